Source: an optimization exercise on an open RTL-to-GDS flow (aim: small area). Production flows keep margins and buffers that such runs may drop. Function was checked by simulation only, so behaviour that the tests miss may differ from the original. The runs stand in the order in which they began. Some may have run side by side, so a run need not build on the results above it, and the first need not be the original design. Some runs may be left out. An edit can pass the tests and still lose a function that they never use. No activity file was given, so power comes from the tool's default toggle rates.

File: flow/design.v
`timescale 1ns / 1ps
module UART(
    input               clk,
    input               rst,
    input               EIGHT,
    input               PEN,
    input               OHEL,
    input               RX,
    input               Write,
    input   [1:0]       Read,
    input   [3:0]       Baud,
    input   [15:0]      OUT_PORT,
    output              TX,
    output              UART_INT,
    output  reg [7:0]   UART_DS
    );
    reg [18:0] tk, th;
    always @(*)
        case(Baud)
            4'd0: tk = 19'h0c157;   
            4'd1: tk = 19'h489f2;   
            4'd2: tk = 19'h4f593;   
            4'd3: tk = 19'h24543;   
            4'd4: tk = 19'h1a612;   
            4'd5: tk = 19'h705ee;   
            4'd6: tk = 19'h7b2b5;   
            4'd7: tk = 19'h7c52f;   
            4'd8: tk = 19'h04e5f;   
            4'd9: tk = 19'h62e76;   
            4'd10: tk = 19'h4db27;   
            4'd11: tk = 19'h25fb2;   
            4'd12: tk = 19'h00000;   
            4'd13: tk = 19'h00000;   
            4'd14: tk = 19'h00000;   
            4'd15: tk = 19'h00000;   
        endcase
    always @(*)
        case(Baud)
            4'd0: th = 19'h6e8e8;   
            4'd1: th = 19'h27ac9;   
            4'd2: th = 19'h24543;   
            4'd3: th = 19'h4d309;   
            4'd4: th = 19'h705ee;   
            4'd5: th = 19'h7b2b5;   
            4'd6: th = 19'h624cc;   
            4'd7: th = 19'h04e5f;   
            4'd8: th = 19'h62e76;   
            4'd9: th = 19'h4db27;   
            4'd10: th = 19'h52fd9;   
            4'd11: th = 19'h30bc0;   
            4'd12: th = 19'h00000;   
            4'd13: th = 19'h00000;   
            4'd14: th = 19'h00000;   
            4'd15: th = 19'h00000;   
        endcase
    function [18:0] step;
        input [18:0] q;
        step = {q[17:0], ~(q[18] ^ q[5])};
    endfunction
    reg         TXRDY, tdoit, tld;
    reg  [18:0] tq;              
    reg  [3:0]  tc;              
    reg  [10:0] ts;              
    wire        tbtu  = (tq == tk);
    wire        tdone = (tc == 4'd11);
    reg bit_10, bit_9;
    always @(*)
        case({EIGHT,PEN,OHEL})
            3'b000, 3'b001: {bit_10,bit_9} = 2'b11;
            3'b010 : {bit_10,bit_9} = {1'b1,^OUT_PORT[6:0]};
            3'b011 : {bit_10,bit_9} = {1'b1,~^OUT_PORT[6:0]};
            3'b100, 3'b101: {bit_10,bit_9} = {1'b1,OUT_PORT[7]};
            3'b110 : {bit_10,bit_9} = {^OUT_PORT[7:0],OUT_PORT[7]};
            default: {bit_10,bit_9} = {~^OUT_PORT[7:0],OUT_PORT[7]};
        endcase
    always @(posedge clk, posedge rst)
        if(rst) begin
            TXRDY <= 1'b1;
            tdoit <= 1'b0;
            tld   <= 1'b0;
        end else begin
            TXRDY <= tdone | (TXRDY & ~Write);
            tdoit <= Write | (tdoit & ~tdone);
            tld   <= Write;
        end
    always @(posedge clk) begin
        tq <= (tdoit & ~tbtu) ? step(tq) : 19'd0;
        tc <= ~tdoit ? 4'd0 : tbtu ? tc + 4'd1 : tc;
    end
    always @(posedge clk, posedge rst)
        if(rst)
            ts <= 11'h7ff;
        else begin
            if(Write)           ts[10:2] <= {bit_10, bit_9, OUT_PORT[6:0]};
            else if(tld)        ts[10:2] <= ts[10:2];
            else if(tbtu)       ts[10:2] <= {1'b1, ts[10:3]};
            if(tld)             ts[1:0] <= 2'b01;
            else if(tbtu)       ts[1:0] <= ts[2:1];
        end
    assign TX = ts[0];
    reg         ract, rstart;
    reg  [18:0] rq;
    reg  [3:0]  rc;
    reg  [9:0]  rsr;
    reg         RXRDY, PERR, FERR, OVF;
    wire        rbtu  = (rq == (rstart ? th : tk));
    reg  [3:0]  fx;
    always @(*)
        case({EIGHT,PEN})
            2'b00:   fx = 4'd9;
            2'b11:   fx = 4'd11;
            default: fx = 4'd10;
        endcase
    wire        rdone = (rc == fx);
    always @(posedge clk, posedge rst)
        if(rst) begin
            ract   <= 1'b0;
            rstart <= 1'b0;
        end else begin
            ract   <= (ract & ~rstart) ? ~rdone : ~RX;
            rstart <= ~RX & (~ract | (rstart & ~rbtu));
        end
    always @(posedge clk) begin
        rq <= (ract & ~rbtu) ? step(rq) : 19'd0;
        rc <= ~ract ? 4'd0 : rbtu ? rc + 4'd1 : rc;
    end
    always @(posedge clk, posedge rst)
        if(rst)                  rsr <= 10'd0;
        else if(rbtu & ~rstart)  rsr <= {RX, rsr[9:1]};
    reg  [9:0] qo;
    always @(*)
        if(EIGHT ^ PEN)          qo = {1'b1, rsr[9:1]};
        else if(~EIGHT & ~PEN)   qo = {2'b11, rsr[9:2]};
        else                     qo = rsr;
    wire pgen   = EIGHT ? qo[7] : 1'b0;
    wire prcv   = EIGHT ? qo[8] : qo[7];
    wire stopb  = ({EIGHT,PEN} == 2'b00) ? qo[7] :
                  ({EIGHT,PEN} == 2'b11) ? qo[9] : qo[8];
    wire perr_s = PEN & (^{qo[6:0], pgen, OHEL, prcv});
    always @(posedge clk, posedge rst)
        if(rst) begin
            RXRDY <= 1'b0;
            PERR  <= 1'b0;
            FERR  <= 1'b0;
            OVF   <= 1'b0;
        end else begin
            RXRDY <= rdone | (RXRDY & ~Read[0]);
            PERR  <= (rdone & perr_s) | (PERR & ~Read[0]);
            FERR  <= (rdone & stopb)  | (FERR & ~Read[0]);
            OVF   <= (rdone & RXRDY)  | (OVF  & ~Read[0]);
        end
    reg ev1, intr;
    always @(posedge clk, posedge rst)
        if(rst) begin
            ev1  <= 1'b1;
            intr <= 1'b0;
        end else begin
            ev1  <= (tdone & ~TXRDY) | (rdone & ~RXRDY);
            intr <= ev1;
        end
    assign UART_INT = intr;
    always @(*)
        if(Read[1])         UART_DS = {3'b000, OVF, FERR, PERR, TXRDY, RXRDY};
        else if(Read[0])    UART_DS = qo[7:0];
        else                UART_DS = 8'd0;
endmodule
File: flow/config.mk
export PLATFORM = sky130hd
export DESIGN_NAME = UART
export DESIGN_NICKNAME = UART
export VERILOG_FILES = /design/flow/design.v
export SDC_FILE = /design/flow/constraint.sdc
export NUM_CORES = 4
export LEC_CHECK = 0
export CAP_MARGIN = 20
export CORE_MARGIN = 2
export CORE_UTILIZATION = 40
export SLEW_MARGIN = 20
File: flow/constraint.sdc
create_clock -name core_clock -period 10.0 [get_ports {clk}]
set_input_delay 2.0000 -clock core_clock [delete_from_list [all_inputs] [get_ports {clk}]]
set_output_delay 2.0000 -clock core_clock [all_outputs]
set_load 0.01 [all_outputs]
File: flow/run.sh
#!/bin/bash
# synth_recipe.tcl (not shown) runs the flow's synth.tcl, then flattens the netlist and writes it again
# the make line also repeats each setting of config.mk as NAME=value (left out here)
make -C /OpenROAD-flow-scripts/flow DESIGN_CONFIG=/design/flow/config.mk WORK_HOME=/design/flow/orfs CLKGATE_MAP_FILE= SYNTH_SCRIPT=/design/flow/synth_recipe.tcl finish
==> reports/results.tsv, run 1 <==
metric	value	unit
wire_per_inst	16.1	um
via_count	4003	
ant_nets	0	
rrSetupSlack	6.35	ns
drtPass1Iterations	7	
rr_endpoint	rsr[0]	
worst-path-buf-inv	3	
cts_root_buffer	clkbuf_16	
synth_nets	590	
rows	40	
syn_area	4940	sq um
hold_violations	0	
synth_commonest_cells	dfxtp_1 (46), and3_1 (38), o21ai_0 (35)	
drt_wl_total	11.4	mm
min_path_cells	0	
viasPerCell	5.65	
cts_made_buffers	9	
grt_pass1_wl	19.3	mm
insertion_delay	0.33	ns
cts_resized	0	
holdWs	0.407	ns
stdcell_area	5520	sq um
cts_hold_buf	0	
grt_util_all_layers	18.3	%
clock.fmax	0.148	GHz
first_global_vias	3891	
htreeDepth	3	
r2r_start	rstart	
yosysWarnings	1	
slowest_delay	0.74	ns
power.density	156	nW/um^2
leakage	2.25	nW
crit_top_cell	clkdlybuf4s50_1	
fin_nets	600	
synth.most_common_cell	dfxtp_1	
cpLargestDelayFamily	buffers and inverters	
clkTransAtPathRegs	0.06	ns
run_status	timing/DRC/antenna clean	
clock_sinks	78	
hold_end	intr	
start_util	41.1	%
cts_buffer_depth	2	
die_width	115	um
synth_area_leader_cell	dfxtp_1	
die_h	115	um
synth_edf_count	0	
place_congestion	0.857	
slew_violations	0	
crit_required	8.00	ns
min_period	6.75	ns
yosysSeqAreaShare	35.2	%
critPathCaptureType	primary output	
grt-ovfl-total	0	
setup_violations	0	
dp_hpwl	7.75	mm
die_area	13200	sq um
worstSetupStartpointType	input port	
drive_gt1_share	11.8	%
ir_drop	0.0855	mV
yosys.area.top_type_share	18.7	%
r2r_cells	9	
finalCritPeriodShare	67.5	%
critical_path_class	in -> out	
antenna_found_initial	0	
synthFlopType	dfxtp_1	
area_growth	11.8	%
rsz0062_at_grt	no	
synthArstFlopShare	41.0	%
pin_count	39	
drc_errors	0	
synth_cell_type_count	65	
hold_path_class	reg -> reg	
worstPathCellList	clkdlybuf4s50_1 > inv_1 > ha_1 > a21oi_1 > o21ai_0 > clkdlybuf4s50_1	
grt_max_degree	50	
first_iter_violations	292	
postPlaceCellArea	5250	sq um
hp-start	ev1	
path_max_fanout	23	
io_buffers	30	
cts_tree	built	
synth_area_leaders	dfxtp_1 (19%), dfrtp_1 (9.6%), dfstp_2 (6.9%)	
antenna_cells	0	
worst_slew_margin_rel	40.5	%
setup-tns-final	0	ns
cp_slowest_cell	ha_1	
cp.arrival	4.75	ns
core	12000	sq um
synthCells	546	
synth_seq_cells	78	
syn_area_per_cell	9.04	sq um
post-cts-setup-buffers	0	
finClkSkew	0.00484	ns
cap_violations	0	
worst_pin_slew	0.892	ns
-- final cells by class --
type	count	area, sq um
Clock buffer	10	229
Clock inverter	6	38.8
Fill cell	1201	6490
Inverter	25	93.8
Multi-Input combinational cell	408	2910
Sequential cell	78	1740
Tap cell	147	184
Timing Repair Buffer	34	330
-- how the worst max path moves through the flow --
stage                      from    endpoint  slack (ns)  cells past startpoint
after global routing      EIGHT  UART_DS[1]        3.06                      6
after CTS                 EIGHT  UART_DS[4]        3.23                      7
final                     EIGHT  UART_DS[0]        3.25                      6
after global placement    EIGHT  UART_DS[4]        3.24                      7
after floorplan             PEN  UART_DS[1]        4.65                      7
after detailed placement  EIGHT  UART_DS[4]        3.24                      7
-- cells by family (layout without fill, tap and decap cells) --
family          count (synthesis)  count (layout)  synth area share (%)
mux                            43              43                  9.12
xor+xnor                       55              55                  9.76
simple gates                  168             168                  19.9
buf+inv                        60              75                  5.96
fa+ha+maj                      15              15                  3.80
flops                          78              78                  35.2
compound gates                127             127                  16.3
-- power by group --
group	internal [mW]	total [mW]	leakage (nW)	switching, mW
Combinational	0.0894	0.182	1.35	0.0923
Clock	0.167	0.295	0.128	0.128
Sequential	0.354	0.385	0.770	0.0316
Total	0.610	0.862	2.25	0.252
-- stage by stage --
step	power, mW	utilization (%)	instances	setup slack (ns)
after CTS	0.869	45.9	708	3.23
after global placement	0.567	43.7	692	3.24
final	0.862	45.9	708	3.25
after detailed placement	0.571	43.7	692	3.24
after global routing	0.910	45.9	708	3.06
after floorplan	0.524	-	546	4.65
-- flip-flops by register name, indices dropped and copies added (netlist names), 4 cells and up --
signal / count
rq: 19
tq: 19
ts: 11
rsr: 10
rc: 4
tc: 4
-- cells in the final DEF (no fill, tap or decap), types with 4 or more instances in the layout --
master and instances:
buf_4 4, nor2b_1 9, mux2_2 16, dfrtp_1 19
dfxtp_1 46, clkdlybuf4s50_1 30, nor2_1 27, a31oi_1 5
inv_1 23, nand2b_1 12, and3_1 38, o221ai_1 4
a211oi_1 4, nand4_1 5, nand3b_1 8, o21ai_0 35
nand2_1 20, xor2_1 30, o31a_1 4, or2_2 6
and2_1 4, mux2i_1 27, nor3_1 8, xnor2_1 25
o22ai_1 17, nand3_1 7, or3_1 8, ha_1 15
clkbuf_16 9, a21oi_1 31, dfstp_2 13
-- layer usage --
metal,track usage (%),share of wire (%),vias to the layer above
li1,-,-,1974
met1,25.6,47,1900
met2,27.8,46,111
met3,3.90,5.0,18
met4,6.99,1.7,0
met5,0,0,-
==> run 2: changes to the inputs <==
--- a/flow/design.v
+++ b/flow/design.v
@@ -15,52 +15,26 @@
     output  reg [7:0]   UART_DS
     );
-    reg [18:0] tk, th;
+    reg [18:0] k;
     always @(*)
         case(Baud)
-            4'd0: tk = 19'h0c157;   
-            4'd1: tk = 19'h489f2;   
-            4'd2: tk = 19'h4f593;   
-            4'd3: tk = 19'h24543;   
-            4'd4: tk = 19'h1a612;   
-            4'd5: tk = 19'h705ee;   
-            4'd6: tk = 19'h7b2b5;   
-            4'd7: tk = 19'h7c52f;   
-            4'd8: tk = 19'h04e5f;   
-            4'd9: tk = 19'h62e76;   
-            4'd10: tk = 19'h4db27;   
-            4'd11: tk = 19'h25fb2;   
-            4'd12: tk = 19'h00000;   
-            4'd13: tk = 19'h00000;   
-            4'd14: tk = 19'h00000;   
-            4'd15: tk = 19'h00000;   
+            4'd0:  k = 19'd333333;
+            4'd1:  k = 19'd83333;
+            4'd2:  k = 19'd41667;
+            4'd3:  k = 19'd20833;
+            4'd4:  k = 19'd10417;
+            4'd5:  k = 19'd5208;
+            4'd6:  k = 19'd2604;
+            4'd7:  k = 19'd1736;
+            4'd8:  k = 19'd868;
+            4'd9:  k = 19'd434;
+            4'd10: k = 19'd217;
+            4'd11: k = 19'd109;
+            default: k = 19'd0;
         endcase
-    always @(*)
-        case(Baud)
-            4'd0: th = 19'h6e8e8;   
-            4'd1: th = 19'h27ac9;   
-            4'd2: th = 19'h24543;   
-            4'd3: th = 19'h4d309;   
-            4'd4: th = 19'h705ee;   
-            4'd5: th = 19'h7b2b5;   
-            4'd6: th = 19'h624cc;   
-            4'd7: th = 19'h04e5f;   
-            4'd8: th = 19'h62e76;   
-            4'd9: th = 19'h4db27;   
-            4'd10: th = 19'h52fd9;   
-            4'd11: th = 19'h30bc0;   
-            4'd12: th = 19'h00000;   
-            4'd13: th = 19'h00000;   
-            4'd14: th = 19'h00000;   
-            4'd15: th = 19'h00000;   
-        endcase
-    function [18:0] step;
-        input [18:0] q;
-        step = {q[17:0], ~(q[18] ^ q[5])};
-    endfunction
     reg         TXRDY, tdoit, tld;
     reg  [18:0] tq;              
     reg  [3:0]  tc;              
     reg  [10:0] ts;              
-    wire        tbtu  = (tq == tk);
+    wire        tbtu  = &(tq | ~k);
     wire        tdone = (tc == 4'd11);
     reg bit_10, bit_9;
@@ -85,5 +59,5 @@
         end
     always @(posedge clk) begin
-        tq <= (tdoit & ~tbtu) ? step(tq) : 19'd0;
+        tq <= (tdoit & ~tbtu) ? tq + 19'd1 : 19'd0;
         tc <= ~tdoit ? 4'd0 : tbtu ? tc + 4'd1 : tc;
     end
@@ -104,5 +78,5 @@
     reg  [9:0]  rsr;
     reg         RXRDY, PERR, FERR, OVF;
-    wire        rbtu  = (rq == (rstart ? th : tk));
+    wire        rbtu  = &(rq | ~{k[18:1], k[0] & ~rstart});
     reg  [3:0]  fx;
     always @(*)
@@ -122,5 +96,5 @@
         end
     always @(posedge clk) begin
-        rq <= (ract & ~rbtu) ? step(rq) : 19'd0;
+        rq <= (ract & ~rbtu & ~(rstart & RX)) ? rq + {rstart, ~rstart} : 19'd0;
         rc <= ~ract ? 4'd0 : rbtu ? rc + 4'd1 : rc;
     end
==> run 2 against run 1 <==
- sequential cell count is the same
- sequential power up 7.5%
- critical path type unchanged
- largest power group unchanged
- via count is 6.5% lower
- highest routed layer unchanged
- die area fell by 4.2%
- synthesized area down 4.3%
- setup slack gained 0.20 ns
- final cell count decreased by 2.7%
- critical path depth increased by 1
==> reports/results.tsv, run 2 <==
metric	value	unit	change
die_width	113	um	-2.1%
synth_nets	565		-4.2%
drt_wl_total	10.1	mm	-12%
cts_hold_buf	0		unchanged
syn_area	4720	sq um	-4.3%
wire_per_inst	14.6	um	-9.1%
swShare	30.2	%	+1.0 points
clock.fmax	0.153	GHz	+3.1%
viasPerCell	5.43		-3.9%
core	11500	sq um	-4.5%
antenna_cells	0		unchanged
synth.most_common_cell	dfxtp_1		
postPlaceCellArea	5100	sq um	-2.9%
synth_cell_type_count	73		+12%
drive_gt1_share	12.3	%	+0.51 points
cts_tree	built		
crit_required	8.00	ns	about the same
run_status	timing/DRC/antenna clean		
worst_slew_margin_rel	34.1	%	-6.4 points
insertion_delay	0.33	ns	about the same
die_area	12700	sq um	-4.2%
synthCells	518		-5.1%
ant_nets	0		unchanged
finClkSkew	0.00465	ns	-0.000191 ns
critical_path_class	in -> out		
drtPass1Iterations	4		-3
synth_commonest_cells	dfxtp_1 (46), nor2_1 (44), nand2_1 (43)		
grt_pass1_wl	17.4	mm	-9.8%
clkTransAtPathRegs	0.06	ns	about the same
ir_drop	0.0934	mV	+9.3%
yosys.area.top_type_share	19.5	%	+0.84 points
place_congestion	0.849		-0.88%
synth_edf_count	0		unchanged
critPathCaptureType	primary output		
hold_violations	0		unchanged
first_iter_violations	155		-47%
start_util	41.2	%	+0.085 points
worst_slack	3.45	ns	+0.203 ns
cap_violations	0		unchanged
setup-tns-final	0	ns	unchanged
synth_area_leaders	dfxtp_1 (19%), dfrtp_1 (10%), dfstp_2 (7.2%)		
drc_errors	0		unchanged
pin_count	39		unchanged
synthFlopType	dfxtp_1		
fin_util	47.5	%	+1.5 points
area_growth	15.3	%	
die_h	113	um	-2.1%
stdcell_area	5450	sq um	-1.3%
seqPwrFrac	40.0	%	-4.7 points
layout_commonest_cell	dfxtp_1		
dp_slack	3.47	ns	+0.231 ns
p_comb_share	23.3	%	+2.2 points
total_power	1.03	mW	+20%
mostFrequentLayoutCells	dfxtp_1 (46), nor2_1 (44), nand2_1 (43)		
leakage	2.16	nW	-4.2%
rows	39		-2.5%
cts_made_buffers	9		unchanged
antenna_found_initial	0		unchanged
cts_resized	0		unchanged
io_buffers	30		unchanged
hold_path_class	reg -> reg		
syn_area_per_cell	9.12	sq um	+0.84%
slew_violations	0		unchanged
worst_pin_slew	0.988	ns	+0.0965 ns
htreeDepth	3		unchanged
synthArstFlopShare	41.0	%	unchanged
path_max_fanout	18		-22%
cts_buffer_depth	2		unchanged
grt-ovfl-total	0		unchanged
power.density	190	nW/um^2	+21%
cts_root_buffer	clkbuf_16		
clkPwrFrac	36.6	%	+2.4 points
finalCritPeriodShare	65.5	%	-2.0 points
yosysSeqAreaShare	36.8	%	+1.6 points
clock_sinks	78		unchanged
setup_violations	0		unchanged
synth_area_leader_cell	dfxtp_1		
grt_util_all_layers	16.5	%	-1.8 points
via_count	3742		-6.5%
biggestRegsByFlops	rq: 19 flops, tq: 19 flops, ts: 11 flops		
cp.arrival	4.55	ns	-0.20 ns
p_switching	313	uW	+24%
worstSetupStartpointType	input port		
grt_max_degree	33		-34%
yosysWarnings	1		unchanged
post-cts-setup-buffers	0		unchanged
first_global_vias	3625		-6.8%
rsz0062_at_grt	no		
intPower	721	uW	+18%
synth_seq_cells	78		unchanged
dp_hpwl	7.09	mm	-8.5%
fin_nets	588		-2.0%
min_period	6.55	ns	-0.203 ns
## run 2: final timing paths
check / startpoint / end / slack [ns] / cells past startpoint
max: EIGHT / UART_DS[0] / 3.45 / 7
max reg2reg: tq[7] / tq[18] / 7.28 / 5
min: ev1 / intr / 0.41 / 0
min reg2reg: ev1 / intr / 0.41 / 0
max in group asynchronous: rst / ts[4] / 7.63 / 3
min in group asynchronous: rst / intr / 2.05 / 3
## run 2: stage by stage
step | std cells | hold slack (ns)
after CTS | 689 | 0.406
final | 689 | 0.410
after detailed placement | 673 | 0.397
after global routing | 689 | 0.409
after global placement | 673 | 0.398
after floorplan | 518 | 0.379
## run 2: metal layers
metal	wire [um]	vias up	share of wire, %	global-route usage [%]
met5	0	-	0	0
met4	154	0	1.5	5.85
met3	207	11	2.1	2.11
met2	4710	37	47	26.5
met1	5010	1797	50	22.9
li1	-	1897	-	-
## run 2: power by group through the flow
stage | Combinational (mW) | Clock, mW | Sequential, mW
2_1_floorplan | 0.197 | 0 | 0.401
3_3_place_gp | 0.235 | 0 | 0.417
3_5_place_dp | 0.241 | 0 | 0.419
4_1_cts | 0.244 | 0.385 | 0.413
5_1_grt | 0.272 | 0.397 | 0.421
6_report | 0.241 | 0.379 | 0.414
## run 2: final cells by class
class                           count  area [sq um]
Fill cell                        1071          6020
Multi-Input combinational cell    395          2770
Clock buffer                       10           239
Clock inverter                      6           109
Tap cell                          143           179
Sequential cell                    78          1740
Inverter                           25          93.8
Timing Repair Buffer               32           315
## run 2: cells by family (layout without fill, tap and decap cells)
logic type	Yosys count	count (layout)	synth area share [%]
mux	28	28	6.33
simple gates	197	197	21.7
fa+ha+maj	18	18	4.93
compound gates	101	101	16.0
flops	78	78	36.8
xor+xnor	51	51	9.75
buf+inv	45	73	4.50
## run 2: critical path: stages
cell and delay (ns):
clkdlybuf4s50_1 0.48, inv_1 0.18, ha_1 0.63, mux2_2 0.41, mux2i_1 0.20, o21ai_0 0.14
clkdlybuf4s50_1 0.50
==> run 3: changes to the inputs <==
--- a/flow/design.v
+++ b/flow/design.v
@@ -73,9 +73,10 @@
         end
     assign TX = ts[0];
-    reg         ract, rstart;
+    reg         ract;
     reg  [18:0] rq;
     reg  [3:0]  rc;
     reg  [9:0]  rsr;
     reg         RXRDY, PERR, FERR, OVF;
+    wire        rstart = ract & (rc == 4'd0);
     wire        rbtu  = &(rq | ~{k[18:1], k[0] & ~rstart});
     reg  [3:0]  fx;
@@ -88,23 +89,16 @@
     wire        rdone = (rc == fx);
     always @(posedge clk, posedge rst)
-        if(rst) begin
-            ract   <= 1'b0;
-            rstart <= 1'b0;
-        end else begin
-            ract   <= (ract & ~rstart) ? ~rdone : ~RX;
-            rstart <= ~RX & (~ract | (rstart & ~rbtu));
-        end
+        if(rst) ract <= 1'b0;
+        else    ract <= (ract & ~rstart) ? ~rdone : ~RX;
     always @(posedge clk) begin
         rq <= (ract & ~rbtu & ~(rstart & RX)) ? rq + {rstart, ~rstart} : 19'd0;
         rc <= ~ract ? 4'd0 : rbtu ? rc + 4'd1 : rc;
     end
+    wire both    = EIGHT & PEN;
+    wire neither = ~EIGHT & ~PEN;
     always @(posedge clk, posedge rst)
         if(rst)                  rsr <= 10'd0;
-        else if(rbtu & ~rstart)  rsr <= {RX, rsr[9:1]};
-    reg  [9:0] qo;
-    always @(*)
-        if(EIGHT ^ PEN)          qo = {1'b1, rsr[9:1]};
-        else if(~EIGHT & ~PEN)   qo = {2'b11, rsr[9:2]};
-        else                     qo = rsr;
+        else if(rbtu & ~rstart)  rsr <= {RX, both ? rsr[9] : RX, neither ? RX : rsr[8], rsr[7:1]};
+    wire [9:0] qo = {~both | rsr[9], neither | rsr[8], rsr[7:0]};
     wire pgen   = EIGHT ? qo[7] : 1'b0;
     wire prcv   = EIGHT ? qo[8] : qo[7];
--- a/flow/config.mk
+++ b/flow/config.mk
@@ -9,3 +9,4 @@
 export CORE_MARGIN = 2
 export CORE_UTILIZATION = 40
+export CTS_BUF_LIST = sky130_fd_sc_hd__clkbuf_4 sky130_fd_sc_hd__clkbuf_8
 export SLEW_MARGIN = 20
==> run 3 against run 2 <==
- combinational power shrank 43%
- clock-buffer cell count grew 1
- fmax grew 15%
- total power shrank 27%
- clock skew grew 0.0037 ns
- largest power group unchanged
- sequential share of layout area grew 2.5 points
- still clean on timing, DRC and antenna
- critical endpoint is now UART_DS[1]
==> reports/results.tsv, run 3 <==
metric	value	unit	change
slew_violations	0		unchanged
hold_path_class	reg -> reg		
area_growth	12.7	%	
synth_edf_count	0		unchanged
multi_input_area	2500	sq um	-9.7%
worst_pin_slew	1.02	ns	+0.0311 ns
path_max_fanout	8		-10
pin_count	39		unchanged
antenna_cells	0		unchanged
layout_commonest_cell	nor2_1		
cts_root_buffer	clkbuf_8		
start_util	41.0	%	-0.23 points
drc_errors	0		unchanged
cts_resized	0		unchanged
hold_violations	0		unchanged
min_period	5.68	ns	-0.867 ns
antenna_found_initial	0		unchanged
synthCells	466		-10%
grt_util_all_layers	16.3	%	-0.17 points
cts_made_buffers	9		unchanged
synth_nets	514		-9.0%
die_width	109	um	-3.1%
cts_buffer_depth	2		unchanged
synth_seq_cells	77		-1.3%
rsz0062_at_grt	no		
post-cts-setup-buffers	0		unchanged
cp.arrival	3.68	ns	-0.87 ns
critPathCaptureType	primary output		
first_iter_violations	124		-20%
grt_pass1_wl	15.2	mm	-13%
ir_drop	0.0588	mV	-37%
setup-tns-final	0	ns	unchanged
dp_hpwl	6.44	mm	-9.3%
synth_commonest_cells	nor2_1 (64), dfxtp_1 (46), xnor2_1 (32)		
yosysSeqAreaShare	38.7	%	+2.0 points
fillers	1019		-4.9%
cts_tree	built		
drtPass1Iterations	4		unchanged
die_h	109	um	-3.1%
fin_nets	540		-8.2%
power.density	151	nW/um^2	-20%
io_buffers	30		unchanged
synth.most_common_cell	nor2_1		
finalCritPeriodShare	56.8	%	-8.7 points
wire_per_inst	13.8	um	-5.4%
clkTransAtPathRegs	0.08	ns	+0.02 ns
total_power	752	uW	-27%
yosysWarnings	1		unchanged
dp.cells	621		-7.7%
synth_cell_type_count	67		-8.2%
fin_cells	637		-7.5%
rows	38		-2.6%
insertion_delay	0.36	ns	+0.03 ns
drt_wl_total	8.82	mm	-13%
grt-ovfl-total	0		unchanged
worst_slew_margin_rel	31.8	%	-2.3 points
finClkSkew	0.00839	ns	+0.00374 ns
leakage	2.07	nW	-4.1%
yosys.area.top_type_share	20.8	%	+1.3 points
critical_path_class	in -> out		
first_global_vias	3168		-13%
die_area	11900	sq um	-6.2%
htreeDepth	3		unchanged
ant_nets	0		unchanged
run_status	timing/DRC/antenna clean		
drive_gt1_share	11.3	%	-1.0 points
biggestRegsByFlops	rq: 19 flops, tq: 19 flops, ts: 11 flops		
syn_area_per_cell	9.49	sq um	+4.0%
worstSetupStartpointType	input port		
clock.fmax	0.176	GHz	+15%
viasPerCell	5.08		-6.4%
synthFlopType	dfxtp_1		
setup_violations	0		unchanged
mostFrequentLayoutCells	nor2_1 (64), dfxtp_1 (46), xnor2_1 (32)		
cap_violations	0		unchanged
clock_sinks	77		-1.3%
regArea	1710	sq um	-1.4%
cts_hold_buf	0		unchanged
syn_area	4420	sq um	-6.4%
crit_required	8.00	ns	about the same
via_count	3239		-13%
synthArstFlopShare	40.3	%	-0.77 points
grt_max_degree	32		-3.0%
synth_area_leader_cell	dfxtp_1		
core	10800	sq um	-5.9%
synth_area_leaders	dfxtp_1 (21%), dfrtp_1 (10%), dfstp_2 (7.7%)		
place_congestion	0.787		-7.4%
-- run 3: changes by cell type after synthesis, sizes merged, moves of 7 or more --
| cell | change |
|---|---|
| o31ai | -8 |
| nor3 | -9 |
| xnor2 | +11 |
| and2 | +7 |
| o211ai | -9 |
| mux2i | +7 |
| nand2 | -14 |
| nand2b | -7 |
| nor2 | +10 |
| clkbuf | -7 |
-- run 3: power breakdown --
group | total [mW] | internal (mW) | switching, mW
Combinational | 0.137 | 0.0688 | 0.0679
Sequential | 0.373 | 0.341 | 0.0317
Clock | 0.242 | 0.122 | 0.120
-- run 3: worst paths after layout --
path / from / endpoint / slack [ns] / cells after the start
max in group asynchronous: rst / ts[4] / 7.67 / 3
hold reg to reg: ev1 / intr / 0.39 / 0
setup reg to reg: rc[0] / rq[18] / 6.81 / 13
min in group asynchronous: rst / intr / 2.01 / 3
hold / removal: ev1 / intr / 0.39 / 0
setup / recovery: Read[0] / UART_DS[1] / 4.32 / 4
-- run 3: final cells by class --
| type | count | share of cell area, % |
|---|---|---|
| multi-input combinational | 351 | 50.3 |
| inverter | 22 | 1.66 |
| sequential | 77 | 34.4 |
| clock buffer | 11 | 2.79 |
| timing repair buffer | 31 | 6.18 |
| tap | 140 | 3.52 |
| clock inverter | 5 | 1.23 |
-- run 3: layer usage --
metal | part of all wire (%) | global-route usage [%] | vias to the layer above
li1 | - | - | 1664
met1 | 50 | 22.3 | 1535
met2 | 46 | 25.2 | 31
met3 | 1.8 | 2.57 | 9
met4 | 1.7 | 7.60 | 0
met5 | 0 | 0 | -
-- run 3: critical path, cell delays in order --
cell             delay, ns
clkdlybuf4s50_1       0.55
nor2b_1               0.40
a22o_1                0.20
clkdlybuf4s50_1       0.53
-- run 3: cell families (layout without fill, tap and decap cells) --
| group | after synthesis | count (layout) | synth area share [%] |
|---|---|---|---|
| AO/OA/AOI/OAI | 65 | 65 | 10.7 |
| XOR/XNOR | 57 | 57 | 11.3 |
| adder cells (fa/ha/maj) | 19 | 19 | 5.55 |
| buffers and inverters | 38 | 69 | 4.61 |
| flip-flops | 77 | 77 | 38.7 |
| multiplexers | 30 | 30 | 8.01 |
| AND/OR/NAND/NOR | 180 | 180 | 21.1 |
-- run 3: metrics by stage --
step | cell area [sq um] | hold WS [ns] | util [%] | worst slack (ns)
6_report | 4980 | 0.394 | 46.2 | 4.32
5_1_grt | 4980 | 0.404 | 46.2 | 4.23
4_1_cts | 4980 | 0.396 | 46.2 | 4.30
3_5_place_dp | 4780 | 0.387 | 44.3 | 4.30
3_3_place_gp | 4780 | 0.383 | 44.3 | 4.31
2_1_floorplan | 4420 | 0.379 | - | 5.49
==> run 4: changes to the inputs <==
==> flow/flow/run.sh (new file) <==
#!/bin/bash
# Own flow: the standard layout (standard.sh) with three changes:
#  - synthesis maps the logic for area (flow/abc_override.tcl, flow/abc_area.script);
#  - the port buffers are buf_1 cells, the smallest buffer;
#  - clock tree synthesis uses small clock buffers and no dummy loads.
# Each tool's output goes to its log under orfs/logs/; make's output to flow_make.log.
set -euo pipefail
here=$(pwd)
export OWN_ABC_SCRIPT="$here/flow/abc_area.script"
{ head -n 1 synth_recipe.tcl; cat flow/abc_override.tcl; tail -n +2 synth_recipe.tcl; } > own_synth.tcl
sed "s#/synth_recipe\.tcl#/own_synth.tcl#g" standard.sh > own_standard.sh
grep -q own_synth.tcl own_standard.sh
bash own_standard.sh \
  "BUFFER_PORTS_ARGS=-buffer_cell sky130_fd_sc_hd__buf_1" \
  "CTS_ARGS=-sink_clustering_enable -repair_clock_nets -dont_use_dummy_load -buf_list {sky130_fd_sc_hd__clkbuf_2 sky130_fd_sc_hd__clkbuf_4 sky130_fd_sc_hd__clkbuf_8}" \
  finish > flow_make.log 2>&1
==> flow/flow/abc_area.script (new file) <==
strash
&get -n
&fraig -x
&put
scorr
dc2
dretime
strash
dch -f
amap
strash
dch -f
amap
==> flow/flow/abc_override.tcl (new file) <==
# Technology mapping for area. The standard synthesis hands ABC its speed
# script with buffering and upsizing, and maps adders to half/full-adder
# cells before ABC sees them. Here ABC maps the whole logic, adders included,
# with an area script; everything else in the synthesis is as is, so the
# registers, their names and cell types are the standard synthesis's.
proc extract_fa {args} { puts "own flow: adders left to ABC" }
proc abc {args} {
  set out {}
  for {set i 0} {$i < [llength $args]} {incr i} {
    set a [lindex $args $i]
    if {$a eq "-script"} { incr i; lappend out -script $::env(OWN_ABC_SCRIPT); continue }
    if {$a eq "-D"} { incr i; continue }
    lappend out $a
  }
  yosys abc {*}$out
}
==> flow/standard.sh (new file) <==
#!/bin/bash
# synth_recipe.tcl (not shown) runs the flow's synth.tcl, then flattens the netlist and writes it again
# the make line also repeats each setting of config.mk as NAME=value (left out here)
make -C /OpenROAD-flow-scripts/flow DESIGN_CONFIG=/design/flow/config.mk WORK_HOME=/design/flow/orfs CLKGATE_MAP_FILE= SYNTH_SCRIPT=/design/flow/synth_recipe.tcl "${@:-finish}"
--- a/flow/config.mk
+++ b/flow/config.mk
@@ -9,4 +9,3 @@
 export CORE_MARGIN = 2
 export CORE_UTILIZATION = 40
-export CTS_BUF_LIST = sky130_fd_sc_hd__clkbuf_4 sky130_fd_sc_hd__clkbuf_8
 export SLEW_MARGIN = 20
removed: flow/run.sh
==> run 4 against run 3 <==
- still clean on timing, DRC and antenna
- die area shrank 22%
- clock-buffer cell count shrank 2
- non-clock buffer count grew 1
- clock skew grew 0.016 ns
- synthesized cell count shrank 7.9%
- clock power shrank 27%
- final area shrank 23%
- final cell count shrank 9.7%
- highest routed layer unchanged
==> reports/results.tsv, run 4 <==
metric	value	unit	change
critPathCaptureType	flip-flop		
cap_violations	0		unchanged
finClkSkew	0.0244	ns	+0.0160 ns
setup_violations	0		unchanged
layout_commonest_cell	nor2_1		
ir_drop	0.0681	mV	+16%
area_growth	11.1	%	
ant_nets	0		unchanged
post-cts-setup-buffers	0		unchanged
mostFrequentLayoutCells	nor2_1 (96), clkinv_1 (48), dfxtp_1 (46)		
power.density	185	nW/um^2	+22%
cts_tree	built		
synth_cell_type_count	29		-57%
insertion_delay	0.35	ns	about the same
synthFlopType	dfxtp_1		
die_width	96.7	um	-11%
grt_max_degree	32		unchanged
finalCritPeriodShare	49.3	%	-7.5 points
synth.most_common_cell	nor2_1		
fin_util	46.2	%	+0.065 points
synth_xor_area_share	0.255	%	-11 points
dp_hpwl	5.46	mm	-15%
clock.fmax	0.203	GHz	+15%
total_power	705	uW	-6.2%
pin_count	39		unchanged
slew_violations	0		unchanged
rsz0062_at_grt	no		
min_path_cells	0		unchanged
synth_fa_ha_area_share	0	%	-5.5 points
crit_required	10.23	ns	+2.23 ns
worst_slew_margin_rel	47.1	%	+15 points
first_iter_violations	132		+6.5%
core	8260	sq um	-23%
r2r_cells	16		+3
worstSetupStartpointType	input port		
htreeDepth	3		unchanged
drtPass1Iterations	4		unchanged
synth_area_leader_cell	dfxtp_1		
synth_commonest_cells	nor2_1 (96), clkinv_1 (48), dfxtp_1 (46)		
critical_path_class	in -> reg		
die_area	9340	sq um	-22%
synth_top_family_by_area	simple AND/OR/NAND/NOR gates		
synth_area_leaders	dfxtp_1 (27%), dfrtp_1 (13%), nor2_1 (10%)		
grt-ovfl-total	0		unchanged
synthCells	429		-7.9%
leakage	1.43	nW	-31%
cts_root_buffer	clkbuf_8		
yosysWarnings	1		unchanged
run_status	timing/DRC/antenna clean		
cts_resized	0		unchanged
synth_edf_count	0		unchanged
grt_util_all_layers	15.8	%	-0.48 points
drive_gt1_share	5.11	%	-6.2 points
yosys.area.top_type_share	26.8	%	+6.0 points
hold_violations	0		unchanged
cts_made_buffers	9		unchanged
path_max_fanout	11		+3
synthArstFlopShare	40.3	%	unchanged
via_count	3057		-5.6%
wire_per_inst	12.7	um	-8.6%
grt_pass1_wl	12.5	mm	-18%
place_congestion	0.858		+9.1%
first_global_vias	2913		-8.0%
synth_nets	458		-11%
biggestRegsByFlops	rq: 19 flops, tq: 19 flops, ts: 11 flops		
synth-simple-area-share	25.6	%	+4.5 points
cts_hold_buf	0		unchanged
drc_errors	0		unchanged
syn_area	3430	sq um	-22%
cp.arrival	5.15	ns	+1.47 ns
fin_cells	575		-9.7%
fin_nets	501		-7.2%
worst_pin_slew	0.790	ns	-0.230 ns
muxShareOfSynthArea	0	%	-8.0 points
rows	33		-13%
holdWs	0.394	ns	+0.000500 ns
die_h	96.7	um	-11%
antenna_found_initial	0		unchanged
clock_sinks	77		unchanged
yosysSeqAreaShare	49.9	%	+11 points
min_period	4.93	ns	-0.754 ns
dp.cells	566		-8.9%
synth_compound_area_share	19.0	%	+8.3 points
clkTransAtPathRegs	0.07	ns	about the same
antenna_cells	0		unchanged
drt_wl_total	7.28	mm	-17%
viasPerCell	5.32		+4.6%
start_util	41.6	%	+0.63 points
syn_area_per_cell	8.01	sq um	-16%
io_buffers	30		unchanged
synth_seq_cells	77		unchanged
cts_buffer_depth	2		unchanged
setup-tns-final	0	ns	unchanged
hold_path_class	reg -> reg		
## run 4: cell types whose count changed after synthesis, sizes merged, moves of 16 or more
| cell | delta |
|---|---|
| o21ai | +16 |
| inv | -21 |
| nor2 | +32 |
| mux2i | -20 |
| clkinv | +47 |
| nor3 | +28 |
| o22ai | +33 |
| xnor2 | -32 |
| nand3 | -18 |
| ha | -18 |
| xor2 | -24 |
## run 4: stage by stage
stage / cell area, sq um / setup WS (ns)
2_1_floorplan: 3430 / 5.52
3_3_place_gp: 3690 / 4.81
3_5_place_dp: 3690 / 4.80
4_1_cts: 3820 / 5.15
5_1_grt: 3820 / 4.67
6_report: 3820 / 5.07
## run 4: cell families (layout without fill, tap and decap cells)
kind of cell,count (synthesis),after routing
flops,77,77
compound gates,105,105
simple gates,198,198
xor+xnor,1,1
buf+inv,48,89
## run 4: final timing paths
kind                               from      to  slack (ns)
worst max-delay path            Baud[3]  rsr[9]        5.07
worst min-delay path                ev1    intr        0.39
worst max register to register    rc[1]  rq[17]        6.78
worst min register to register      ev1    intr        0.39
max in group asynchronous           rst   ts[7]        7.97
min in group asynchronous           rst     tld        1.68
## run 4: critical path: stages
cell	delay, ns
buf_1	0.27
clkinv_1	0.27
nand3_1	0.23
a21boi_0	0.35
nor2_1	0.09
nor4_1	0.27
o2111ai_1	0.27
nor2_1	0.63
clkinv_1	0.49
o22a_1	0.27
## run 4: metal layers
metal / global-route usage (%) / part of all wire [%] / vias to the layer above
met1: 20.3 / 47 / 1374
met3: 4.55 / 5.2 / 4
met5: 0 / 0 / -
met4: 4.66 / 0.67 / 0
li1: - / - / 1603
met2: 26.0 / 47 / 76
## run 4: layout make-up
| class | instances | area, sq um |
|---|---|---|
| Sequential cell | 77 | 1710 |
| Timing Repair Buffer | 32 | 128 |
| Inverter | 48 | 180 |
| Tap cell | 105 | 131 |
| Clock buffer | 9 | 124 |
| Fill cell | 845 | 4440 |
| Multi-Input combinational cell | 304 | 1540 |
## run 4: where the power goes
part,internal [mW],switching (mW)
clock network,0.0805,0.0962
logic,0.0570,0.0861
registers,0.356,0.0292
total,0.494,0.212
==> run 5: changes to the inputs <==
--- a/flow/flow/run.sh
+++ b/flow/flow/run.sh
@@ -13,4 +13,4 @@
 bash own_standard.sh \
   "BUFFER_PORTS_ARGS=-buffer_cell sky130_fd_sc_hd__buf_1" \
-  "CTS_ARGS=-sink_clustering_enable -repair_clock_nets -dont_use_dummy_load -buf_list {sky130_fd_sc_hd__clkbuf_2 sky130_fd_sc_hd__clkbuf_4 sky130_fd_sc_hd__clkbuf_8}" \
+  "CTS_ARGS=-sink_clustering_enable -repair_clock_nets -dont_use_dummy_load -buf_list {sky130_fd_sc_hd__clkbuf_4}" \
   finish > flow_make.log 2>&1
--- a/flow/config.mk
+++ b/flow/config.mk
@@ -8,4 +8,4 @@
 export CAP_MARGIN = 20
 export CORE_MARGIN = 2
-export CORE_UTILIZATION = 40
+export CORE_UTILIZATION = 70
 export SLEW_MARGIN = 20
==> run 5 against run 4 <==
- total power fell by 6.0%
- synthesized area did not move
- utilization rose by 32 points
- sequential share of layout area rose by 1.3 points
- setup slack improved by 0.11 ns
- largest power group unchanged
- highest routed layer unchanged
==> reports/results.tsv, run 5 <==
metric	value	unit	change
run_status	timing/DRC/antenna clean		
fin_util	78.5	%	+32 points
seqPwrFrac	58.3	%	+3.6 points
dp_hpwl	5.25	mm	-3.9%
insertion_delay	0.41	ns	+0.06 ns
io_buffers	30		unchanged
slew_violations	0		unchanged
mostFrequentLayoutCells	nor2_1 (96), clkinv_1 (47), dfxtp_1 (46)		
yosysWarnings	1		unchanged
clock.fmax	0.208	GHz	+2.2%
hold_violations	0		unchanged
synth_seq_cells	77		unchanged
total_power	663	uW	-6.0%
synth_commonest_cells	nor2_1 (96), clkinv_1 (48), dfxtp_1 (46)		
p_switching	208	uW	-1.5%
htreeDepth	3		unchanged
synth_nets	458		unchanged
cp.arrival	2.82	ns	-2.33 ns
yosys.area.top_type_share	26.8	%	unchanged
synth_cell_type_count	29		unchanged
syn_area	3430	sq um	unchanged
crit_required	8.00	ns	-2.23 ns
grt-ovfl-total	0		unchanged
synthArstFlopShare	40.3	%	unchanged
worstSetupStartpointType	input port		
biggestRegsByFlops	rq: 19 flops, tq: 19 flops, ts: 11 flops		
cts_root_buffer	clkbuf_4		
cts_made_buffers	9		unchanged
cts_buffer_depth	2		unchanged
first_global_vias	2771		-4.9%
cts_tree	built		
ir_drop	0.108	mV	+58%
path_max_fanout	8		-3
rows	25		-24%
leakage	1.41	nW	-1.8%
layout_commonest_cell	nor2_1		
die_width	74.0	um	-23%
drtPass1Iterations	5		+1
synthFlopType	dfxtp_1		
setup-tns-final	0	ns	unchanged
die_h	74.0	um	-23%
power.density	179	nW/um^2	-3.2%
clkTransAtPathRegs	0.12	ns	+0.05 ns
synth_edf_count	0		unchanged
viasPerCell	5.90		+11%
hold_path_class	reg -> reg		
drt_wl_total	7.08	mm	-2.8%
worst_slack	5.18	ns	+0.108 ns
cts_resized	0		unchanged
clkPwrFrac	20.0	%	-5.0 points
pin_count	39		unchanged
synth_area_leaders	dfxtp_1 (27%), dfrtp_1 (13%), nor2_1 (10%)		
swShare	31.4	%	+1.4 points
synth.most_common_cell	nor2_1		
first_iter_violations	260		+97%
wire_per_inst	13.2	um	+4.3%
antenna_found_initial	0		unchanged
worst_slew_margin_rel	48.8	%	+1.6 points
yosysSeqAreaShare	49.9	%	unchanged
via_count	3162		+3.4%
post-cts-setup-buffers	0		unchanged
fillers	355		-58%
clock_sinks	77		unchanged
rsz0062_at_grt	no		
finalCritPeriodShare	48.2	%	-1.1 points
fin_nets	500		-0.20%
dp_slack	4.86	ns	+0.0573 ns
synth_area_leader_cell	dfxtp_1		
finClkSkew	0.0293	ns	+0.00494 ns
syn_area_per_cell	8.01	sq um	unchanged
die_area	5480	sq um	-41%
cts_hold_buf	0		unchanged
ant_nets	0		unchanged
core	4720	sq um	-43%
area_growth	7.91	%	
min_period	4.82	ns	-0.108 ns
drive_gt1_share	5.12	%	+0.011 points
p_comb_share	21.8	%	+1.5 points
antenna_cells	0		unchanged
grt_pass1_wl	11.7	mm	-6.8%
intPower	455	uW	-7.9%
setup_violations	0		unchanged
critPathCaptureType	primary output		
place_congestion	0.977		+14%
synthCells	429		unchanged
start_util	72.7	%	+31 points
grt_max_degree	32		unchanged
grt_util_all_layers	27.4	%	+12 points
cap_violations	0		unchanged
drc_errors	0		unchanged
worst_pin_slew	0.766	ns	-0.0241 ns
critical_path_class	in -> out		
[run 5: power groups by stage]
stage / clock [mW] / sequential (mW) / combinational (mW)
floorplan: 0 / 0.384 / 0.112
global placement: 0 / 0.391 / 0.136
detailed placement: 0 / 0.392 / 0.144
CTS: 0.135 / 0.386 / 0.144
global route: 0.146 / 0.393 / 0.163
finish: 0.133 / 0.386 / 0.144
[run 5: final timing paths]
kind	startpoint	to	slack [ns]	depth (start not counted)
max	Read[0]	UART_DS[2]	5.18	4
min	ev1	intr	0.40	0
max reg2reg	rc[1]	rq[18]	6.67	17
min reg2reg	ev1	intr	0.40	0
max in group asynchronous	rst	RXRDY	7.93	2
min in group asynchronous	rst	rsr[0]	1.63	2
[run 5: per-layer routing]
layer  part of all wire, %  GRT usage, %  up-vias
li1                      -             -     1596
met1                    44          33.5     1425
met4                   2.1          10.9        0
met2                    48          47.2      123
met3                   5.7          5.96       18
met5                     0             0        -
[run 5: logic make-up after synthesis]
group | synth area share, %
AND/OR/NAND/NOR | 25.6
flip-flops | 49.9
buffers and inverters | 5.25
XOR/XNOR | 0.255
AO/OA/AOI/OAI | 19.0
[run 5: cell type report]
cell class              instances  area [sq um]  share of cell area [%]
clock buffers                   9          67.6                    1.82
repair buffers                 31           120                    3.24
well taps                      67          83.8                    2.26
inverters                      48           180                    4.86
multi-input cells             304          1540                    41.6
flip-flops and latches         77          1710                    46.2
[run 5: metrics by stage]
stage                     hold WS, ns  instances  cell area, sq um
after floorplan                 0.379        429              3430
after global placement          0.380        527              3640
after detailed placement        0.381        527              3640
after CTS                       0.398        536              3710
after global routing            0.401        536              3710
final                           0.397        536              3710
[run 5: worst max-delay path: stages]
cell and delay (ns):
buf_1 0.22, nand2_1 0.22, o22ai_1 0.21, buf_1 0.17
==> run 6: changes to the inputs <==
--- a/flow/design.v
+++ b/flow/design.v
@@ -63,12 +63,15 @@
     end
     always @(posedge clk, posedge rst)
-        if(rst)
-            ts <= 11'h7ff;
+        if(rst)                 ts[0] <= 1'b1;
+        else if(tld)            ts[0] <= 1'b1;
+        else if(tbtu)           ts[0] <= ts[1];
+    always @(posedge clk)
+        if(rst)                 ts[10:1] <= 10'h3ff;
         else begin
             if(Write)           ts[10:2] <= {bit_10, bit_9, OUT_PORT[6:0]};
             else if(tld)        ts[10:2] <= ts[10:2];
             else if(tbtu)       ts[10:2] <= {1'b1, ts[10:3]};
-            if(tld)             ts[1:0] <= 2'b01;
-            else if(tbtu)       ts[1:0] <= ts[2:1];
+            if(tld)             ts[1] <= 1'b0;
+            else if(tbtu)       ts[1] <= ts[2];
         end
     assign TX = ts[0];
==> run 6 against run 5 <==
- global-route usage rose by 1.5 points
- final area fell by 1.2%
- clock skew fell by 0.0028 ns
- hold slack improved by 0.0010 ns
==> reports/results.tsv, run 6 <==
metric	value	unit	change
run_status	timing/DRC/antenna clean		
dp_hpwl	5.35	mm	+1.9%
syn_area_per_cell	7.79	sq um	-2.7%
cp_slowest_cell	nor2_1		
area_growth	7.97	%	about the same
hp-start	ev1		
fin_nets	507		+1.4%
cts_tree	built		
rows	25		unchanged
wire_per_inst	13.6	um	+2.9%
synthArstFlopShare	27.3	%	-13 points
cpLargestDelayFamily	simple AND/OR/NAND/NOR gates		
clock.fmax	0.197	GHz	-5.3%
worst-path-buf-inv	3		+1
drt_wl_total	7.20	mm	+1.7%
layout_commonest_cell	nor2_1		
synth_edf_count	0		unchanged
yosys.area.top_type_share	33.1	%	+6.3 points
fin_cells	530		-1.1%
synth_area_leader_cell	dfxtp_1		
pin_count	39		unchanged
synth_area_leaders	dfxtp_1 (33%), dfrtp_1 (13%), nor2_1 (12%)		
hold_path_class	reg -> reg		
worst_slew_margin_rel	48.5	%	-0.24 points
worstPathCellList	buf_1 > clkinv_1 > o21ai_0 > nor2_1 > o32ai_1 > o22ai_1 > nor4_1 > nand3_1 > nor2_1 > clkinv_1 > o22a_1		
min_period	5.09	ns	+0.270 ns
path_max_fanout	12		+4
cp.arrival	5.36	ns	+2.54 ns
grt-ovfl-total	0		unchanged
antenna_cells	0		unchanged
biggestRegsByFlops	rq: 19 flops, tq: 19 flops, ts: 11 flops		
yosysSeqAreaShare	48.7	%	-1.2 points
crit_required	10.28	ns	+2.28 ns
critical_path_class	in -> reg		
mostFrequentLayoutCells	nor2_1 (106), clkinv_1 (56), dfxtp_1 (56)		
synth_commonest_cells	nor2_1 (106), clkinv_1 (56), dfxtp_1 (56)		
synth_cell_type_count	31		+6.9%
cts_made_buffers	9		unchanged
core	4690	sq um	-0.66%
worst_pin_slew	0.766	ns	-0.000130 ns
stdcell_area	3660	sq um	-1.2%
r2r_start	rc[3]		
synthFlopType	dfxtp_1		
clkTransAtPathRegs	0.11	ns	about the same
hold_violations	0		unchanged
syn_area	3390	sq um	-1.3%
cp-startpoint	Baud[0]		
critPathCaptureType	flip-flop		
synth_seq_cells	77		unchanged
ir_drop	0.129	mV	+20%
viasPerCell	6.16		+4.4%
die_h	73.6	um	-0.62%
die_width	73.6	um	-0.62%
setup-tns-final	0	ns	unchanged
postPlaceCellArea	3580	sq um	-1.7%
first_global_vias	2966		+7.0%
rsz0062_at_grt	no		
synth_nets	464		+1.3%
grt_util_all_layers	28.9	%	+1.5 points
io_buffers	30		unchanged
worstSetupStartpointType	input port		
drtPass1Iterations	5		unchanged
grt_pass1_wl	12.1	mm	+3.8%
htreeDepth	3		unchanged
first_iter_violations	270		+3.8%
slew_violations	0		unchanged
leakage	1.36	nW	-3.5%
cts_hold_buf	0		unchanged
ant_nets	0		unchanged
finalCritPeriodShare	50.9	%	+2.7 points
insertion_delay	0.41	ns	about the same
drc_errors	0		unchanged
via_count	3264		+3.2%
synth.most_common_cell	nor2_1		
setup_violations	0		unchanged
place_congestion	0.967		-0.99%
drive_gt1_share	2.94	%	-2.2 points
cts_resized	0		unchanged
total_power	680	uW	+2.5%
grt_max_degree	31		-3.1%
synthCells	435		+1.4%
die_area	5410	sq um	-1.2%
cts_buffer_depth	2		unchanged
yosysWarnings	1		unchanged
power.density	186	nW/um^2	+3.8%
antenna_found_initial	0		unchanged
cts_root_buffer	clkbuf_4		
post-cts-setup-buffers	0		unchanged
start_util	72.2	%	-0.48 points
slowest_delay	0.64	ns	+0.42 ns
dp.cells	520		-1.3%
finClkSkew	0.0265	ns	-0.00279 ns
fin_util	78.0	%	-0.46 points
cap_violations	0		unchanged
clock_sinks	77		unchanged
## run 6: cell count changes after synthesis, moves of 4 or more
cell	previous run	this run
a211oi_1	9	13
a222oi_1	0	4
and3_1	22	15
clkinv_1	48	56
dfstp_2	13	3
dfxtp_1	46	56
nand2_1	30	25
nor2_1	96	106
o22ai_1	37	32
## run 6: final timing paths
path                       endpoint  slack, ns  cells after the start
max                          rsr[9]       4.91                     11
min                            intr       0.40                      0
min in group asynchronous     tdoit       1.55                      2
max reg2reg                  rq[18]       6.42                     19
min reg2reg                    intr       0.40                      0
max in group asynchronous    rsr[1]       8.03                      3
## run 6: cells by family (layout without fill, tap and decap cells)
family | Yosys count | after routing | share of synthesized area (%)
DFF | 77 | 77 | 48.7
AOI/OAI and AO/OA | 105 | 105 | 19.6
and+or+nand+nor | 197 | 197 | 25.5
buffers and inverters | 56 | 97 | 6.20
## run 6: where the power goes
group | total (mW) | leakage (nW) | internal [mW] | switching, mW
combinational | 0.156 | 0.622 | 0.0608 | 0.0950
sequential | 0.393 | 0.695 | 0.359 | 0.0342
clock | 0.131 | 0.0414 | 0.0419 | 0.0889
## run 6: cell type report
class | instances | area [sq um]
Fill cell | 373 | 1030
Clock buffer | 9 | 67.6
Sequential cell | 77 | 1650
Tap cell | 54 | 67.6
Multi-Input combinational cell | 302 | 1530
Inverter | 56 | 210
Timing Repair Buffer | 32 | 135
## run 6: layer usage
layer / track usage (%) / share of wire, %
met4: 15.2 / 3.5
met3: 6.72 / 6.9
met2: 48.5 / 47
met5: 0 / 0
met1: 34.2 / 42
## run 6: stage by stage
stage                     worst slack (ns)  hold WS [ns]
after global routing                  4.51         0.403
after global placement                4.67         0.378
after detailed placement              4.66         0.382
after floorplan                       5.56         0.376
after CTS                             5.07         0.398
final                                 4.91         0.398
## run 6: worst reg2reg max path: stages, from the launching register on
cell and delay [ns]:
dfxtp_1 0.35, nor4_1 0.34, nor2b_1 0.28, nor2_1 0.10, nor2b_1 0.21, and3_1 0.23, and3_1 0.20, and3_1 0.22
and3_1 0.22, nand2_1 0.10, nor2_1 0.16, and2_0 0.21, nand2_1 0.10, nor2_1 0.18, nand2_1 0.12, nor2_1 0.15
clkinv_1 0.10, nor2_1 0.12, nor2_1 0.05, nor2_1 0.08
==> run 7: changes to the inputs <==
--- a/flow/config.mk
+++ b/flow/config.mk
@@ -6,6 +6,6 @@
 export NUM_CORES = 4
 export LEC_CHECK = 0
-export CAP_MARGIN = 20
+export CAP_MARGIN = 0
 export CORE_MARGIN = 2
 export CORE_UTILIZATION = 70
-export SLEW_MARGIN = 20
+export SLEW_MARGIN = 0
==> run 7 against run 6 <==
- synthesized area unchanged
- non-clock buffer count down 1
- routed wire length down 0.92%
- clock-buffer cell count unchanged
- critical path depth unchanged
- fmax up 0.26%
==> reports/results.tsv, run 7 <==
metric	value	unit	change
worst_pin_slew	0.938	ns	+0.172 ns
critical_path_class	in -> reg		
first_global_vias	2966		unchanged
worstSetupStartpointType	input port		
drt_wl_total	7.13	mm	-0.92%
first_iter_violations	276		+2.2%
ant_nets	0		unchanged
fin_nets	506		-0.20%
finalCritPeriodShare	50.7	%	-0.13 points
power.density	186	nW/um^2	+0.24%
antenna_cells	0		unchanged
cap_violations	0		unchanged
ir_drop	0.129	mV	+0.10%
antenna_found_initial	0		unchanged
layout_commonest_cell	nor2_1		
critPathCaptureType	flip-flop		
synth_seq_cells	77		unchanged
yosysSeqAreaShare	48.7	%	unchanged
area_growth	7.53	%	
drive_gt1_share	2.74	%	-0.20 points
clock.fmax	0.197	GHz	+0.26%
syn_area_per_cell	7.79	sq um	unchanged
synthCells	435		unchanged
mostFrequentLayoutCells	nor2_1 (106), clkinv_1 (56), dfxtp_1 (56)		
biggestRegsByFlops	rq: 19 flops, tq: 19 flops, ts: 11 flops		
drtPass1Iterations	6		+1
worst_slack	4.93	ns	+0.0134 ns
die_width	73.6	um	unchanged
cts_resized	0		unchanged
htreeDepth	3		unchanged
hold_violations	0		unchanged
synth_area_leaders	dfxtp_1 (33%), dfrtp_1 (13%), nor2_1 (12%)		
via_count	3228		-1.1%
synthFlopType	dfxtp_1		
wire_per_inst	13.5	um	-0.73%
synth.most_common_cell	nor2_1		
die_h	73.6	um	unchanged
setup_violations	0		unchanged
yosys.area.top_type_share	33.1	%	unchanged
viasPerCell	6.10		-0.92%
insertion_delay	0.40	ns	about the same
clkTransAtPathRegs	0.11	ns	about the same
worst_slew_margin_rel	37.1	%	-11 points
path_max_fanout	12		unchanged
grt_pass1_wl	12.1	mm	unchanged
cts_made_buffers	9		unchanged
synth_nets	464		unchanged
r2r_start	rc[3]		
cp.arrival	5.35	ns	about the same
cts_buffer_depth	2		unchanged
dp_hpwl	5.35	mm	unchanged
rows	25		unchanged
setup-tns-final	0	ns	unchanged
dp_slack	4.66	ns	unchanged
io_buffers	30		unchanged
slew_violations	0		unchanged
holdWs	0.398	ns	+0.000238 ns
hp-start	ev1		
cts_root_buffer	clkbuf_4		
place_congestion	0.967		unchanged
core	4690	sq um	unchanged
synthArstFlopShare	27.3	%	unchanged
synth_cell_type_count	31		unchanged
cts_tree	built		
drc_errors	0		unchanged
synth_commonest_cells	nor2_1 (106), clkinv_1 (56), dfxtp_1 (56)		
die_area	5410	sq um	unchanged
hold_path_class	reg -> reg		
grt_util_all_layers	28.9	%	unchanged
cp-startpoint	Baud[0]		
start_util	72.2	%	unchanged
synth_area_leader_cell	dfxtp_1		
rsz0062_at_grt	no		
run_status	timing/DRC/antenna clean		
grt_max_degree	31		unchanged
synth_edf_count	0		unchanged
clock_sinks	77		unchanged
post-cts-setup-buffers	0		unchanged
leakage	1.35	nW	-0.55%
fin_util	77.7	%	-0.32 points
min_period	5.07	ns	-0.0134 ns
syn_area	3390	sq um	unchanged
crit_required	10.27	ns	about the same
cts_hold_buf	0		unchanged
total_power	678	uW	-0.17%
grt-ovfl-total	0		unchanged
pin_count	39		unchanged
yosysWarnings	1		unchanged
finClkSkew	0.0275	ns	+0.00100 ns
## run 7: cell count changes in the layout (fill, tap and decap cells not counted)
cell / before / now
buf_8: 1 / 0
## run 7: path summary, 6_finish.rpt
check | to | slack (ns) | depth (start not counted)
worst min register to register | intr | 0.40 | 0
worst max-delay path | rsr[9] | 4.93 | 11
max in group asynchronous | OVF | 7.87 | 2
worst min-delay path | intr | 0.40 | 0
worst max register to register | rq[18] | 6.42 | 19
min in group asynchronous | tld | 1.67 | 2
## run 7: cells by family after synthesis
kind of cell	synth area share (%)
compound gates	19.6
buf+inv	6.20
flops	48.7
simple gates	25.5
## run 7: critical path: stages
cell,delay [ns]
buf_1,0.32
clkinv_1,0.27
o21ai_0,0.40
nor2_1,0.10
o32ai_1,0.24
o22ai_1,0.13
nor4_1,0.28
nand3_1,0.23
nor2_1,0.63
clkinv_1,0.46
o22a_1,0.27
## run 7: power breakdown
part           internal, mW  switching [mW]  total [mW]
clock                0.0419          0.0887       0.131
sequential            0.359          0.0341       0.393
combinational        0.0603          0.0946       0.155
## run 7: final cells by class
| class | count | area [sq um] |
|---|---|---|
| Sequential cell | 77 | 1650 |
| Multi-Input combinational cell | 302 | 1530 |
| Fill cell | 375 | 1050 |
| Inverter | 56 | 210 |
| Timing Repair Buffer | 31 | 120 |
| Clock buffer | 9 | 67.6 |
| Tap cell | 54 | 67.6 |
## run 7: per-layer routing
metal / track usage [%] / share of wire [%]
met1: 34.2 / 43
met5: 0 / 0
met3: 6.72 / 6.3
met2: 48.5 / 48
met4: 15.2 / 2.9
## run 7: per-stage QoR
stage	cell area, sq um	cells
2_1_floorplan	3390	435
3_3_place_gp	3580	520
3_5_place_dp	3580	520
4_1_cts	3640	529
5_1_grt	3640	529
6_report	3640	529
==> run 8: changes to the inputs <==
--- a/flow/flow/abc_override.tcl
+++ b/flow/flow/abc_override.tcl
@@ -13,4 +13,11 @@
     lappend out $a
   }
+  # Cells with a stronger one of the same area: leave them out, so that ABC
+  # takes the stronger (this changes no area but spares repair buffers).
+  foreach c {inv_1 clkinv_1 o21ai_0 and2_0 or2_0 or2_1 a21boi_0 a31o_1 mux2_1
+             mux4_1 a21bo_1 and4bb_1 o211a_1 o21ba_1 o221a_1 o311ai_0 or3b_1
+             or4b_1} {
+    lappend out -dont_use sky130_fd_sc_hd__$c
+  }
   yosys abc {*}$out
 }
--- a/flow/config.mk
+++ b/flow/config.mk
@@ -6,6 +6,6 @@
 export NUM_CORES = 4
 export LEC_CHECK = 0
-export CAP_MARGIN = 0
+export CAP_MARGIN = 20
 export CORE_MARGIN = 2
 export CORE_UTILIZATION = 70
-export SLEW_MARGIN = 0
+export SLEW_MARGIN = 20
==> run 8 against run 7 <==
- via count decreased by 1.5%
- sequential share of layout area unchanged
- fmax increased by 6.5%
- combinational power increased by 3%
- non-clock buffer count unchanged
- clock skew about the same
- final area unchanged
- synthesized cell count unchanged
- sequential cell count unchanged
- hold slack got worse by 0.017 ns
- utilization unchanged
==> reports/results.tsv, run 8 <==
metric	value	unit	change
run_status	timing/DRC/antenna clean		
grt-ovfl-total	0		unchanged
layout_commonest_cell	nor2_1		
r2r_start	rc[0]		
rrSetupSlack	6.49	ns	+0.07 ns
clock_sinks	77		unchanged
cp_slowest_cell	nand2_1		
critical_path_class	in -> out		
wire_per_inst	13.7	um	+1.2%
worst_slew_margin_rel	46.9	%	+9.8 points
grt_max_degree	31		unchanged
fin_nets	506		unchanged
cap_violations	0		unchanged
antenna_cells	0		unchanged
drc_errors	0		unchanged
biggestRegsByFlops	rq: 19 flops, tq: 19 flops, ts: 11 flops		
synthFlopType	dfxtp_1		
area_growth	7.53	%	unchanged
core	4690	sq um	unchanged
pin_count	39		unchanged
yosys.area.top_type_share	33.1	%	unchanged
drive_gt1_share	14.7	%	+12 points
first_global_vias	2722		-8.2%
total_power	688	uW	+1.5%
ir_drop	0.167	mV	+29%
first_iter_violations	293		+6.2%
synth_cell_type_count	31		unchanged
worstPathCellList	buf_1 > nand2_1 > o22ai_1 > buf_1		
rows	25		unchanged
die_area	5410	sq um	unchanged
cts_buffer_depth	2		unchanged
worstSetupStartpointType	input port		
synth_commonest_cells	nor2_1 (106), dfxtp_1 (56), inv_2 (56)		
hold_path_class	reg -> reg		
rsz0062_at_grt	no		
synth.most_common_cell	nor2_1		
synth_edf_count	0		unchanged
slew_violations	0		unchanged
synth_area_leaders	dfxtp_1 (33%), dfrtp_1 (13%), nor2_1 (12%)		
cts_resized	0		unchanged
cts_tree	built		
yosysSeqAreaShare	48.7	%	unchanged
cts_made_buffers	9		unchanged
post-cts-setup-buffers	0		unchanged
drtPass1Iterations	5		-1
r2r_cells	19		unchanged
place_congestion	0.979		+1.2%
worst_pin_slew	0.793	ns	-0.145 ns
finClkSkew	0.0271	ns	-0.000413 ns
insertion_delay	0.42	ns	+0.02 ns
antenna_found_initial	0		unchanged
syn_area_per_cell	7.79	sq um	unchanged
cts_hold_buf	0		unchanged
die_width	73.6	um	unchanged
worst-path-buf-inv	2		-1
cpLargestDelayFamily	buffers and inverters		
io_buffers	30		unchanged
dp.cells	520		unchanged
min_path_cells	2		+2
grt_pass1_wl	11.4	mm	-6.3%
hold_violations	0		unchanged
seqPwrFrac	57.5	%	-0.4 points
yosysWarnings	1		unchanged
intPower	464	uW	+0.57%
min_period	4.77	ns	-0.308 ns
p_switching	225	uW	+3.3%
viasPerCell	6.01		-1.5%
grt_util_all_layers	27.3	%	-1.6 points
crit_required	8.00	ns	-2.27 ns
synthArstFlopShare	27.3	%	unchanged
clkPwrFrac	19.3	%	about the same
htreeDepth	3		unchanged
setup_violations	0		unchanged
mostFrequentLayoutCells	nor2_1 (106), inv_2 (56), dfxtp_1 (56)		
synth_area_leader_cell	dfxtp_1		
p_comb_share	23.2	%	+0.4 points
syn_area	3390	sq um	unchanged
clkTransAtPathRegs	0.12	ns	about the same
slowest_delay	0.23	ns	-0.40 ns
synthCells	435		unchanged
start_util	72.2	%	unchanged
cts_root_buffer	clkbuf_4		
via_count	3181		-1.5%
ant_nets	0		unchanged
finalCritPeriodShare	47.7	%	-3.1 points
rr_endpoint	rq[18]		
leakage	1.47	nW	+9.1%
setup-tns-final	0	ns	unchanged
crit_top_cell	buf_1		
power.density	189	nW/um^2	+1.5%
hold_end	ts[0]		
drt_wl_total	7.22	mm	+1.2%
cp.arrival	2.77	ns	-2.58 ns
synth_seq_cells	77		unchanged
hp-start	ts[1]		
fin_cells	529		unchanged
die_h	73.6	um	unchanged
dp_hpwl	5.31	mm	-0.70%
clock.fmax	0.210	GHz	+6.5%
swShare	32.6	%	+0.59 points
fillers	350		-6.7%
path_max_fanout	8		-4
critPathCaptureType	primary output		
synth_nets	464		unchanged
## run 8: cell count changes after synthesis, sizes merged
cell and change:
clkinv -56, inv +56
## run 8: area by class of cell
cell class                      instances  area [sq um]  area share [%]
Clock buffer                            9          67.6            1.85
Inverter                               56           210            5.77
Multi-Input combinational cell        302          1530            41.9
Sequential cell                        77          1650            45.3
Tap cell                               54          67.6            1.85
Timing Repair Buffer                   31           120            3.30
## run 8: metal layers
layer  part of all wire, %  GRT usage (%)  wire, um  vias to the layer above
met5                     0              0         0                        -
met4                   1.8           10.1       132                        0
met3                   5.4           7.13       389                       13
met2                    48           46.4      3470                       99
met1                    45           33.2      3230                     1464
li1                      -              -         -                     1605
## run 8: worst max-delay path by stage
| stage | from | endpoint | cells past startpoint |
|---|---|---|---|
| after floorplan | Read[1] | UART_DS[0] | 3 |
| after global placement | Baud[0] | rsr[9] | 12 |
| after detailed placement | Baud[0] | ts[7] | 14 |
| after CTS | Read[0] | UART_DS[0] | 4 |
| after global routing | Read[0] | UART_DS[0] | 4 |
| final | Read[0] | UART_DS[0] | 4 |
## run 8: kinds of logic (layout without fill, tap and decap cells)
group           count (synthesis)  after routing  share of synthesized area (%)
simple gates                  197            197                           25.5
compound gates                105            105                           19.6
flops                          77             77                           48.7
buf+inv                        56             96                           6.20
## run 8: worst reg2reg max path, cell delays in order, from the launching register on
cell and delay (ns):
dfxtp_1 0.35, nor4_1 0.35, nor2b_1 0.27, nor2_1 0.11
nor2b_1 0.19, and3_1 0.22, and3_1 0.21, and3_1 0.22
and3_1 0.22, nand2_1 0.10, nor2_1 0.17, and2_1 0.20
nand2_1 0.10, nor2_1 0.19, nand2_1 0.12, nor2_1 0.16
inv_2 0.05, nor2_1 0.11, nor2_1 0.05, nor2_1 0.07
## run 8: power groups by stage
stage / clock network (mW) / registers, mW / logic [mW]
3_3_place_gp: 0 / 0.399 / 0.151
4_1_cts: 0.136 / 0.395 / 0.159
5_1_grt: 0.149 / 0.401 / 0.183
3_5_place_dp: 0 / 0.402 / 0.158
6_report: 0.133 / 0.396 / 0.160
2_1_floorplan: 0 / 0.392 / 0.123
## run 8: metrics by stage
stage | util, % | cell area (sq um) | hold slack (ns) | setup WS, ns
floorplan | - | 3390 | 0.379 | 5.57
global placement | 76.2 | 3580 | 0.381 | 5.06
detailed placement | 76.2 | 3580 | 0.382 | 5.05
CTS | 77.7 | 3640 | 0.380 | 5.25
global route | 77.7 | 3640 | 0.399 | 5.14
finish | 77.7 | 3640 | 0.381 | 5.23
==> run 9: changes to the inputs <==
--- a/flow/config.mk
+++ b/flow/config.mk
@@ -9,3 +9,4 @@
 export CORE_MARGIN = 2
 export CORE_UTILIZATION = 70
+export PLACE_DENSITY = 0.85
 export SLEW_MARGIN = 20
==> run 9 against run 8 <==
- die area unchanged
- final cell count unchanged
- critical endpoint unchanged
- fmax decreased by 0.35%
- highest routed layer unchanged
- clock skew increased by 0.0034 ns
- total power decreased by 0.30%
- largest cell class unchanged
- clock power about the same
- still clean
- routed wire length decreased by 1.7%
- global-route usage increased by 0.73 points
- hold slack improved by 0.022 ns
- sequential power about the same
- sequential share of layout area unchanged
==> reports/results.tsv, run 9 <==
metric	value	unit	change
synthArstFlopShare	27.3	%	unchanged
mostFrequentLayoutCells	nor2_1 (106), inv_2 (56), dfxtp_1 (56)		
cts_made_buffers	9		unchanged
finalCritPeriodShare	47.8	%	+0.17 points
run_status	timing/DRC/antenna clean		
drt_wl_total	7.10	mm	-1.7%
synth_area_leader_cell	dfxtp_1		
antenna_cells	0		unchanged
drive_gt1_share	14.7	%	unchanged
grt_util_all_layers	28.0	%	+0.73 points
setup_violations	0		unchanged
syn_area_per_cell	7.79	sq um	unchanged
cp_slowest_cell	nand2_1		
pin_count	39		unchanged
drtPass1Iterations	5		unchanged
place_congestion	0.979		about the same
worst-path-buf-inv	2		unchanged
area_growth	7.53	%	unchanged
synth_fa_ha_area_share	0	%	unchanged
clock.fmax	0.209	GHz	-0.35%
intPower	464	uW	about the same
core	4690	sq um	unchanged
critical_path_class	in -> out		
swShare	32.4	%	-0.21 points
layout_commonest_cell	nor2_1		
grt_pass1_wl	11.7	mm	+3.0%
cap_violations	0		unchanged
synth_commonest_cells	nor2_1 (106), dfxtp_1 (56), inv_2 (56)		
min_period	4.78	ns	+0.0170 ns
via_count	3161		-0.63%
synth-simple-area-share	25.5	%	unchanged
antenna_found_initial	0		unchanged
first_iter_violations	236		-19%
path_max_fanout	8		unchanged
htreeDepth	3		unchanged
p_comb_share	22.8	%	-0.4 points
cts_tree	built		
synthCells	435		unchanged
cp-startpoint	Read[0]		
grt-ovfl-total	0		unchanged
seqPwrFrac	57.6	%	about the same
hold_path_class	reg -> reg		
fin_nets	506		unchanged
synth_top_family_by_area	simple AND/OR/NAND/NOR gates		
io_buffers	30		unchanged
leakage	1.47	nW	unchanged
r2r_start	rc[0]		
dp_hpwl	5.27	mm	-0.89%
die_width	73.6	um	unchanged
die_h	73.6	um	unchanged
clkTransAtPathRegs	0.12	ns	about the same
worstPathCellList	buf_1 > nand2_1 > o22ai_1 > buf_1		
finClkSkew	0.0305	ns	+0.00337 ns
synth_area_leaders	dfxtp_1 (33%), dfrtp_1 (13%), nor2_1 (12%)		
cp.arrival	2.78	ns	about the same
worstSetupStartpointType	input port		
setup-tns-final	0	ns	unchanged
cts_root_buffer	clkbuf_4		
ant_nets	0		unchanged
viasPerCell	5.98		-0.63%
drc_errors	0		unchanged
ir_drop	0.131	mV	-22%
worst_pin_slew	0.838	ns	+0.0454 ns
rsz0062_at_grt	no		
syn_area	3390	sq um	unchanged
slowest_delay	0.23	ns	about the same
synth.most_common_cell	nor2_1		
biggestRegsByFlops	rq: 19 flops, tq: 19 flops, ts: 11 flops		
synth_xor_area_share	0	%	unchanged
synth_seq_cells	77		unchanged
worst_slew_margin_rel	43.6	%	-3.3 points
p_switching	223	uW	-0.94%
yosysWarnings	1		unchanged
first_global_vias	2812		+3.3%
total_power	686	uW	-0.30%
start_util	72.2	%	unchanged
die_area	5410	sq um	unchanged
cts_hold_buf	0		unchanged
clock_sinks	77		unchanged
yosysSeqAreaShare	48.7	%	unchanged
synth_compound_area_share	19.6	%	unchanged
hp-start	ev1		
crit_top_cell	buf_1		
muxShareOfSynthArea	0	%	unchanged
post-cts-setup-buffers	0		unchanged
synth_nets	464		unchanged
cts_resized	0		unchanged
yosys.area.top_type_share	33.1	%	unchanged
synthFlopType	dfxtp_1		
rows	25		unchanged
wire_per_inst	13.4	um	-1.7%
cpLargestDelayFamily	buffers and inverters		
grt_max_degree	31		unchanged
synth_cell_type_count	31		unchanged
hold_violations	0		unchanged
cts_buffer_depth	2		unchanged
critPathCaptureType	primary output		
synth_edf_count	0		unchanged
clkPwrFrac	19.6	%	+0.3 points
slew_violations	0		unchanged
crit_required	8.00	ns	about the same
power.density	188	nW/um^2	-0.30%
insertion_delay	0.43	ns	about the same
[run 9: cell counts in the layout (fill, tap and decap cells not counted)]
Identical to the previous run, type by type.
[run 9: path summary, 6_finish.rpt]
path                       cells past startpoint  slack (ns)         end
setup / recovery                               4        5.22  UART_DS[0]
hold / removal                                 0        0.40        intr
setup reg to reg                              19        6.48      rq[18]
hold reg to reg                                0        0.40        intr
max in group asynchronous                      2        7.98       TXRDY
min in group asynchronous                      2        1.60         tld
[run 9: stage by stage]
stage	worst slack [ns]	hold WS [ns]	utilization (%)	cell area (sq um)	instances
2_1_floorplan	5.57	0.379	-	3390	435
3_3_place_gp	5.08	0.382	76.2	3580	520
3_5_place_dp	5.06	0.386	76.2	3580	520
4_1_cts	5.22	0.403	77.7	3640	529
5_1_grt	5.04	0.410	77.7	3640	529
6_report	5.22	0.402	77.7	3640	529
[run 9: cell families (layout without fill, tap and decap cells)]
| logic type | after synthesis | after routing |
|---|---|---|
| AND/OR/NAND/NOR | 197 | 197 |
| AO/OA/AOI/OAI | 105 | 105 |
| flip-flops | 77 | 77 |
| buffers and inverters | 56 | 96 |
[run 9: metal layers]
layer	track usage (%)	up-vias	share of wire (%)	routed length (um)
li1	-	1616	-	-
met1	33.5	1430	46	3230
met2	48.4	97	47	3350
met3	5.90	18	5.0	354
met4	12.3	0	2.3	163
met5	0	-	0	0
[run 9: power by group through the flow]
stage / registers, mW / clock network, mW / logic [mW]
global route: 0.401 / 0.147 / 0.179
detailed placement: 0.401 / 0 / 0.156
floorplan: 0.392 / 0 / 0.123
CTS: 0.394 / 0.136 / 0.156
finish: 0.395 / 0.135 / 0.156
global placement: 0.399 / 0 / 0.150
[run 9: layout make-up]
cell class              instances  area, sq um
well taps                      54         67.6
inverters                      56          210
fillers                       357         1050
repair buffers                 31          120
multi-input cells             302         1530
clock buffers                   9         67.6
flip-flops and latches         77         1650
[run 9: worst reg2reg max path, cell delays in order (launching register included)]
cell     delay, ns
dfxtp_1       0.35
nor4_1        0.35
nor2b_1       0.27
nor2_1        0.11
nor2b_1       0.18
and3_1        0.22
and3_1        0.20
and3_1        0.23
and3_1        0.22
nand2_1       0.09
nor2_1        0.19
and2_1        0.21
nand2_1       0.10
nor2_1        0.18
nand2_1       0.11
nor2_1        0.16
inv_2         0.05
nor2_1        0.13
nor2_1        0.05
nor2_1        0.07
==> run 10: changes to the inputs <==
--- a/flow/design.v
+++ b/flow/design.v
@@ -100,13 +100,17 @@
     wire both    = EIGHT & PEN;
     wire neither = ~EIGHT & ~PEN;
+    reg rpar;
     always @(posedge clk, posedge rst)
-        if(rst)                  rsr <= 10'd0;
-        else if(rbtu & ~rstart)  rsr <= {RX, both ? rsr[9] : RX, neither ? RX : rsr[8], rsr[7:1]};
+        if(rst) begin
+            rsr  <= 10'd0;
+            rpar <= 1'b0;
+        end else if(rbtu & ~rstart) begin
+            rsr  <= {RX, both ? rsr[9] : RX, neither ? RX : rsr[8], rsr[7:1]};
+            rpar <= rpar ^ rsr[0] ^ (both ? rsr[9] : rsr[8]);
+        end
     wire [9:0] qo = {~both | rsr[9], neither | rsr[8], rsr[7:0]};
-    wire pgen   = EIGHT ? qo[7] : 1'b0;
-    wire prcv   = EIGHT ? qo[8] : qo[7];
     wire stopb  = ({EIGHT,PEN} == 2'b00) ? qo[7] :
                   ({EIGHT,PEN} == 2'b11) ? qo[9] : qo[8];
-    wire perr_s = PEN & (^{qo[6:0], pgen, OHEL, prcv});
+    wire perr_s = PEN & (rpar ^ OHEL);
     always @(posedge clk, posedge rst)
         if(rst) begin
--- a/flow/config.mk
+++ b/flow/config.mk
@@ -9,4 +9,3 @@
 export CORE_MARGIN = 2
 export CORE_UTILIZATION = 70
-export PLACE_DENSITY = 0.85
 export SLEW_MARGIN = 20
==> run 10 against run 9 <==
- still clean on timing, DRC and antenna
- setup slack worse by 0.10 ns
- routed wire length is 3.2% lower
- final area is 0.31% lower
- utilization is 0.24 points lower
==> reports/results.tsv, run 10 <==
metric	value	unit	change
antenna_found_initial	0		unchanged
drt_wl_total	6.88	mm	-3.2%
yosysSeqAreaShare	49.6	%	+0.90 points
viasPerCell	5.97		about the same
syn_area	3380	sq um	-0.33%
hold_path_class	reg -> reg		
clock_sinks	78		+1.3%
yosysWarnings	1		unchanged
cts_root_buffer	clkbuf_4		
hold_end	ts[0]		
synthFlopType	dfxtp_1		
grt_util_all_layers	28.0	%	-0.092 points
wl_met2	3.16	mm	-5.6%
grt_pass1_wl	11.7	mm	-0.30%
slew_violations	0		unchanged
rrSetupSlack	6.53	ns	+0.05 ns
cts_hold_buf	0		unchanged
syn_area_per_cell	8.01	sq um	+2.7%
setup-tns-final	0	ns	unchanged
worst_slew_margin_rel	46.3	%	+2.6 points
mostFrequentLayoutCells	nor2_1 (92), dfxtp_1 (56), inv_2 (55)		
layout_commonest_cell	nor2_1		
first_global_vias	2719		-3.3%
highest_layer	met4		
cts_tree	built		
fillers	356		-0.28%
place_congestion	0.888		-9.3%
r2r_cells	18		-1
hold_violations	0		unchanged
synth.most_common_cell	nor2_1		
r2r_start	rc[0]		
cap_violations	0		unchanged
critPathCaptureType	flip-flop		
die_h	73.5	um	-0.16%
path_max_fanout	12		+4
synth_seq_cells	78		+1.3%
run_status	timing/DRC/antenna clean		
wire_per_inst	13.3	um	-0.74%
met1_length	3.30	mm	+2.0%
synth_cell_type_count	28		-9.7%
pin_count	39		unchanged
area_growth	7.56	%	about the same
io_buffers	30		unchanged
power.density	181	nW/um^2	-3.6%
synth_nets	451		-2.8%
yosys.area.top_type_share	33.2	%	+0.11 points
critical_path_class	in -> reg		
synth_edf_count	0		unchanged
regArea	1680	sq um	+1.5%
insertion_delay	0.41	ns	-0.02 ns
via_count	3082		-2.5%
total_power	659	uW	-3.9%
dp_slack	4.70	ns	-0.360 ns
clock.fmax	0.205	GHz	-2.1%
cp.arrival	5.23	ns	+2.45 ns
die_area	5400	sq um	-0.31%
drive_gt1_share	14.9	%	+0.20 points
holdWs	0.399	ns	-0.00359 ns
ir_drop	0.133	mV	+2.0%
finalCritPeriodShare	48.9	%	+1.0 points
min_path_cells	2		+2
start_util	72.0	%	-0.24 points
hp-start	ts[1]		
synth_commonest_cells	nor2_1 (92), dfxtp_1 (56), inv_2 (55)		
die_width	73.5	um	-0.16%
synth_area_leader_cell	dfxtp_1		
cts_buffer_depth	2		unchanged
synthCells	422		-3.0%
fin_cells	516		-2.5%
finClkSkew	0.0256	ns	-0.00487 ns
rsz0062_at_grt	no		
dp_hpwl	5.20	mm	-1.2%
synthArstFlopShare	28.2	%	+0.93 points
first_iter_violations	148		-37%
htreeDepth	3		unchanged
dp.cells	507		-2.5%
worstSetupStartpointType	input port		
antenna_cells	0		unchanged
cts_made_buffers	9		unchanged
met3_length	296	um	-16%
synth_area_leaders	dfxtp_1 (33%), dfrtp_1 (14%), nor2_1 (10%)		
ant_nets	0		unchanged
rr_endpoint	rq[18]		
biggestRegsByFlops	rq: 19 flops, tq: 19 flops, ts: 11 flops		
cts_resized	0		unchanged
drc_errors	0		unchanged
post-cts-setup-buffers	0		unchanged
worst_pin_slew	0.803	ns	-0.0355 ns
fin_nets	493		-2.6%
clkTransAtPathRegs	0.11	ns	about the same
grt-ovfl-total	0		unchanged
setup_violations	0		unchanged
multi_input_area	1500	sq um	-2.1%
leakage	1.53	nW	+3.5%
worst_slack	5.11	ns	-0.102 ns
grt_max_degree	32		+3.2%
core	4690	sq um	unchanged
min_period	4.89	ns	+0.102 ns
crit_required	10.34	ns	+2.34 ns
rows	25		unchanged
drtPass1Iterations	4		-1
==> run 10: changes by cell type after synthesis, moves of 3 or more <==
cell,delta
a222oi_1,-4
nor2_1,-14
and3_1,+6
a211oi_1,-3
o221ai_1,+6
nand2_1,-3
o21ai_1,-3
==> run 10: report_power, final <==
part,switching [mW],internal (mW),leakage (nW)
registers,0.0335,0.361,0.707
logic,0.0799,0.0549,0.777
clock network,0.0884,0.0419,0.0414
total,0.202,0.458,1.53
==> run 10: logic make-up after synthesis <==
kind of cell	share of synthesized area, %
xor+xnor	0.259
buf+inv	6.11
simple gates	24.1
flops	49.6
compound gates	19.9
==> run 10: routing by layer <==
layer	track usage [%]	vias to the layer above
met3	4.53	12
met5	0	-
met2	43.7	67
li1	-	1581
met4	11.7	0
met1	38.7	1422
==> run 10: area by class of cell <==
type	count	share of cell area, %
clock buffer	9	1.86
tap	54	1.86
multi-input combinational	289	41.2
inverter	55	5.68
sequential	78	46.1
timing repair buffer	31	3.31
==> run 10: worst max path at each step <==
stage          startpoint          to  cells after the start
5_1_grt           Baud[0]        rpar                     15
3_3_place_gp      Baud[0]        rpar                     15
6_report          Baud[0]        rpar                     15
3_5_place_dp      Baud[0]        rpar                     15
4_1_cts           Baud[0]        rpar                     15
2_1_floorplan     Read[1]  UART_DS[0]                      3
==> run 10: critical path, stage by stage <==
cell and delay, ns:
buf_1 0.29, nor2_1 0.13, a21oi_1 0.23, nor3_1 0.07, a211oi_1 0.32, o22ai_1 0.12, nor4_1 0.17, o21ai_1 0.10
nor3_1 0.15, o211ai_1 0.20, nor2_1 0.66, inv_2 0.23, a211oi_1 0.37, nor2_1 0.07, a21oi_1 0.11
==> run 10: per-stage QoR <==
step / instance area (sq um) / util, %
after floorplan: 3380 / -
after global placement: 3560 / 75.8
after detailed placement: 3570 / 76.0
after CTS: 3630 / 77.4
after global routing: 3630 / 77.4
final: 3630 / 77.4

[re-timing with driven ports]
In the flow no input, the clock included, has a driving cell. The finished layouts below were timed again as built, in two steps. Step 1: set_driving_cell puts a clkbuf_16 on clk and a buf_2 on each other input, an assumption about the parent block. Step 2 adds t to the input delays and takes it off the output delays; t is the mean of the earliest and latest rising clock arrival at the registers after step 1. Input paths then give back, and output paths get back, about the clock's delay inside the block. Slacks: ideal / step 1 / step 2; pairs: ideal / step 1.
| run | t (ns) | setup slack, ns | latest minus earliest clock arrival (ns) |
|---|---|---|---|
| run 1 | 0.370 | 3.249 / 3.228 / 3.228 | 0.006 / 0.005 |
| run 2 | 0.367 | 3.452 / 3.429 / 3.429 | 0.004 / 0.005 |
| run 3 | 0.386 | 4.319 / 4.297 / 4.297 | 0.009 / 0.009 |
| run 4 | 0.362 | 5.074 / 5.077 / 4.715 | 0.025 / 0.026 |
| run 5 | 0.423 | 5.182 / 5.159 / 4.762 | 0.030 / 0.029 |
| run 6 | 0.421 | 4.912 / 4.916 / 4.494 | 0.030 / 0.029 |
| run 7 | 0.417 | 4.925 / 4.929 / 4.512 | 0.030 / 0.031 |
| run 8 | 0.436 | 5.233 / 5.205 / 5.007 | 0.030 / 0.030 |
| run 9 | 0.439 | 5.216 / 5.194 / 5.019 | 0.031 / 0.030 |
| run 10 | 0.425 | 5.114 / 5.118 / 4.692 | 0.029 / 0.029 |
After both steps every run listed still meets setup and hold. The setup slack of run 10, which loses most, moves by +0.004 ns with the drivers and by -0.422 ns with both steps.
